Context: an optimization exercise on an open-source flow, tuned for small area and a short achievable clock period. The choices shown serve that exercise and are no tape-out recipe.
RTL that was checked went through simulation tests only; none was proved equivalent to the original.
The runs stand in the order in which they began. Some may have run side by side, so a run need not build on the results above it, and the first need not be the original design.
Not every run is shown, and edits may drop behaviour that the tests do not exercise.
Only the layout flow was run in runs 2 to 4; the RTL was not checked for function there.
Power and IR drop assume default switching activity.

--- flow/run.sh ---
#!/bin/bash
# synth_recipe.tcl (not shown) runs the flow's synth.tcl, then flattens the netlist and writes it again
# the make line also repeats each setting of config.mk as NAME=value (left out here)
make -C /OpenROAD-flow-scripts/flow DESIGN_CONFIG=/design/flow/config.mk WORK_HOME=/design/flow/orfs CLKGATE_MAP_FILE= SYNTH_SCRIPT=/design/flow/synth_recipe.tcl finish
--- flow/constraint.sdc ---
create_clock -name core_clock -period 16.0 [get_ports {clk}]
set_input_delay 3.2000 -clock core_clock [delete_from_list [all_inputs] [get_ports {clk}]]
set_output_delay 3.2000 -clock core_clock [all_outputs]
set_load 0.01 [all_outputs]
--- flow/design.v ---
typedef logic[31:0] word_t;
typedef logic[4:0] reg_addr_t;
typedef struct packed {
    logic pcsrcD;
    word_t pc_branchD;
    word_t instrD;
} sign_fetch_t; 
typedef struct packed{
    logic regwrite;
    logic memtoreg; 
    logic memwrite; 
    logic[2:0] alucontrol; 
    logic alusrc; 
    logic regdst; 
    logic branch; 
    logic pcsrc;  
    logic jump;
}control_sign_t;    
typedef struct packed {
    word_t instr;
    word_t pc_plus4;
}fetch_data_t;
typedef struct packed{
    word_t RD1_data,RD2_data;
    word_t signimm;
    reg_addr_t rs_addr,rt_addr,rd_addr;
    word_t pc_branch;
    logic zero;
    word_t instr;
    word_t signimm_sl2;
}decode_data_t;
typedef struct packed {
    word_t aluout;
    word_t srcAE;
    word_t srcBE;
    word_t writedata;
    word_t writereg;
    reg_addr_t rs_addr,rt_addr,rd_addr;
    word_t instr;
} execute_data_t;
typedef struct packed {
    word_t aluout;
    word_t writedata;
    word_t writereg;
    word_t readdata;
    word_t instr;
}memory_data_t;
typedef struct packed {
    reg_addr_t writereg;
    word_t result;
    word_t instr;
}wb_data_t;
typedef struct packed {
    logic forwardAD,forwardBD;
    logic[1:0] forwardAE,forwardBE;
    logic stallF,stallD,flushE;
} hazard_sign_t;
`timescale 1ns / 1ps
module adder(
	input wire[31:0] a,b,
	output wire[31:0] y
    );
	assign y = a + b;
endmodule
module alu (
    input wire [2:0] op,
    input wire [31:0] num1,
    input wire [31:0] num2,
    output wire [31:0] ans,  
    output wire zero
);
    assign ans = ({32{op == 3'b010}} & (num1 + num2))
                |({32{op == 3'b110}} & (num1 - num2))
                |({32{op == 3'b000}} & (num1 & num2))
                |({32{op == 3'b001}} & (num1 | num2))
                |({32{op == 3'b111}} & ((num1<num2)?32'h0000_0001:32'h0000_0000));   
    assign zero = (op == 3'b110&num1==num2)?1:0;           
endmodule
module alu_decode (
    input wire [1:0] aluop,
    input wire [5:0] funct,
    output wire [2:0] alucontrol
);
    assign alucontrol =
    (aluop == 2'b10 && funct == 6'b100000)?(3'b010): 
    (aluop == 2'b10 && funct == 6'b100010)?(3'b110): 
    (aluop == 2'b10 && funct == 6'b100100)?(3'b000): 
    (aluop == 2'b10 && funct == 6'b100101)?(3'b001): 
    (aluop == 2'b10 && funct == 6'b101010)?(3'b111): 
    (aluop == 2'b00 )?(3'b010):                      
    (aluop == 2'b01 )?(3'b110):                      
    (3'b000);            
endmodule
module main_decode (
    input wire [5:0] op,
    output wire regdst,regwrite,memtoreg,memwrite,alusrc,branch,jump,
    output wire [1:0] aluop
);
    wire [8:0] s;
    assign s = 
    (op==0)?(9'b1100_0010_0): 
    (op==6'b100011)?(9'b1010_0100_0): 
    (op==6'b101011)?(9'b0010_1000_0): 
    (op==6'b000100)?(9'b0001_0001_0): 
    (op==6'b001000)?(9'b1010_0000_0): 
    (op==6'b000010)?(9'b0000_0000_1):  
    (9'b0000_0000_0);                    
    assign jump = s[0];
    assign aluop = s[2:1];
    assign memtoreg = s[3];
    assign memwrite = s[4];
    assign branch = s[5];
    assign alusrc = s[6];
    assign regdst = s[7];
    assign regwrite = s[8];
endmodule
module controller (
    input word_t instrD,
    output control_sign_t decode_sign,
    input wire zero
);
  wire [1:0]  aluop;
  logic regwrite,memtoreg,memwrite,alusrc,regdst,branch,jump;
  logic [2:0] alucontrol;
  always_comb begin 
    decode_sign.regwrite = regwrite;
    decode_sign.memtoreg = memtoreg;
    decode_sign.memwrite = memwrite;
    decode_sign.alucontrol = alucontrol;
    decode_sign.alusrc = alusrc;
    decode_sign.regdst = regdst;
    decode_sign.branch = branch;
    decode_sign.pcsrc = branch&zero;
    decode_sign.jump = jump;    
  end
    main_decode main_decode_gata (
      .op (instrD[31:26] ),
      .regdst (regdst ),
      .regwrite (regwrite ),
      .memtoreg (memtoreg ),
      .memwrite (memwrite ),
      .alusrc (alusrc ),
      .branch (branch ),
      .jump (jump ),
      .aluop ( aluop)
    );
    alu_decode alu_decode_dut (
      .aluop (aluop ),
      .funct (instrD[5:0] ),
      .alucontrol  ( alucontrol)
    );
endmodule
module mux (
    input  wire [31:0] a_1,b_0,
    input wire sel,
    output wire [31:0] out
);
assign out = (sel == 1) ? a_1:b_0;
endmodule
module mux3_1 (
    input wire [31:0] a_00,b_01,c_10,
    input wire [1:0] sel,
    output wire [31:0] out
);
    assign out = ({32{sel == 2'b00}} & (a_00))
                |({32{sel == 2'b01}} & (b_01))
                |({32{sel == 2'b10}} & (c_10));
endmodule
module pc_plus4(
    input wire [31:0] pc_new,
    output wire [31:0] pc_plus4F
);
assign  pc_plus4F = pc_new + 4;
endmodule
module pc_reg (
    input wire clk,rst,
    input wire [31:0] pc ,
    output reg [31:0] pc_new
);
always @(negedge clk ) begin
    if (rst) begin
        pc_new = 0;
    end
    else begin
        pc_new = pc;
    end
end
endmodule
module regfile(
	input wire clk,
	input wire we3,
	input wire[4:0] ra1,ra2,wa3, 
	input wire[31:0] wd3,
	output wire[31:0] rd1,rd2 
    );
	reg [31:0] rf[31:0];
	always @(negedge clk) begin
		if(we3) begin
			 rf[wa3] <= wd3;
		end
	end
	assign rd1 = (ra1 != 0) ? rf[ra1] : 0; 
	assign rd2 = (ra2 != 0) ? rf[ra2] : 0;
endmodule
module sign_extention #(
    parameter width = 16
) (
    input wire [width-1:0] num,
    output wire [31:0] se_num
);
    assign se_num = {{(32-width){num[width-1]}},num};
endmodule
module f_d_reg (
    input wire clk,
    input wire rst,
    input wire stallD,
    input wire clear,
    input fetch_data_t data_in,
    output fetch_data_t data_out
);
always_ff @( posedge clk ) begin 
    if(rst) begin
        data_out<=0;
    end 
    else if(clear) begin
        data_out<=0;
    end 
    else if(~stallD) begin
        data_out<=data_in;
    end
end
endmodule
module d_e_reg (
    input wire clk,
    input wire rst,
    input wire en,
    input wire clear,
    input decode_data_t data_in,
    input control_sign_t sign_in,
    output control_sign_t sign_out,
    output decode_data_t data_out
);
always_ff @( posedge clk ) begin 
    if(rst) begin
        data_out<=0;
        sign_out<=0;
    end 
    else if(clear) begin
        data_out<=0;
        sign_out<=0;
    end 
    else if(en) begin
        data_out<=data_in;
        sign_out<=sign_in;
    end
end
endmodule
module e_m_reg (
    input wire clk,
    input wire rst,
    input wire en,
    input wire clear,
    input execute_data_t data_in,
    input control_sign_t sign_in,
    output control_sign_t sign_out,
    output execute_data_t data_out
);
always_ff @( posedge clk ) begin 
    if(rst) begin
        data_out<=0;
        sign_out<=0;
    end 
    else if(clear) begin
        data_out<=0;
        sign_out<=0;
    end 
    else if(en) begin
        data_out<=data_in;
        sign_out<=sign_in;
    end
end
endmodule
module m_w_reg (
    input wire clk,
    input wire rst,
    input wire en,
    input wire clear,
    input control_sign_t sign_in,
    output control_sign_t sign_out,
    input memory_data_t data_in,
    output memory_data_t data_out
);
always_ff @( posedge clk ) begin 
    if(rst) begin
        data_out<=0;
        sign_out<=0;
    end 
    else if(clear) begin
        data_out<=0;
        sign_out<=0;
    end 
    else if(en) begin
        data_out<=data_in;
        sign_out<=sign_in;
    end
end
endmodule
module fetch (
    input wire clk,
    input wire rst,
    input word_t instrF,
    output word_t pc,
    output fetch_data_t fetch_data,
    input decode_data_t decode_data,
    input control_sign_t decode_sign
);
word_t pc_plus4F;
word_t pc_new;
word_t PC2F,PC1F;
word_t jump_addr_F;
pc_reg pc_gate (.clk (clk ),.rst (rst ),.pc (PC2F ),.pc_new  ( pc_new));                    
pc_plus4 pc_plus4F_gate (.pc_new (pc_new ),.pc_plus4F ( pc_plus4F));                   
mux mux_pcsrcD (.a_1 (decode_data.pc_branch ),.b_0 (pc_plus4F ),.sel (decode_sign.pcsrc ),.out  ( PC1F));     
assign jump_addr_F = {{pc_plus4F[31:28]},{decode_data.instr[25:0]},{2'b00}};                         
mux mux_jump (.a_1 (jump_addr_F),.b_0 (PC1F ),.sel (decode_sign.jump ),.out  ( PC2F));                
assign pc = pc_new;
always_comb begin 
    fetch_data.pc_plus4 = pc_plus4F;
    fetch_data.instr = instrF;
end
endmodule
module decode (
    input clk,
    input fetch_data_t decode_data_in,
    input logic forwardAD, forwardBD,
    input control_sign_t decode_sign,
    input wb_data_t wb_data,
    input execute_data_t execute_data,
    input control_sign_t wb_sign,
    output decode_data_t decode_data
);
assign decode_data.instr = decode_data_in.instr;
assign decode_data.rs_addr = decode_data_in.instr[25:21];
assign decode_data.rt_addr = decode_data_in.instr[20:16];
assign decode_data.rd_addr = decode_data_in.instr[15:11];
regfile regfile_dut (
  .clk (clk ),
  .we3 (wb_sign.regwrite ),
  .ra1 (decode_data.rs_addr ),
  .ra2 (decode_data.rt_addr ),
  .wa3 (wb_data.writereg ),
  .wd3 ( wb_data.result),
  .rd1 (decode_data.RD1_data),
  .rd2 (decode_data.RD2_data)
);
word_t RD1D_equal,RD2D_equal;
mux mux2_1_RD1D (.a_1 (execute_data.aluout ),.b_0 (decode_data.RD1_data ),.sel (forwardAD ), .out  ( RD1D_equal ));
mux mux2_1_RD2D (.a_1 (execute_data.aluout),.b_0 (decode_data.RD2_data  ),.sel (forwardBD ), .out  ( RD2D_equal ));
assign decode_data.zero = (RD1D_equal==RD2D_equal);
sign_extention #(16) sign_extention_dut (.num (decode_data_in.instr[15:0]),.se_num  (decode_data.signimm));
assign decode_data.signimm_sl2 = decode_data.signimm<<2;
adder adder_dut (.a (decode_data.signimm_sl2  ),.b (decode_data_in.pc_plus4-4),.y  (decode_data.pc_branch));
endmodule
module execute (
    input logic[1:0] forwardAE,forwardBE,
    input control_sign_t execute_sign,
    input decode_data_t execute_data_in,
    input memory_data_t memory_data,
    input wb_data_t wb_data,
    output execute_data_t execute_data
);
assign execute_data.instr=execute_data_in.instr;
always_comb begin 
  execute_data.rs_addr =execute_data_in.rs_addr;
  execute_data.rt_addr =execute_data_in.rt_addr;
  execute_data.rd_addr =execute_data_in.rd_addr;
end
mux3_1 mux3_1_srcAE (
  .a_00 (execute_data_in.RD1_data ),
  .b_01 (wb_data.result),
  .c_10 (memory_data.aluout ),
  .sel (forwardAE ),
  .out  ( execute_data.srcAE)
);
mux3_1 mux3_1_writedataE (
  .a_00 (execute_data_in.RD2_data ),
  .b_01 (wb_data.result ),
  .c_10 (memory_data.aluout ),
  .sel (forwardBE ),
  .out  (execute_data.writedata)
);
mux mux_srcBE (
    .a_1 (execute_data_in.signimm ),
    .b_0 (execute_data.writedata ),
    .sel (execute_sign.alusrc ),
    .out  ( execute_data.srcBE )
);
mux mux_regdst (
    .a_1 ({27'b0, execute_data_in.rd_addr}), 
    .b_0 ({27'b0, execute_data_in.rt_addr}),
    .sel (execute_sign.regdst ),
    .out  ( execute_data.writereg)
);
alu alu_dut (
    .op (execute_sign.alucontrol ),
    .num1 (execute_data.srcAE ),
    .num2 (execute_data.srcBE ),
    .ans  ( execute_data.aluout),
    .zero ()
);
endmodule
module memory (
    input control_sign_t memory_sign,
    input execute_data_t memory_data_in,
    output memory_data_t memory_data,
    input word_t readdataM
);
assign memory_data.instr =memory_data_in.instr;
    always_comb begin 
        memory_data.aluout = memory_data_in.aluout;
        memory_data.writedata = memory_data_in.writedata;
        memory_data.writereg = memory_data_in.writereg;
        memory_data.readdata = readdataM;
    end
endmodule
module writeback (
    input memory_data_t wb_data_in,
    input control_sign_t wb_sign,
    output wb_data_t wb_data
);
assign wb_data.instr=wb_data_in.instr;
mux mux_memtoreg (
  .a_1 (wb_data_in.readdata ),
  .b_0 (wb_data_in.aluout ),
  .sel (wb_sign.memtoreg ),
  .out  ( wb_data.result)
);
always_comb begin 
    wb_data.writereg = wb_data_in.writereg;
end
endmodule
module hazard (
    input  wire rst,
    input decode_data_t decode_data,
    input execute_data_t execute_data,
    input memory_data_t memory_data,
    input wb_data_t wb_data,
    input control_sign_t decode_sign,execute_sign,memory_sign,wb_sign,
    output hazard_sign_t hazard_sign
);
    assign hazard_sign.forwardAE = (memory_sign.regwrite & (execute_data.rs_addr == memory_data.writereg) & (execute_data.rs_addr !=0)) ? 2'b10:        
                        (wb_sign.regwrite& (execute_data.rs_addr == wb_data.writereg) & (execute_data.rs_addr !=0))? 2'b01:2'b00;  
    assign hazard_sign.forwardBE = (memory_sign.regwrite & (execute_data.rt_addr == memory_data.writereg) & (execute_data.rt_addr !=0)) ? 2'b10:
                        (wb_sign.regwrite & (execute_data.rt_addr == wb_data.writereg) & (execute_data.rt_addr !=0))? 2'b01:2'b00;  
    assign hazard_sign.forwardAD = (execute_sign.regwrite & (decode_data.rs_addr == execute_data.writereg) & (decode_data.rs_addr != 0)) ; 
    assign hazard_sign.forwardBD = (execute_sign.regwrite & (decode_data.rt_addr == execute_data.writereg) & (decode_data.rt_addr != 0)) ; 
    wire lwstall , branch_stall;
    assign lwstall = (execute_sign.memtoreg & ((execute_data.rt_addr == decode_data.rt_addr)| (execute_data.rt_addr == decode_data.rs_addr))); 
    assign branch_stall = (decode_sign.branch & execute_sign.regwrite & (execute_data.writereg == decode_data.rs_addr)|(execute_data.writereg == decode_data.rt_addr))| 
                        (decode_sign.branch & memory_sign.memtoreg & (memory_data.writereg == decode_data.rs_addr)|(memory_data.writereg == decode_data.rt_addr));   
    assign hazard_sign.stallF = rst ? 1'b0 : (lwstall | branch_stall);
    assign hazard_sign.stallD = rst ? 1'b0 : (lwstall | branch_stall);
    assign hazard_sign.flushE = rst ? 1'b0 : (lwstall | branch_stall);
endmodule
module datapath (
    input wire clk,rst,
    output wire [31:0]pc,
    input word_t readdataM,
    input word_t instrF,
    output memory_data_t memory_data,
    output decode_data_t decode_data,
    input control_sign_t decode_sign,
    output control_sign_t memory_sign
);
control_sign_t execute_sign,wb_sign;
hazard_sign_t hazard_sign;
fetch_data_t decode_data_in,fetch_data; 
decode_data_t execute_data_in;
execute_data_t execute_data,memory_data_in;
memory_data_t wb_data_in;
wb_data_t wb_data;
fetch  fetch (
  . clk(clk),
  . rst(rst),
  . pc(pc),
  . instrF(instrF),
  . fetch_data(fetch_data),
  . decode_data(decode_data),
  . decode_sign(decode_sign)
);
logic stallD;
assign stallD = (hazard_sign.stallD & decode_sign.pcsrc );
f_d_reg f_d_reg_dut (
  .clk (clk ),
  .rst (rst ),
  .stallD (stallD ),
  .clear (1'b0 ),
  .data_in (fetch_data ),
  .data_out  ( decode_data_in)
);
decode decode_dut (
  .clk(clk),
  .decode_data_in (decode_data_in ),
  .forwardAD (hazard_sign.forwardAD ),
  .forwardBD (hazard_sign.forwardBD ),
  .decode_sign (decode_sign ),
  .execute_data (execute_data ),
  .decode_data  ( decode_data ),
  .wb_data(wb_data),
  .wb_sign(wb_sign)
);
logic flushE;
assign flushE = hazard_sign.flushE & decode_sign.pcsrc;   
d_e_reg d_e_reg_dut (
  .clk (clk ),
  .rst (rst ),
  .en (1'b1 ),
  .clear ( flushE),
  .data_in (decode_data ),
  .sign_in (decode_sign ),
  .sign_out (execute_sign ),
  .data_out  ( execute_data_in)
);
execute execute_dut (
  .forwardAE (hazard_sign.forwardAE ),
  .forwardBE (hazard_sign.forwardBE ),
  .execute_sign (execute_sign ),
  .execute_data_in (execute_data_in ),
  .memory_data (memory_data ),
  .wb_data (wb_data ),
  .execute_data  ( execute_data)
);
e_m_reg e_m_reg_dut (
  .clk (clk ),
  .rst (rst ),
  .en (1'b1 ),
  .clear (1'b0 ),
  .sign_in (execute_sign ),
  .sign_out (memory_sign ),
  .data_in (execute_data ),
  .data_out  ( memory_data_in)
);
memory memory_dut (
  .readdataM(readdataM),
  .memory_sign(memory_sign),
  .memory_data_in (memory_data_in ),
  .memory_data  ( memory_data)
);
m_w_reg m_w_reg_dut (
  .clk (clk ),
  .rst (rst ),
  .en (1'b1 ),
  .clear (1'b0 ),
  .sign_in (memory_sign ),
  .sign_out (wb_sign ),
  .data_in (memory_data ),
  .data_out  ( wb_data_in)
);
writeback writeback_dut (
  .wb_data_in (wb_data_in ),
  .wb_sign (wb_sign ),
  .wb_data  ( wb_data)
);
hazard hazard_dut (
  .rst (rst ),
  .decode_data (decode_data ),
  .execute_data (execute_data ),
  .memory_data (memory_data ),
  .wb_data (wb_data ),
  .decode_sign (decode_sign ),
  .execute_sign (execute_sign ),
  .memory_sign (memory_sign ),
  .wb_sign (wb_sign ),
  .hazard_sign  ( hazard_sign)
);
endmodule
`timescale 1ns / 1ps
module mips(
input wire clk,rst,
output word_t pc,
input word_t instrF,
input word_t readdataM, 
output logic memwriteM,
output word_t aluout,writedata
);
control_sign_t decode_sign;
decode_data_t decode_data;
fetch_data_t fetch_data;
memory_data_t memory_data;
control_sign_t memory_sign;
controller controller_dut (
  .instrD (decode_data.instr ),
  .zero (decode_data.zero ),
  .decode_sign  ( decode_sign)
);
always_comb begin 
	memwriteM = memory_sign.memwrite;
	aluout = memory_data.aluout;
	writedata = memory_data.writedata;
end
datapath datapath_dut (
  .clk (clk ),
  .rst (rst ),
  .pc (pc ),
  .instrF(instrF),
  .readdataM(readdataM),
  .memory_data (memory_data ),
  .decode_data (decode_data ),
  .decode_sign  ( decode_sign),
  .memory_sign(memory_sign)
);
endmodule
--- flow/config.mk ---
export PLATFORM = sky130hd
export DESIGN_NAME = mips
export DESIGN_NICKNAME = mips
export VERILOG_FILES = /design/flow/design.v
export SDC_FILE = /design/flow/constraint.sdc
export NUM_CORES = 4
export LEC_CHECK = 0
export CAP_MARGIN = 20
export CORE_MARGIN = 2
export CORE_UTILIZATION = 40
export SLEW_MARGIN = 20
==> qor.csv, run 1 <==
stage;metric;value;unit
hold_path;hold_end;datapath_dut.e_m_reg_dut.sign_out[8];
grt;grt_max_degree;104;
logic_synthesis;synth_top_area_frac;0.423;
timing;final_max_slew_viol_count;0;
logic_synthesis;synth_cell_types;104;
route;postRouteAntennaNets;0;
timing;rsz0062_at_grt;false;
placement;port_buffers;162;
clock_network;worstSkewPairLatency;0.83;ns
hold_path;holdCritStartpoint;datapath_dut.d_e_reg_dut.sign_out[8];
logic_synthesis;netlist_instances;5585;
logic_synthesis;synthAdderAreaFrac;0.0274;
grt;track_usage;0.289;
run;cap_violations;0;
grt;first_global_vias;56200;
clock_network;h-tree-depth;4;
logic_synthesis;async_reset_ff_frac;0;
floorplanning;ios;163;
setup_path;path_common_cell;mux2i_1;
route;vias;56500;
logic_synthesis;synth-xor-area-share;0.0137;
floorplanning;die_x;430;µm
setup_path;path_cells;buf_12 -> mux2_2 -> mux2i_1 -> o21ai_0 -> mux2i_1 -> ha_1 -> nor2b_1 -> or4_1 -> o211a_1 -> o211ai_1 -> a21oi_1 -> o32ai_1 -> mux2i_1 -> nor4_1 -> a2111oi_1 -> a22oi_1 -> and4_1 -> buf_12 -> nand3_2 -> mux2_2;
timing;finalSetupViolations;0;
logic_synthesis;synth_top_family_by_area;multiplexers;
route;wirelength;274;mm
power_and_ir_drop;powerDensity;117;nW/µm²
timing;fin_skew;0.0664;ns
logic_synthesis;netlist_area;72600;µm²
cells_and_area;fill_cells;16200;
clock_network;clkSlewWorstSetupHoldPaths;0.06;ns
clock_network;clkSinkCount;1361;
clock_network;cts_inserted_buffers;151;
setup_path;reg2reg_depth;20;
timing;final_hold_viol_count;0;
route;wl_per_cell;29.9;µm
setup_path;slowest_stage;a2111oi_1;
setup_path;path_class;flop to flop;
power_and_ir_drop;power_leakage;0.0335;µW
floorplanning;coreArea;181000;µm²
setup_path;arrival;8.49;ns
logic_synthesis;synth.most_common_cell;edfxtp_1;
logic_synthesis;ys_ff_latch;1361;
logic_synthesis;synth_compound_area_frac;0.0876;
clock_network;hold_buffers;0;
logic_synthesis;synth_commonest_cells;edfxtp_1, mux4_2, nand2_1;
route;vias_per_cell;6.16;
clock_network;cts_setup_buffers;0;
hold_path;hp-class;flop to flop;
cells_and_area;area_growth;18.1;%
grt;grt_overflow;0;
cells_and_area;fin_cells;9166;
clock_network;cts_resized;0;
grt;grt_pass1_wl;387;mm
floorplanning;rows;156;
cells_and_area;nets;6890;
route;drc;0;
setup_path;r2r-start;datapath_dut.m_w_reg_dut.sign_out[9];
floorplanning;die_area;185000;µm²
power_and_ir_drop;fin_total_pwr;10000;µW
logic_synthesis;yosys-top-cells-area;edfxtp_1, mux4_2, dfxtp_1, mux2i_1, ha_1;
cells_and_area;drive_gt1_frac;0.163;
clock_network;clockRootBuffer;clkbuf_16;
timing;final.setup.tns;0;ns
setup_path;crit_required;8.66;ns
logic_synthesis;synth_top_area_cell;edfxtp_1;
logic_synthesis;synth_mux_area_frac;0.209;
route;drt_iter0_drc;7235;
clock_network;cts_tree;done;
clock_network;cts_max_path_buffers;3;
setup_path;cp-end-kind;flop;
floorplanning;die_h;430;µm
timing;tightest_slew;1.22;ns
setup_path;worstPathMaxFanout;34;
hold_path;holdPathStages;1;
run_status;status;no timing/DRC/antenna violations;
floorplanning;initial_core_util;0.402;
setup_path;critPathLaunchType;flop;
logic_synthesis;synth-edff-count;1024;
logic_synthesis;synth_seq_area_share;0.516;
logic_synthesis;synthSimpleGateAreaFrac;0.0988;
setup_path;slowest_delay;0.80;ns
logic_synthesis;synth-main-ff-cell;edfxtp_1;
placement;dpl.cell_count;7829;
power_and_ir_drop;peakVddDrop;0.0000841;V
placement;place.gp.congestion;0.990;
logic_synthesis;synth-warning-count;12;
setup_path;timing.rr.end;datapath_dut.fetch.pc_gate.pc_new[28];
setup_path;r2r_setup_slack;0.17;ns
timing;slew_headroom;0.188;
cells_and_area;multi_input_area;32100;µm²
cells_and_area;register_area;37500;µm²
grt;antenna_found_initial;12;
route;first_pass_iters;6;
placement;dp_hpwl;175;mm
logic_synthesis;syn_area_per_cell;13.0;µm²
-- how the worst max path moves through the flow --
| stage | from | endpoint | slack (ns) | depth (start not counted) |
|---|---|---|---|---|
| 2_1_floorplan | datapath_dut.d_e_reg_dut.data_out[104] | datapath_dut.fetch.pc_gate.pc_new[5] | 1.47 | 26 |
| 3_3_place_gp | datapath_dut.d_e_reg_dut.data_out[103] | datapath_dut.fetch.pc_gate.pc_new[28] | 0.51 | 24 |
| 3_5_place_dp | datapath_dut.m_w_reg_dut.sign_out[9] | datapath_dut.fetch.pc_gate.pc_new[28] | 0.38 | 20 |
| 4_1_cts | datapath_dut.m_w_reg_dut.sign_out[9] | datapath_dut.fetch.pc_gate.pc_new[28] | 0.30 | 20 |
| 5_1_grt | datapath_dut.d_e_reg_dut.data_out[103] | datapath_dut.fetch.pc_gate.pc_new[28] | 0.07 | 22 |
| 6_report | datapath_dut.m_w_reg_dut.sign_out[9] | datapath_dut.fetch.pc_gate.pc_new[28] | 0.17 | 20 |
-- final cells by class --
cell class                      count  area share
Timing Repair Buffer              336      0.0374
Inverter                          216     0.00948
Clock inverter                   1158      0.0588
Antenna cell                        4    0.000117
Multi-Input combinational cell   3545       0.374
Clock buffer                      176      0.0481
Sequential cell                  1361       0.438
Tap cell                         2370      0.0346
-- kinds of logic (layout without fill, tap and decap cells) --
family | Yosys count | count (layout)
buffers and inverters | 679 | 1886
muxes | 930 | 930
and+or+nand+nor | 1426 | 1426
DFF | 1361 | 1361
AOI/OAI and AO/OA | 918 | 918
other | 0 | 4
xor gates and xnor gates | 114 | 114
adders and majority gates | 157 | 157
-- critical path, delay by kind of cell (launching register included) --
family	cells	cell delay, ns
DFF	1	0.50
AOI/OAI and AO/OA	7	2.63
adders and majority gates	1	0.59
and+or+nand+nor	5	1.33
buffers and inverters	2	0.49
muxes	5	2.09
-- power breakdown --
| part | leakage, µW | internal [µW] | switching (µW) |
|---|---|---|---|
| combinational | 0.0131 | 500 | 878 |
| sequential | 0.0122 | 3870 | 66.0 |
| clock | 0.00821 | 2490 | 2250 |
-- placed cells by master (no fill, tap or decap), types with 26 or more instances in the layout --
master,count
clkdlybuf4s50_1,161
nand3_1,110
and3_1,44
mux2_2,133
edfxtp_1,1024
nor3_1,156
o21ai_0,157
clkinvlp_2,26
mux2i_1,333
nor2_1,272
nor2_4,33
xor2_1,55
and2_1,65
a31oi_1,42
clkbuf_16,160
ha_1,154
buf_4,152
nor4_1,30
a21oi_1,151
or3_1,28
nand2b_1,41
nand4_1,60
mux4_2,434
xnor2_1,59
a211oi_1,60
o21a_1,29
nand2_1,339
dfxtp_1,324
o22ai_1,46
a21o_1,33
o211ai_1,46
inv_1,1293
a22oi_1,82
nor2b_1,117
-- flip-flops by register name, summed over array words and instances (netlist names), named ones only --
| register | flops |
|---|---|
| datapath_dut.fetch.pc_gate.pc_new | 30 |
| datapath_dut.m_w_reg_dut.sign_out | 2 |
| datapath_dut.e_m_reg_dut.data_out | 69 |
| datapath_dut.f_d_reg_dut.data_out | 64 |
| datapath_dut.m_w_reg_dut.data_out | 69 |
| datapath_dut.decode_dut.regfile_dut.rf | 1024 |
| datapath_dut.d_e_reg_dut.sign_out | 8 |
| datapath_dut.d_e_reg_dut.data_out | 90 |
| datapath_dut.e_m_reg_dut.sign_out | 3 |
-- per-stage QoR --
stage	util	area (µm²)	hold WS (ns)	worst slack, ns
after global placement	0.424	76600	0.432	0.513
after floorplan	-	72600	0.414	1.47
final	0.475	85800	0.445	0.168
after CTS	0.475	85800	0.454	0.302
after global routing	0.475	85800	0.461	0.0677
after detailed placement	0.424	76600	0.437	0.383
-- metal layers --
metal	up-vias	wire (µm)	GRT usage
li1	23800	-	-
met1	28300	103000	0.365
met2	3636	127000	0.450
met3	717	28600	0.0746
met4	2	15500	0.171
met5	-	16	0
==> run 2: changes to the inputs <==
==> flow/design.v (replaced) <==
`timescale 1ns / 1ps
module mips(
  input  wire        clk, rst,
  output wire [31:0] pc,
  input  wire [31:0] instrF,
  input  wire [31:0] readdataM,
  output wire        memwriteM,
  output wire [31:0] aluout, writedata
);
  reg  [31:2] P;             
  reg  [31:0] instrD;        
  reg  [31:2] pcD;           
  reg  [31:0] preA, preB;    
  reg         fwdAD, fwdBD;  
  reg  [31:0] srcAE;         
  reg  [31:0] srcBE;         
  reg  [31:0] writedataE;
  reg         arithE, orE, sltE, cinE;    
  reg         regwriteE, memtoregE, memwriteE;
  reg  [4:0]  wrE;
  reg  [31:0] aluoutM, writedataM;
  reg         memwriteM_r, memtoregM, wenM;
  reg  [4:0]  wrM;
  reg  [31:0] resultW;
  reg         wenW;
  reg  [4:0]  wrW;
  reg  [32*32-1:32] rf;      
  wire [5:0]  opD    = instrD[31:26];
  wire [4:0]  rsD    = instrD[25:21];
  wire [4:0]  rtD    = instrD[20:16];
  wire [4:0]  rdD    = instrD[15:11];
  wire [5:0]  functD = instrD[5:0];
  wire rtypeD  = (opD == 6'b000000);
  wire lwD     = (opD == 6'b100011);
  wire swD     = (opD == 6'b101011);
  wire beqD    = (opD == 6'b000100);
  wire addiD   = (opD == 6'b001000);
  wire jD      = (opD == 6'b000010);
  wire f_add = (functD == 6'b100000);
  wire f_sub = (functD == 6'b100010);
  wire f_or  = (functD == 6'b100101);
  wire f_slt = (functD == 6'b101010);
  wire regwriteD = rtypeD | lwD | addiD;
  wire alusrcD   = lwD | swD | addiD;
  wire [4:0] wrD = rtypeD ? rdD : rtD;
  wire sltD   = rtypeD & f_slt;
  wire orD    = rtypeD & f_or;
  wire arithD = ~rtypeD | f_add | f_sub;
  wire cinD   = beqD | (rtypeD & (f_sub | f_slt));
  wire [31:0] signimmD = {{16{instrD[15]}}, instrD[15:0]};
  wire [32:0] sumE = {1'b0, srcAE} + {1'b0, srcBE} + {32'b0, cinE};
  wire        ltE  = ~sumE[32];
  wire [31:0] aluoutE = arithE ? sumE[31:0] :
                        orE    ? (srcAE | srcBE) :
                        sltE   ? {31'b0, ltE} :
                                 (srcAE & srcBE);
  wire [31:0] K = fwdAD ? preB : preA;
  wire [31:0] xe = srcAE ^ srcBE ^ K;
  wire [31:0] ge = (srcAE & srcBE) | ((srcAE | srcBE) & ~K);
  wire eq_arith = (xe == {ge[30:0], cinE});
  wire eq_or    = ((srcAE | srcBE) == K);
  wire eq_and   = ((srcAE & srcBE) == K);
  wire eq_slt   = (K[31:1] == 31'b0) & (K[0] == ltE);
  wire eqK = arithE ? eq_arith : orE ? eq_or : sltE ? eq_slt : eq_and;
  wire eqAB = (preA == preB);
  wire zero_pre = (fwdAD & fwdBD) | (~fwdAD & ~fwdBD & eqAB) | ((fwdAD ^ fwdBD) & eqK);
  wire pcsrcD = beqD & zero_pre;
  wire [31:2] P4 = P + 30'd1;
  wire [31:2] branchD = pcD + signimmD[29:0];
  wire [31:2] jumpD = {P4[31:28], instrD[25:0]};
  wire [31:2] Pk = rst ? 30'b0 : jD ? jumpD : pcsrcD ? branchD : P4;
  assign pc = {Pk, 2'b00};
  wire [31:0] rd1D = (wenW & (wrW == rsD)) ? resultW : preA;
  wire [31:0] rd2D = (wenW & (wrW == rtD)) ? resultW : preB;
  wire [31:0] cmpA = fwdAD ? aluoutE : rd1D;
  wire [31:0] cmpB = fwdBD ? aluoutE : rd2D;
  wire zero_post = (cmpA == cmpB);
  wire lwstall = memtoregE & ((wrE == rtD) | (wrE == rsD));
  wire bstall  = (regwriteE & (wrE == rsD)) | (wrE == rtD) |
                 (memtoregM & (wrM == rsD)) | (wrM == rtD);
  wire stall = beqD & zero_post & (lwstall | bstall);
  wire [31:0] resultM = memtoregM ? readdataM : aluoutM;
  wire fwdMA = wenM & (wrM == rsD);
  wire fwdMB = wenM & (wrM == rtD);
  wire [31:0] srcA_n = fwdAD ? aluoutE : fwdMA ? resultM : rd1D;
  wire [31:0] srcW_n = fwdBD ? aluoutE : fwdMB ? resultM : rd2D;
  wire [31:0] srcB_n = alusrcD ? signimmD : (cinD ? ~srcW_n : srcW_n);
  wire [4:0] rsF = instrF[25:21];
  wire [4:0] rtF = instrF[20:16];
  reg  [31:0] rdAF, rdBF;
  integer i;
  always @* begin
    rdAF = 32'b0;
    rdBF = 32'b0;
    for (i = 1; i < 32; i = i + 1) begin
      rdAF = rdAF | ({32{rsF == i[4:0]}} & rf[32*i +: 32]);
      rdBF = rdBF | ({32{rtF == i[4:0]}} & rf[32*i +: 32]);
    end
  end
  wire wenD = regwriteD & (wrD != 5'd0);
  always @(posedge clk) begin
    P <= Pk;
    if (!stall) pcD <= Pk;
    if (rst) begin
      instrD <= 32'b0;
      preA <= 32'b0;
      preB <= 32'b0;
      fwdAD <= 1'b0;
      fwdBD <= 1'b0;
    end else if (stall) begin
      preA <= rd1D;
      preB <= rd2D;
      fwdAD <= 1'b0;
      fwdBD <= 1'b0;
    end else begin
      instrD <= instrF;
      preA <= rdAF;
      preB <= rdBF;
      fwdAD <= wenD & (rsF == wrD);
      fwdBD <= wenD & (rtF == wrD);
    end
    writedataE <= srcW_n;
    if (rst | stall) begin
      srcAE <= 32'b0;
      srcBE <= 32'b0;
      arithE <= 1'b0; orE <= 1'b0; sltE <= 1'b0; cinE <= 1'b0;
      regwriteE <= 1'b0; memtoregE <= 1'b0; memwriteE <= 1'b0;
      wrE <= 5'b0;
    end else begin
      srcAE <= srcA_n;
      srcBE <= srcB_n;
      arithE <= arithD; orE <= orD; sltE <= sltD; cinE <= cinD;
      regwriteE <= regwriteD; memtoregE <= lwD; memwriteE <= swD;
      wrE <= wrD;
    end
    writedataM <= writedataE;
    if (rst) begin
      aluoutM <= 32'b0;
      memwriteM_r <= 1'b0; memtoregM <= 1'b0; wenM <= 1'b0;
      wrM <= 5'b0;
    end else begin
      aluoutM <= aluoutE;
      memwriteM_r <= memwriteE; memtoregM <= memtoregE;
      wenM <= regwriteE & (wrE != 5'd0);
      wrM <= wrE;
    end
    resultW <= resultM;
    wrW <= wrM;
    wenW <= ~rst & wenM;
  end
  genvar g;
  generate
    for (g = 1; g < 32; g = g + 1) begin : rfw
      always @(posedge clk)
        if (~rst & wenM & (wrM == g)) rf[32*g +: 32] <= resultM;
    end
  endgenerate
  assign memwriteM = memwriteM_r;
  assign aluout = aluoutM;
  assign writedata = writedataM;
endmodule
==> qor.csv, run 2 <==
stage;metric;value;unit;change
run_status;status;no timing/DRC/antenna violations;;
route;drc;0;;unchanged
grt;antenna_found_initial;20;;+8
timing;final_max_slew_viol_count;0;;unchanged
setup_path;critPathLaunchType;flop;;
logic_synthesis;synth_top_area_cell;edfxtp_1;;
route;drt_iter0_drc;12200;;+68%
logic_synthesis;netlist_area;65900;µm²;-9.3%
power_and_ir_drop;power_leakage;0.0260;µW;-22%
cells_and_area;regMostFlops;rf;;
floorplanning;rows;148;;-5.1%
floorplanning;die_h;410;µm;-4.7%
timing;finalSetupViolations;0;;unchanged
timing;fin_crit_sh;0.595;;
route;first_pass_iters;13;;+7
grt;track_usage;0.361;;+0.0713
setup_path;arrival;6.32;ns;-2.17 ns
logic_synthesis;synth-edff-count;1022;;-0.20%
floorplanning;ios;163;;unchanged
power_and_ir_drop;powerDensity;114;nW/µm²;-2.9%
timing;slew_headroom;0.167;;-0.0209
clock_network;cts_setup_buffers;0;;unchanged
setup_path;r2r_setup_slack;8.24;ns;+8.07 ns
cells_and_area;nets;5787;;-16%
clock_network;hold_buffers;0;;unchanged
timing;max_freq;105;MHz;
logic_synthesis;synth_cell_types;106;;+1.9%
placement;pre_cts_slack;7.41;ns;+7.02 ns
cells_and_area;register_area;37600;µm²;+0.25%
route;vias_per_cell;7.16;;+16%
clock_network;worstSkewPairLatency;0.81;ns;-0.02 ns
timing;fin_hold_ws;0.326;ns;-0.119 ns
clock_network;clkSinkCount;1368;;+0.51%
clock_network;cts_inserted_buffers;148;;-2.0%
placement;port_buffers;160;;-1.2%
grt;grt_max_degree;70;;-33%
setup_path;path_class;flop to output pin;;
setup_path;cpLargestDelayFamily;compound AO/OA/AOI/OAI gates;;
power_and_ir_drop;peakVddDrop;0.0000921;V;+9.5%
route;vias;56300;;-0.38%
cells_and_area;final_cell_mix;edfxtp_1, a22oi_1, dfxtp_1;;
floorplanning;coreArea;163000;µm²;-9.6%
placement;place.gp.congestion;0.991;;about the same
route;postRouteAntennaNets;0;;unchanged
cells_and_area;drive_gt1_frac;0.110;;-0.0532
logic_synthesis;synth.most_common_cell;edfxtp_1;;
clock_network;clockRootBuffer;clkbuf_16;;
clock_network;h-tree-depth;4;;unchanged
clock_network;cts_resized;0;;unchanged
logic_synthesis;synth-warning-count;1;;-11
clock_network;cts_max_path_buffers;3;;unchanged
run;cap_violations;0;;unchanged
timing;final_hold_viol_count;0;;unchanged
floorplanning;die_area;168000;µm²;-9.2%
cells_and_area;multi_input_area;26900;µm²;-16%
timing;tightest_slew;1.24;ns;+0.0231 ns
cells_and_area;fin_cells;7861;;-14%
logic_synthesis;synth_top_area_frac;0.466;;+0.0425
cells_and_area;largest_reg_flops;992;;-3.1%
cells_and_area;layout_commonest_cell;edfxtp_1;;
timing;rsz0062_at_grt;false;;
route;wl_per_cell;40.0;µm;+34%
placement;dpl.cell_count;7585;;-3.1%
setup_path;slowest_delay;0.83;ns;+0.03 ns
grt;first_global_vias;52500;;-6.6%
logic_synthesis;netlist_instances;5489;;-1.7%
setup_path;path_buf_inv;2;;unchanged
cells_and_area;finalInstanceArea;75300;µm²;-12%
logic_synthesis;synth-main-ff-cell;edfxtp_1;;
placement;place_area;70400;µm²;-8.1%
logic_synthesis;syn_area_per_cell;12.0;µm²;-7.7%
placement;dp_hpwl;177;mm;+1.2%
setup_path;worstPathMaxFanout;57;;+68%
logic_synthesis;async_reset_ff_frac;0;;unchanged
timing;fin_skew;0.0322;ns;-0.0342 ns
clock_network;cts_tree;done;;
grt;grt_overflow;0;;unchanged
timing;period_needed;9.52;ns;
route;wirelength;315;mm;+15%
logic_synthesis;yosys-top-cells-area;edfxtp_1, dfxtp_1, a22oi_1, xnor2_1, a221oi_1;;
cells_and_area;fill_cells;14700;;-9.0%
clock_network;clkSlewWorstSetupHoldPaths;0.06;ns;about the same
hold_path;hp-class;flop to flop;;
logic_synthesis;ys_ff_latch;1368;;+0.51%
grt;grt_pass1_wl;424;mm;+9.7%
setup_path;path_cells;mux2i_1 -> fa_1 -> xnor2_1 -> nor4_1 -> nand4_1 -> o41ai_1 -> o311ai_0 -> a21o_2 -> buf_4 -> nor2_1 -> a21oi_1 -> a211oi_1 -> clkdlybuf4s50_1;;
timing;worst_slack;6.48;ns;+6.31 ns
logic_synthesis;synth_commonest_cells;edfxtp_1, a22oi_1, nor2_1;;
logic_synthesis;synth_seq_area_share;0.571;;+0.0548
timing;final.setup.tns;0;ns;unchanged
floorplanning;initial_core_util;0.404;;+0.00149
floorplanning;die_x;410;µm;-4.7%
setup_path;slowest_stage;dfxtp_4;;
cells_and_area;area_growth;14.3;%;
setup_path;crit_required;12.80;ns;+4.14 ns
setup_path;cp-end-kind;output pin;;
## run 2: worst register-to-register path: stages, from the launching register on
cell and delay, ns:
dfxtp_4 0.56, buf_4 0.41, inv_2 0.19, buf_4 0.39
buf_4 0.48, nand2_1 0.71, o211a_1 0.36, o211ai_1 0.75
or3b_1 0.45, nor4_2 0.50, nand4_2 0.57, o31ai_4 0.66
buf_4 0.54, buf_4 0.79, nor2_2 0.25
## run 2: through the flow
step	util	total power, µW
after CTS	0.462	8530
after detailed placement	0.432	5070
after global routing	0.462	8740
after floorplan	-	4600
final	0.462	8570
after global placement	0.432	5070
## run 2: final timing paths
kind,cells after the start,end,from
worst max-delay path,13,pc[25],fwdAD
worst max register to register,14,srcAE[23],fwdAD
worst min register to register,0,writedataM[3],writedataE[3]
worst min-delay path,0,writedataM[3],writedataE[3]
## run 2: metal layers
| layer | GRT usage | wire length (µm) | up-vias |
|---|---|---|---|
| met3 | 0.131 | 46400 | 1519 |
| met4 | 0.229 | 25500 | 18 |
| li1 | - | - | 22000 |
| met2 | 0.534 | 133000 | 5374 |
| met1 | 0.445 | 110000 | 27400 |
| met5 | 0.00201 | 138 | - |
## run 2: power breakdown
part	switching [µW]	internal, µW	total [µW]
Clock	1540	1980	3520
Sequential	72.9	3890	3960
Combinational	740	344	1080
## run 2: final cells by class
type | instances | area share
Clock inverter | 84 | 0.0122
Clock buffer | 184 | 0.0529
Sequential cell | 1368 | 0.499
Antenna cell | 8 | 0.000266
Tap cell | 2175 | 0.0361
Timing Repair Buffer | 301 | 0.0353
Multi-Input combinational cell | 3609 | 0.357
Inverter | 132 | 0.00658
## run 2: cell families after synthesis
group	share of synthesized area
and+or+nand+nor	0.0992
muxes	0.0232
AOI/OAI and AO/OA	0.202
other	0.0000569
xor gates and xnor gates	0.0382
DFF	0.571
adders and majority gates	0.0344
buffers and inverters	0.0319
==> run 3: changes to the inputs <==
==> flow/flow/run.sh (new file) <==
#!/bin/bash
# Standard ORFS layout (standard.sh, unchanged synthesis), with
# repair_timing asked for a larger setup margin so that it keeps improving
# the paths to the pc outputs after the 16 ns constraint is met.
set -euo pipefail
bash standard.sh SETUP_SLACK_MARGIN=9 finish > make_finish.log 2>&1
==> flow/standard.sh (new file) <==
#!/bin/bash
# synth_recipe.tcl (not shown) runs the flow's synth.tcl, then flattens the netlist and writes it again
# the make line also repeats each setting of config.mk as NAME=value (left out here)
make -C /OpenROAD-flow-scripts/flow DESIGN_CONFIG=/design/flow/config.mk WORK_HOME=/design/flow/orfs CLKGATE_MAP_FILE= SYNTH_SCRIPT=/design/flow/synth_recipe.tcl "${@:-finish}"
removed: flow/run.sh
==> qor.csv, run 3 <==
stage;metric;value;unit;change
logic_synthesis;synth_seq_area_share;0.571;;unchanged
logic_synthesis;syn_area_per_cell;12.0;µm²;unchanged
setup_path;cp-end-kind;output pin;;
route;drc;0;;unchanged
floorplanning;die_h;410;µm;unchanged
power_and_ir_drop;peakVddDrop;0.000112;V;+22%
floorplanning;die_area;168000;µm²;unchanged
logic_synthesis;synth_cell_types;106;;unchanged
setup_path;critPathLaunchType;flop;;
clock_network;cts_tree;done;;
route;postRouteAntennaNets;0;;unchanged
timing;fin_crit_sh;0.504;;-0.0912
logic_synthesis;netlist_instances;5489;;unchanged
logic_synthesis;synth.most_common_cell;edfxtp_1;;
cells_and_area;final_cell_mix;edfxtp_1, a22oi_1, dfxtp_1;;
route;vias_per_cell;7.13;;-0.44%
logic_synthesis;netlist_area;65900;µm²;unchanged
clock_network;clkSlewWorstSetupHoldPaths;0.06;ns;about the same
logic_synthesis;async_reset_ff_frac;0;;unchanged
route;wirelength;319;mm;+1.4%
logic_synthesis;synth_commonest_cells;edfxtp_1, a22oi_1, nor2_1;;
grt;track_usage;0.367;;+0.00673
clock_network;cts_inserted_buffers;148;;unchanged
route;vias;56700;;+0.79%
cells_and_area;drive_gt1_frac;0.153;;+0.0432
grt;grt_overflow;0;;unchanged
clock_network;cts_max_path_buffers;3;;unchanged
timing;rsz0062_at_grt;true;;
setup_path;r2r_setup_slack;9.07;ns;+0.83 ns
timing;finalSetupViolations;0;;unchanged
logic_synthesis;ys_ff_latch;1368;;unchanged
run_status;status;no timing/DRC/antenna violations;;
placement;port_buffers;160;;unchanged
clock_network;clockRootBuffer;clkbuf_16;;
route;drt_iter0_drc;11900;;-2.0%
placement;place.gp.congestion;1.03;;+3.5%
hold_path;hold_end;writedataM[15];;
floorplanning;coreArea;163000;µm²;unchanged
clock_network;clkSinkCount;1368;;unchanged
cells_and_area;finalInstanceArea;77500;µm²;+2.8%
route;first_pass_iters;13;;unchanged
cells_and_area;nets;5878;;+1.6%
timing;fin_skew;0.0368;ns;+0.00458 ns
timing;final.setup.tns;0;ns;unchanged
grt;grt_pass1_wl;432;mm;+1.7%
placement;dp_hpwl;181;mm;+2.4%
floorplanning;rows;148;;unchanged
grt;antenna_found_initial;15;;-25%
logic_synthesis;synth-main-ff-cell;edfxtp_1;;
timing;slew_headroom;0.193;;+0.0263
hold_path;hp-class;flop to flop;;
cells_and_area;largest_reg_flops;992;;unchanged
logic_synthesis;synth-warning-count;1;;unchanged
hold_path;holdCritStartpoint;writedataE[15];;
logic_synthesis;synth_top_area_cell;edfxtp_1;;
grt;first_global_vias;53500;;+2.0%
grt;grt_max_degree;70;;unchanged
run;cap_violations;0;;unchanged
setup_path;r2r-start;srcBE[0];;
timing;final_max_slew_viol_count;0;;unchanged
timing;tightest_slew;1.20;ns;-0.0355 ns
logic_synthesis;synth-edff-count;1022;;unchanged
setup_path;path_class;flop to output pin;;
clock_network;worstSkewPairLatency;0.83;ns;+0.02 ns
power_and_ir_drop;powerDensity;111;nW/µm²;-2.2%
cells_and_area;layout_commonest_cell;edfxtp_1;;
timing;period_needed;8.06;ns;-1.46 ns
floorplanning;ios;163;;unchanged
setup_path;worstPathMaxFanout;7;;-88%
timing;max_freq;124;MHz;+18%
cells_and_area;area_growth;17.6;%;
clock_network;h-tree-depth;4;;unchanged
route;wl_per_cell;40.1;µm;+0.19%
setup_path;crit_required;12.80;ns;about the same
cells_and_area;regMostFlops;rf;;
setup_path;timing.rr.end;srcAE[18];;
hold_path;holdPathStages;0;;unchanged
logic_synthesis;yosys-top-cells-area;edfxtp_1, dfxtp_1, a22oi_1, xnor2_1, a221oi_1;;
setup_path;arrival;4.86;ns;-1.46 ns
placement;place_area;70900;µm²;+0.63%
timing;final_hold_viol_count;0;;unchanged
floorplanning;die_x;410;µm;unchanged
logic_synthesis;synth_top_area_frac;0.466;;unchanged
power_and_ir_drop;power_leakage;0.0268;µW;+3.3%
cells_and_area;final_core_util;0.475;;+0.0130
setup_path;reg2reg_depth;18;;+4
floorplanning;initial_core_util;0.404;;unchanged
## run 3: cell types whose count changed in the layout (fill, tap and decap cells not counted), moves of 12 or more
| cell | previous run | this run |
|---|---|---|
| buf_4 | 142 | 205 |
| clkdlybuf4s50_1 | 159 | 129 |
| mux2i_4 | 0 | 26 |
| o22ai_1 | 21 | 5 |
| buf_2 | 0 | 25 |
| o21ai_0 | 85 | 73 |
| mux2i_1 | 111 | 78 |
| buf_6 | 0 | 12 |
## run 3: cell type report
cell class | count | area (µm²)
Inverter | 132 | 500
Tap cell | 2175 | 2720
Clock inverter | 85 | 927
Sequential cell | 1368 | 37600
Multi-Input combinational cell | 3609 | 28100
Antenna cell | 14 | 35.0
Timing Repair Buffer | 392 | 3590
Fill cell | 14400 | 85700
Clock buffer | 183 | 3980
## run 3: timing repair
action | 4_1_cts | 5_1_grt
setup buffers | 52 | 21
endpoints found under the setup margin | 62 | 77
gates cloned | 9 | 0
gates resized for setup | 269 | 44
hold buffers | 0 | 0
pin swaps | 37 | 32
## run 3: worst max-delay path: stages, from the launching register on
cell	delay, ns
dfxtp_4	0.35
buf_12	0.14
buf_8	0.12
buf_16	0.12
buf_12	0.11
buf_6	0.10
buf_6	0.11
mux2i_4	0.20
fa_1	0.59
xor2_1	0.14
nand4_1	0.17
o41ai_4	0.50
o311ai_4	0.18
a21o_4	0.34
buf_12	0.19
mux2_4	0.31
mux2i_4	0.16
nor2_4	0.06
buf_6	0.13
## run 3: worst max path at each step
stage	from	endpoint	slack [ns]	cells past startpoint
floorplan	rst	pc[28]	8.89	4
global placement	fwdAD	pc[7]	6.93	12
detailed placement	fwdAD	pc[7]	6.87	12
CTS	fwdAD	pc[12]	7.93	17
global route	fwdAD	pc[12]	7.80	18
finish	fwdAD	pc[12]	7.94	18
## run 3: where the power goes
| group | internal (µW) | switching (µW) |
|---|---|---|
| Sequential | 3890 | 81.8 |
| Clock | 1980 | 1540 |
| Combinational | 370 | 758 |
| Total | 6240 | 2380 |
## run 3: cells by family after synthesis
logic type,after synthesis,synth area share
AOI/OAI and AO/OA,1746,0.202
xor gates and xnor gates,284,0.0382
adders and majority gates,161,0.0344
buffers and inverters,513,0.0319
DFF,1368,0.571
muxes,148,0.0232
other,1,0.0000569
and+or+nand+nor,1268,0.0992
## run 3: layer usage
layer  track usage  wire [µm]  vias up
met5        0.0170        528        -
met4         0.242      27300       18
met3         0.137      46500     1612
met2         0.540     134000     5477
met1         0.449     111000    27400
li1              -          -    22200
## run 3: stage by stage
| step | worst slack [ns] | hold WS, ns | power (µW) | instances |
|---|---|---|---|---|
| after floorplan | 8.89 | 0.310 | 4620 | 5490 |
| after global placement | 6.93 | 0.312 | 5080 | 7594 |
| after detailed placement | 6.87 | 0.312 | 5080 | 7594 |
| after CTS | 7.93 | 0.318 | 8560 | 7923 |
| after global routing | 7.80 | 0.327 | 8800 | 7948 |
| final | 7.94 | 0.324 | 8620 | 7958 |
==> run 4: changes to the inputs <==
--- a/flow/design.v
+++ b/flow/design.v
@@ -12,6 +12,8 @@
   reg  [31:2] pcD;           
   reg  [31:0] preA, preB;    
   reg         fwdAD, fwdBD;  
+  reg  [31:0] K;             
+  reg         fwd1, fwd2;    
   reg  [31:0] srcAE;         
   reg  [31:0] srcBE;         
   reg  [31:0] writedataE;
@@ -48,27 +50,24 @@
   wire arithD = ~rtypeD | f_add | f_sub;
   wire cinD   = beqD | (rtypeD & (f_sub | f_slt));
   wire [31:0] signimmD = {{16{instrD[15]}}, instrD[15:0]};
-  wire [32:0] sumE = {1'b0, srcAE} + {1'b0, srcBE} + {32'b0, cinE};
-  wire        ltE  = ~sumE[32];
-  wire [31:0] aluoutE = arithE ? sumE[31:0] :
-                        orE    ? (srcAE | srcBE) :
-                        sltE   ? {31'b0, ltE} :
-                                 (srcAE & srcBE);
-  wire [31:0] K = fwdAD ? preB : preA;
+  wire [33:0] sumE = {1'b0, srcAE, 1'b1} + {1'b0, srcBE, cinE};
+  wire        ltE  = ~sumE[33];
+  wire [31:0] logicE = orE  ? (srcAE | srcBE) :
+                       sltE ? {31'b0, ltE} :
+                              (srcAE & srcBE);
+  wire [31:0] aluoutE = arithE ? sumE[32:1] : logicE;
   wire [31:0] xe = srcAE ^ srcBE ^ K;
   wire [31:0] ge = (srcAE & srcBE) | ((srcAE | srcBE) & ~K);
   wire eq_arith = (xe == {ge[30:0], cinE});
-  wire eq_or    = ((srcAE | srcBE) == K);
-  wire eq_and   = ((srcAE & srcBE) == K);
-  wire eq_slt   = (K[31:1] == 31'b0) & (K[0] == ltE);
-  wire eqK = arithE ? eq_arith : orE ? eq_or : sltE ? eq_slt : eq_and;
+  wire eqK = arithE ? eq_arith : (logicE == K);
   wire eqAB = (preA == preB);
-  wire zero_pre = (fwdAD & fwdBD) | (~fwdAD & ~fwdBD & eqAB) | ((fwdAD ^ fwdBD) & eqK);
+  wire zero_pre = fwd1 ? eqK : (fwd2 | eqAB);
   wire pcsrcD = beqD & zero_pre;
   wire [31:2] P4 = P + 30'd1;
   wire [31:2] branchD = pcD + signimmD[29:0];
   wire [31:2] jumpD = {P4[31:28], instrD[25:0]};
-  wire [31:2] Pk = rst ? 30'b0 : jD ? jumpD : pcsrcD ? branchD : P4;
+  wire [31:2] seqD = jD ? jumpD : P4;
+  wire [31:2] Pk = pcsrcD ? (branchD & {30{~rst}}) : (seqD & {30{~rst}});
   assign pc = {Pk, 2'b00};
   wire [31:0] rd1D = (wenW & (wrW == rsD)) ? resultW : preA;
   wire [31:0] rd2D = (wenW & (wrW == rtD)) ? resultW : preB;
@@ -85,8 +84,8 @@
   wire [31:0] srcA_n = fwdAD ? aluoutE : fwdMA ? resultM : rd1D;
   wire [31:0] srcW_n = fwdBD ? aluoutE : fwdMB ? resultM : rd2D;
   wire [31:0] srcB_n = alusrcD ? signimmD : (cinD ? ~srcW_n : srcW_n);
-  wire [4:0] rsF = instrF[25:21];
-  wire [4:0] rtF = instrF[20:16];
+  wire [4:0] rsF = instrF[25:21] & {5{~rst}};
+  wire [4:0] rtF = instrF[20:16] & {5{~rst}};
   reg  [31:0] rdAF, rdBF;
   integer i;
   always @* begin
@@ -98,27 +97,23 @@
     end
   end
   wire wenD = regwriteD & (wrD != 5'd0);
+  wire hold = stall & ~rst;
+  wire [31:0] preA_n = hold ? rd1D : rdAF;
+  wire [31:0] preB_n = hold ? rd2D : rdBF;
+  wire fwdAD_n = ~rst & ~stall & wenD & (instrF[25:21] == wrD);
+  wire fwdBD_n = ~rst & ~stall & wenD & (instrF[20:16] == wrD);
   always @(posedge clk) begin
     P <= Pk;
     if (!stall) pcD <= Pk;
-    if (rst) begin
-      instrD <= 32'b0;
-      preA <= 32'b0;
-      preB <= 32'b0;
-      fwdAD <= 1'b0;
-      fwdBD <= 1'b0;
-    end else if (stall) begin
-      preA <= rd1D;
-      preB <= rd2D;
-      fwdAD <= 1'b0;
-      fwdBD <= 1'b0;
-    end else begin
-      instrD <= instrF;
-      preA <= rdAF;
-      preB <= rdBF;
-      fwdAD <= wenD & (rsF == wrD);
-      fwdBD <= wenD & (rtF == wrD);
-    end
+    preA <= preA_n;
+    preB <= preB_n;
+    K <= fwdAD_n ? preB_n : preA_n;
+    fwdAD <= fwdAD_n;
+    fwdBD <= fwdBD_n;
+    fwd1 <= fwdAD_n ^ fwdBD_n;
+    fwd2 <= fwdAD_n & fwdBD_n;
+    if (rst) instrD <= 32'b0;
+    else if (!stall) instrD <= instrF;
     writedataE <= srcW_n;
     if (rst | stall) begin
       srcAE <= 32'b0;
==> qor.csv, run 4 <==
stage;metric;value;unit;change
clock_network;cts_max_path_buffers;3;;unchanged
logic_synthesis;synth_cell_types;84;;-21%
setup_path;arrival;4.55;ns;-0.31 ns
power_and_ir_drop;power_leakage;0.0269;µW;+0.35%
setup_path;path_cells;inv_2 -> ha_4 -> nand4_1 -> nor2_2 -> a311oi_4 -> a211oi_4 -> buf_6 -> a31oi_4 -> o211a_4 -> xnor2_4 -> a21oi_4 -> a211oi_4 -> buf_6 -> buf_12 -> buf_16 -> buf_8 -> a211oi_4 -> buf_2;;
timing;final.setup.tns;0;ns;unchanged
setup_path;crit_required;12.80;ns;about the same
timing;period_needed;7.75;ns;-0.309 ns
logic_synthesis;synth-main-ff-cell;edfxtp_1;;
run;cap_violations;0;;unchanged
cells_and_area;area_growth;17.6;%;about the same
cells_and_area;register_area;38300;µm²;+1.9%
logic_synthesis;ys_ff_latch;1402;;+2.5%
clock_network;h-tree-depth;4;;unchanged
setup_path;crit_cells;18;;unchanged
setup_path;path_common_cell;a211oi_4;;
logic_synthesis;synth_seq_area_share;0.572;;+0.000755
timing;rsz0062_at_grt;true;;
logic_synthesis;synth.most_common_cell;edfxtp_1;;
placement;dpl.cell_count;7960;;+4.8%
logic_synthesis;netlist_instances;5792;;+5.5%
cells_and_area;nets;6173;;+5.0%
setup_path;cp-end-kind;output pin;;
timing;fin_skew;0.0408;ns;+0.00395 ns
timing;fin_hold_ws;0.319;ns;-0.00444 ns
grt;grt_pass1_wl;413;mm;-4.4%
cells_and_area;largest_reg_flops;992;;unchanged
logic_synthesis;synth_top_area_frac;0.458;;-0.00767
power_and_ir_drop;fin_total_pwr;8930;µW;+3.6%
floorplanning;die_area;171000;µm²;+1.7%
grt;antenna_found_initial;9;;-6
route;drc;0;;unchanged
logic_synthesis;synth-warning-count;1;;unchanged
grt;grt_overflow;0;;unchanged
cells_and_area;drive_gt1_frac;0.143;;-0.0103
clock_network;cts_tree;done;;
route;drt_iter0_drc;10400;;-13%
floorplanning;ios;163;;unchanged
setup_path;timing.rr.end;K[20];;
cells_and_area;fin_cells;8312;;+4.4%
logic_synthesis;synth-edff-count;1022;;unchanged
route;postRouteAntennaNets;0;;unchanged
timing;slew_headroom;0.126;;-0.0666
floorplanning;die_h;413;µm;+0.83%
clock_network;clkSlewWorstSetupHoldPaths;0.07;ns;about the same
route;vias_per_cell;6.84;;-4.0%
placement;dp_hpwl;183;mm;+1.3%
cells_and_area;final_cell_mix;edfxtp_1, a22oi_1, dfxtp_1;;
logic_synthesis;synth_commonest_cells;edfxtp_1, a22oi_1, nor2_1;;
run_status;status;no timing/DRC/antenna violations;;
grt;track_usage;0.341;;-0.0263
floorplanning;coreArea;167000;µm²;+2.2%
power_and_ir_drop;powerDensity;113;nW/µm²;+1.8%
timing;final_max_slew_viol_count;0;;unchanged
cells_and_area;regMostFlops;rf;;
placement;port_buffers;160;;unchanged
route;first_pass_iters;10;;-3
route;wirelength;300;mm;-5.9%
logic_synthesis;netlist_area;67000;µm²;+1.7%
timing;max_freq;129;MHz;+4.0%
logic_synthesis;synth_top_area_cell;edfxtp_1;;
setup_path;worstPathMaxFanout;7;;unchanged
timing;finalSetupViolations;0;;unchanged
cells_and_area;layout_commonest_cell;edfxtp_1;;
clock_network;clockRootBuffer;clkbuf_16;;
route;wl_per_cell;36.1;µm;-9.9%
logic_synthesis;syn_area_per_cell;11.6;µm²;-3.6%
logic_synthesis;yosys-top-cells-area;edfxtp_1, dfxtp_1, a22oi_1, a221oi_1, xnor2_1;;
timing;tightest_slew;1.30;ns;+0.0955 ns
cells_and_area;multi_input_area;28200;µm²;+0.58%
placement;place.gp.congestion;0.987;;-3.8%
setup_path;crit_start;srcBE[8];;
floorplanning;die_x;413;µm;+0.83%
clock_network;cts_inserted_buffers;150;;+1.4%
setup_path;slowest_stage;dfxtp_2;;
setup_path;r2r_setup_slack;9.08;ns;about the same
logic_synthesis;async_reset_ff_frac;0;;unchanged
setup_path;critPathLaunchType;flop;;
setup_path;slowest_delay;0.37;ns;-0.22 ns
cells_and_area;fill_cells;14900;;+3.4%
clock_network;clkSinkCount;1402;;+2.5%
floorplanning;rows;150;;+1.4%
cells_and_area;final_core_util;0.473;;-0.00198
floorplanning;initial_core_util;0.402;;-0.00190
route;vias;56900;;+0.23%
power_and_ir_drop;peakVddDrop;0.000122;V;+8.7%
setup_path;path_buf_inv;7;;-1
clock_network;worstSkewPairLatency;0.84;ns;about the same
hold_path;hp-class;flop to flop;;
setup_path;cp-endpoint;pc[13];;
timing;final_hold_viol_count;0;;unchanged
setup_path;r2r-start;instrD[23];;
setup_path;cpLargestDelayFamily;compound AO/OA/AOI/OAI gates;;
grt;first_global_vias;53800;;+0.51%
setup_path;reg2reg_depth;16;;-2
setup_path;path_class;flop to output pin;;
grt;grt_max_degree;65;;-7.1%
timing;fin_crit_sh;0.484;;-0.0193
clock_network;hold_buffers;0;;unchanged
run 4: through the flow:
step / setup WS [ns] / area [µm²]
after detailed placement: 7.26 / 72300
after CTS: 8.26 / 78300
after global routing: 8.18 / 78800
after global placement: 7.44 / 72300
final: 8.25 / 78800
after floorplan: 8.74 / 67500
run 4: kinds of logic after synthesis:
kind of cell / count (synthesis) / synth area share
other cells: 1 / 0.0000560
compound gates: 1647 / 0.181
buf+inv: 552 / 0.0322
simple gates: 1502 / 0.108
xor+xnor: 305 / 0.0401
fa+ha+maj: 128 / 0.0276
mux: 255 / 0.0398
flops: 1402 / 0.572
run 4: timing repair:
action,CTS,global route
endpoints found under the hold margin,0,0
pin swaps,40,41
gates resized for setup,273,56
cloned,4,1
buffers inserted,39,25
setup endpoints to repair,81,92
run 4: report_power, final:
part / leakage (µW) / switching [µW] / internal (µW) / total (µW)
clock network: 0.00247 / 1560 / 2060 / 3620
registers: 0.0127 / 74.7 / 4010 / 4090
logic: 0.0118 / 793 / 425 / 1220
total: 0.0269 / 2430 / 6500 / 8930
run 4: worst min-delay path by stage:
| stage | startpoint | endpoint | slack (ns) | cells after the start |
|---|---|---|---|---|
| floorplan | writedataE[0] | writedataM[0] | 0.31 | 0 |
| global placement | writedataE[20] | writedataM[20] | 0.31 | 0 |
| detailed placement | writedataE[3] | writedataM[3] | 0.31 | 0 |
| CTS | writedataE[22] | writedataM[22] | 0.32 | 0 |
| global route | writedataE[3] | writedataM[3] | 0.33 | 0 |
| finish | writedataE[22] | writedataM[22] | 0.32 | 0 |
run 4: per-layer routing:
| layer | up-vias | GRT usage | part of all wire |
|---|---|---|---|
| li1 | 22900 | - | - |
| met1 | 27600 | 0.420 | 0.35 |
| met2 | 4966 | 0.515 | 0.43 |
| met3 | 1326 | 0.113 | 0.14 |
| met4 | 10 | 0.213 | 0.076 |
| met5 | - | 0.00424 | 0.00032 |
run 4: final cells by class:
class	count	area share
Tap cell	2204	0.0350
Multi-Input combinational cell	3839	0.358
Clock inverter	87	0.0123
Inverter	170	0.00810
Antenna cell	8	0.000254
Clock buffer	186	0.0520
Timing Repair Buffer	416	0.0474
Sequential cell	1402	0.487
==> run 5: changes to the inputs <==
==> flow/design.v (replaced) <==
`timescale 1ns / 1ps
module mips(
  input  wire        clk, rst,
  output wire [31:0] pc,
  input  wire [31:0] instrF,
  input  wire [31:0] readdataM,
  output wire        memwriteM,
  output wire [31:0] aluout, writedata
);
  reg  [31:2] P4;            
  reg  [31:0] instrD;        
  reg  [31:2] tgtD;          
  reg  [31:0] postA, postB;  
  reg  [31:0] K;             
  reg         eqAB;          
  reg         fwdAD, fwdBD;  
  reg         fwd1, fwd2;    
  reg  [31:0] pE, gE;
  reg  [31:0] writedataE;
  reg         arithE, orE, sltE, cinE;    
  reg         ltE;           
  reg         regwriteE, memtoregE, memwriteE;
  reg  [4:0]  wrE;
  reg  [31:0] aluoutM, writedataM;
  reg         memwriteM_r, memtoregM, wenM;
  reg  [4:0]  wrM;
  reg  [32*32-1:32] rf;      
  wire [5:0]  opD    = instrD[31:26];
  wire [4:0]  rsD    = instrD[25:21];
  wire [4:0]  rtD    = instrD[20:16];
  wire [4:0]  rdD    = instrD[15:11];
  wire [5:0]  functD = instrD[5:0];
  wire rtypeD  = (opD == 6'b000000);
  wire lwD     = (opD == 6'b100011);
  wire swD     = (opD == 6'b101011);
  wire beqD    = (opD == 6'b000100);
  wire addiD   = (opD == 6'b001000);
  wire jD      = (opD == 6'b000010);
  wire f_add = (functD == 6'b100000);
  wire f_sub = (functD == 6'b100010);
  wire f_or  = (functD == 6'b100101);
  wire f_slt = (functD == 6'b101010);
  wire regwriteD = rtypeD | lwD | addiD;
  wire alusrcD   = lwD | swD | addiD;
  wire [4:0] wrD = rtypeD ? rdD : rtD;
  wire sltD   = rtypeD & f_slt;
  wire orD    = rtypeD & f_or;
  wire arithD = ~rtypeD | f_add | f_sub;
  wire cinD   = beqD | (rtypeD & (f_sub | f_slt));
  wire [31:0] signimmD = {{16{instrD[15]}}, instrD[15:0]};
  wire [31:0] sumE = pE + {gE[30:0], cinE};
  wire [31:0] logicE = orE  ? (pE | gE) :
                       sltE ? {31'b0, ltE} :
                              gE;
  wire [31:0] aluoutE = arithE ? sumE : logicE;
  wire [31:0] xe = pE ^ K;
  wire [31:0] ge = gE | (pE & ~K);
  wire [31:0] eqbit = arithE ? ~(xe ^ {ge[30:0], cinE}) : ~(logicE ^ K);
  wire eqK = &eqbit;
  wire zero_pre = fwd1 ? eqK : (fwd2 | eqAB);
  wire pcsrcD = beqD & zero_pre;
  wire [31:2] jumpD = {P4[31:28], instrD[25:0]};
  wire [31:2] seqD = jD ? jumpD : P4;
  wire [31:2] Pk = pcsrcD ? (tgtD & {30{~rst}}) : (seqD & {30{~rst}});
  assign pc = {Pk, 2'b00};
  wire [31:0] cmpA = fwdAD ? aluoutE : postA;
  wire [31:0] cmpB = fwdBD ? aluoutE : postB;
  wire zero_post = (cmpA == cmpB);
  wire lwstall = memtoregE & ((wrE == rtD) | (wrE == rsD));
  wire bstall  = (regwriteE & (wrE == rsD)) | (wrE == rtD) |
                 (memtoregM & (wrM == rsD)) | (wrM == rtD);
  wire stall = beqD & zero_post & (lwstall | bstall);
  wire [31:0] resultM = memtoregM ? readdataM : aluoutM;
  wire fwdMA = wenM & (wrM == rsD);
  wire fwdMB = wenM & (wrM == rtD);
  wire [31:0] srcA_n = fwdAD ? aluoutE : fwdMA ? resultM : postA;
  wire [31:0] srcW_n = fwdBD ? aluoutE : fwdMB ? resultM : postB;
  wire [31:0] srcB_n = alusrcD ? signimmD : (cinD ? ~srcW_n : srcW_n);
  wire [4:0] rsF = instrF[25:21] & {5{~rst}};
  wire [4:0] rtF = instrF[20:16] & {5{~rst}};
  reg  [31:0] rdAF, rdBF;
  integer i;
  always @* begin
    rdAF = 32'b0;
    rdBF = 32'b0;
    for (i = 1; i < 32; i = i + 1) begin
      rdAF = rdAF | ({32{rsF == i[4:0]}} & rf[32*i +: 32]);
      rdBF = rdBF | ({32{rtF == i[4:0]}} & rf[32*i +: 32]);
    end
  end
  wire wenD = regwriteD & (wrD != 5'd0);
  wire hold = stall & ~rst;
  wire [4:0] rsN = hold ? rsD : rsF;
  wire [4:0] rtN = hold ? rtD : rtF;
  wire [31:0] preA_n = hold ? postA : rdAF;
  wire [31:0] preB_n = hold ? postB : rdBF;
  wire hitA_n = wenM & ~rst & (wrM == rsN);
  wire hitB_n = wenM & ~rst & (wrM == rtN);
  wire fwdAD_n = ~rst & ~stall & wenD & (instrF[25:21] == wrD);
  wire fwdBD_n = ~rst & ~stall & wenD & (instrF[20:16] == wrD);
  always @(posedge clk) begin
    P4 <= Pk + 30'd1;
    if (!stall) tgtD <= Pk + {{14{instrF[15]}}, instrF[15:0]};
    postA <= hitA_n ? resultM : preA_n;
    postB <= hitB_n ? resultM : preB_n;
    K <= fwdAD_n ? preB_n : preA_n;
    eqAB <= (preA_n == preB_n);
    fwdAD <= fwdAD_n;
    fwdBD <= fwdBD_n;
    fwd1 <= fwdAD_n ^ fwdBD_n;
    fwd2 <= fwdAD_n & fwdBD_n;
    if (rst) instrD <= 32'b0;
    else if (!stall) instrD <= instrF;
    writedataE <= srcW_n;
    if (rst | stall) begin
      pE <= 32'b0;
      gE <= 32'b0;
      ltE <= 1'b0;
      arithE <= 1'b0; orE <= 1'b0; sltE <= 1'b0; cinE <= 1'b0;
      regwriteE <= 1'b0; memtoregE <= 1'b0; memwriteE <= 1'b0;
      wrE <= 5'b0;
    end else begin
      pE <= srcA_n ^ srcB_n;
      gE <= srcA_n & srcB_n;
      ltE <= srcA_n < srcW_n;
      arithE <= arithD; orE <= orD; sltE <= sltD; cinE <= cinD;
      regwriteE <= regwriteD; memtoregE <= lwD; memwriteE <= swD;
      wrE <= wrD;
    end
    writedataM <= writedataE;
    if (rst) begin
      aluoutM <= 32'b0;
      memwriteM_r <= 1'b0; memtoregM <= 1'b0; wenM <= 1'b0;
      wrM <= 5'b0;
    end else begin
      aluoutM <= aluoutE;
      memwriteM_r <= memwriteE; memtoregM <= memtoregE;
      wenM <= regwriteE & (wrE != 5'd0);
      wrM <= wrE;
    end
  end
  genvar g;
  generate
    for (g = 1; g < 32; g = g + 1) begin : rfw
      always @(posedge clk)
        if (~rst & wenM & (wrM == g)) rf[32*g +: 32] <= resultM;
    end
  endgenerate
  assign memwriteM = memwriteM_r;
  assign aluout = aluoutM;
  assign writedata = writedataM;
endmodule
==> flow/flow/run.sh (replaced) <==
#!/bin/bash
# Standard ORFS layout (standard.sh, unchanged synthesis) with two
# changes to how the layout is made:
#  - repair_timing is asked for a larger setup margin, so that it keeps
#    improving the paths to the pc outputs once the 16 ns constraint is met;
#  - the port buffers are buf_2 cells instead of the default delay buffers
#    (every port still gets its buffer; repair_timing resizes them as needed).
set -euo pipefail
bash standard.sh SETUP_SLACK_MARGIN=9 "BUFFER_PORTS_ARGS=-buffer_cell sky130_fd_sc_hd__buf_2" finish > make_finish.log 2>&1
--- a/flow/config.mk
+++ b/flow/config.mk
@@ -8,4 +8,6 @@
 export CAP_MARGIN = 20
 export CORE_MARGIN = 2
 export CORE_UTILIZATION = 40
+export CTS_CLUSTER_DIAMETER = 60
+export CTS_CLUSTER_SIZE = 30
 export SLEW_MARGIN = 20
==> qor.csv, run 5 <==
stage;metric;value;unit;change
clock_network;clkSinkCount;1366;;-2.6%
timing;fin_skew;0.0635;ns;+0.0228 ns
power_and_ir_drop;fin_total_pwr;8300;µW;-7.0%
route;vias;55200;;-3.0%
floorplanning;coreArea;163000;µm²;-2.3%
clock_network;h-tree-depth;3;;-1
setup_path;critPathLaunchType;primary input;;
floorplanning;die_area;167000;µm²;-2.0%
setup_path;path_cells;buf_16 -> clkinv_8 -> o311a_4 -> buf_2;;
timing;final_max_slew_viol_count;0;;unchanged
placement;port_buffers;160;;unchanged
logic_synthesis;synth.most_common_cell;edfxtp_1;;
setup_path;r2r_setup_slack;9.20;ns;+0.12 ns
placement;dpl.cell_count;7723;;-3.0%
clock_network;clockRootBuffer;clkbuf_16;;
clock_network;worstSkewPairLatency;0.78;ns;-0.06 ns
timing;period_needed;7.12;ns;-0.630 ns
timing;max_freq;140;MHz;+8.8%
logic_synthesis;synth_cell_types;99;;+18%
floorplanning;initial_core_util;0.403;;+0.00115
setup_path;crit_required;12.80;ns;about the same
route;postRouteAntennaNets;0;;unchanged
setup_path;cp-end-kind;output pin;;
timing;final_hold_viol_count;0;;unchanged
clock_network;hold_buffers;0;;unchanged
grt;track_usage;0.328;;-0.0135
cells_and_area;area_growth;15.7;%;
setup_path;arrival;3.92;ns;-0.63 ns
power_and_ir_drop;powerDensity;109;nW/µm²;-3.5%
setup_path;slowest_delay;0.25;ns;-0.12 ns
grt;grt_max_degree;73;;+12%
grt;met1_usage;0.418;;-0.00195
grt;antenna_found_initial;9;;unchanged
run_status;status;no timing/DRC/antenna violations;;
logic_synthesis;synth_top_area_cell;edfxtp_1;;
route;wl_per_cell;35.8;µm;-0.93%
timing;rsz0062_at_grt;true;;
hold_path;hp-class;flop to flop;;
logic_synthesis;async_reset_ff_frac;0;;unchanged
grt;grt_overflow;0;;unchanged
route;vias_per_cell;6.89;;+0.74%
setup_path;worstPathMaxFanout;17;;+10
cells_and_area;largest_reg_flops;992;;unchanged
placement;place_area;69800;µm²;-3.5%
timing;tightest_slew;1.25;ns;-0.0508 ns
logic_synthesis;synth_commonest_cells;edfxtp_1, a22oi_1, nor2_1;;
route;first_pass_iters;12;;+2
logic_synthesis;ys_ff_latch;1366;;-2.6%
logic_synthesis;syn_area_per_cell;11.8;µm²;+1.7%
timing;fin_crit_sh;0.445;;-0.0393
cells_and_area;layout_commonest_cell;edfxtp_1;;
logic_synthesis;yosys-top-cells-area;edfxtp_1, dfxtp_1, a22oi_1, mux2i_1, a221oi_1;;
floorplanning;rows;148;;-1.3%
cells_and_area;nets;5956;;-3.5%
run;cap_violations;0;;unchanged
grt;met2_usage;0.486;;-0.0289
grt;first_global_vias;51500;;-4.4%
clock_network;cts_tree;done;;
grt;grt_pass1_wl;393;mm;-4.7%
clock_network;cts_inserted_buffers;109;;-27%
power_and_ir_drop;peakVddDrop;0.0000884;V;-27%
cells_and_area;finalInstanceArea;75900;µm²;-3.6%
placement;dp_hpwl;172;mm;-6.1%
grt;grt_use_met3;0.109;;-0.00447
logic_synthesis;synth_seq_area_share;0.573;;+0.000997
route;drc;0;;unchanged
placement;place.gp.congestion;0.960;;-2.7%
timing;slew_headroom;0.161;;+0.0341
clock_network;cts_max_path_buffers;3;;unchanged
cells_and_area;drive_gt1_frac;0.153;;+0.0105
cells_and_area;regMostFlops;rf;;
floorplanning;die_x;409;µm;-1.0%
route;wirelength;286;mm;-4.6%
setup_path;slowest_stage;o311a_4;;
cells_and_area;final_cell_mix;edfxtp_1, a22oi_1, dfxtp_1;;
route;drt_iter0_drc;10000;;-3.5%
clock_network;clkSlewWorstSetupHoldPaths;0.07;ns;about the same
setup_path;path_class;primary input to output pin;;
floorplanning;die_h;409;µm;-1.0%
power_and_ir_drop;power_leakage;0.0265;µW;-1.4%
logic_synthesis;synth-warning-count;1;;unchanged
logic_synthesis;synth_top_area_frac;0.468;;+0.00960
logic_synthesis;netlist_instances;5581;;-3.6%
logic_synthesis;synth-edff-count;1022;;unchanged
setup_path;cpLargestDelayFamily;buffers and inverters;;
timing;final.setup.tns;0;ns;unchanged
floorplanning;ios;163;;unchanged
logic_synthesis;synth-main-ff-cell;edfxtp_1;;
logic_synthesis;netlist_area;65600;µm²;-2.1%
timing;finalSetupViolations;0;;unchanged
cells_and_area;fin_cells;8006;;-3.7%
grt;busiest_layer;met2;;
setup_path;path_buf_inv;3;;-4
run 5: changes by cell type after synthesis, moves of 33 or more:
cell	change
nor3_1	-62
ha_1	+61
nand2_1	-62
o21ai_0	+66
o211ai_1	+33
dfxtp_1	-36
nor2_1	-58
and2_1	+68
mux2_2	-64
mux2i_1	+91
a21oi_1	-91
run 5: stage by stage:
stage,worst slack [ns],utilization,hold slack [ns]
floorplan,8.77,-,0.310
global placement,7.88,0.429,0.310
detailed placement,7.90,0.429,0.312
CTS,8.88,0.463,0.328
global route,8.86,0.466,0.331
finish,8.88,0.466,0.325
run 5: power breakdown:
part | switching [µW] | internal, µW | total [µW]
sequential | 121 | 3940 | 4060
clock | 1600 | 1520 | 3120
combinational | 734 | 396 | 1130
run 5: worst register-to-register path: stages, from the launching register on:
cell and delay, ns:
dfxtp_1 0.39, ha_1 0.56, and4_1 0.33, nand3_1 0.17, a211o_1 0.44, a21oi_1 0.45, o41ai_4 0.17, a2111oi_2 0.57
nor4_1 0.13, o31ai_2 0.61, xnor2_1 0.19, o21ai_0 0.15, buf_4 0.23, a21o_1 0.29, a21oi_4 0.19, buf_4 0.56
and3_1 0.39, nand4_2 0.11, buf_6 0.24, mux2i_1 0.50
run 5: path summary, 6_finish.rpt:
kind / from / end / cells after the start
hold reg to reg: writedataE[13] / writedataM[13] / 0
hold / removal: writedataE[13] / writedataM[13] / 0
setup / recovery: rst / pc[10] / 4
setup reg to reg: gE[9] / K[24] / 19
run 5: timing repair:
item,CTS,global route
gates cloned,9,3
endpoints found under the setup margin,49,138
setup buffers,40,20
pin swaps,31,33
gates resized for setup,141,99
run 5: area by class of cell:
cell class	instances	area, µm²
timing repair buffer	394	3060
tap	2175	2720
clock inverter	92	1370
clock buffer	114	2810
inverter	166	653
sequential	1366	37600
timing repair inverter	1	16.3
multi-input combinational	3694	27700
fill	14500	86800
antenna	4	10.0
run 5: metal layers:
| layer | vias up | share of wire |
|---|---|---|
| li1 | 22200 | - |
| met1 | 26800 | 0.36 |
| met2 | 4820 | 0.42 |
| met3 | 1335 | 0.14 |
| met4 | 10 | 0.074 |
| met5 | - | 0.00022 |
run 5: kinds of logic after synthesis:
logic type / synth area share
AOI/OAI and AO/OA: 0.184
buffers and inverters: 0.0314
DFF: 0.573
and+or+nand+nor: 0.103
xor gates and xnor gates: 0.0384
adders and majority gates: 0.0304
other: 0.0000572
muxes: 0.0406
==> run 6: changes to the inputs <==
==> flow/run.sh (new file) <==
#!/bin/bash
# synth_recipe.tcl (not shown) runs the flow's synth.tcl, then flattens the netlist and writes it again
# the make line also repeats each setting of config.mk as NAME=value (left out here)
make -C /OpenROAD-flow-scripts/flow DESIGN_CONFIG=/design/flow/config.mk WORK_HOME=/design/flow/orfs CLKGATE_MAP_FILE= SYNTH_SCRIPT=/design/flow/synth_recipe.tcl finish
--- a/flow/config.mk
+++ b/flow/config.mk
@@ -10,4 +10,5 @@
 export CORE_UTILIZATION = 40
 export CTS_CLUSTER_DIAMETER = 60
 export CTS_CLUSTER_SIZE = 30
+export SETUP_SLACK_MARGIN = 5
 export SLEW_MARGIN = 20
removed: flow/flow/run.sh
removed: flow/standard.sh
==> qor.csv, run 6 <==
stage;metric;value;unit;change
logic_synthesis;synth_commonest_cells;edfxtp_1, a22oi_1, nor2_1;;
route;postRouteAntennaNets;0;;unchanged
timing;fin_skew;0.0388;ns;-0.0247 ns
clock_network;cts_inserted_buffers;110;;+0.92%
cells_and_area;regMostFlops;rf;;
route;vias_per_cell;6.92;;+0.42%
grt;grt_pass1_wl;388;mm;-1.4%
grt;track_usage;0.323;;-0.00461
power_and_ir_drop;power_leakage;0.0254;µW;-4.2%
route;first_pass_iters;14;;+2
power_and_ir_drop;powerDensity;109;nW/µm²;-0.24%
setup_path;cp-end-kind;output pin;;
power_and_ir_drop;power_frac_comb;0.134;;-0.002
timing;rsz0062_at_grt;false;;
route;drc;0;;unchanged
hold_path;hp-class;flop to flop;;
route;drt_iter0_drc;10600;;+5.4%
timing;final_hold_viol_count;0;;unchanged
logic_synthesis;synth_cell_types;99;;unchanged
power_and_ir_drop;seqPwrFrac;0.497;;+0.008
power_and_ir_drop;p_switching;2380;µW;-3.1%
run_status;status;no timing/DRC/antenna violations;;
logic_synthesis;ys_ff_latch;1366;;unchanged
setup_path;crit_cells;12;;+8
floorplanning;rows;148;;unchanged
grt;grt_max_degree;73;;unchanged
timing;tightest_slew;1.32;ns;+0.0716 ns
timing;finalSetupViolations;0;;unchanged
clock_network;cts_resized;0;;-100%
clock_network;clkSinkCount;1366;;unchanged
clock_network;clkSlewWorstSetupHoldPaths;0.07;ns;about the same
timing;period_needed;9.30;ns;+2.18 ns
hold_path;holdPathStages;0;;unchanged
logic_synthesis;synth-edff-count;1022;;unchanged
setup_path;path_cells;inv_1 -> ha_1 -> xnor2_1 -> nand4_1 -> or4_1 -> o21ai_0 -> a41oi_4 -> buf_4 -> nor2_2 -> a21oi_1 -> nor2_1 -> clkdlybuf4s50_1;;
placement;place_area;70400;µm²;+0.92%
cells_and_area;fin_cells;7938;;-0.85%
setup_path;arrival;6.10;ns;+2.18 ns
route;vias;54900;;-0.43%
setup_path;path_class;flop to output pin;;
floorplanning;die_h;409;µm;unchanged
cells_and_area;area_growth;13.8;%;
floorplanning;initial_core_util;0.403;;unchanged
grt;first_global_vias;51000;;-0.89%
timing;final.setup.tns;0;ns;unchanged
grt;antenna_found_initial;11;;+2
power_and_ir_drop;internal-power;5770;µW;-1.4%
logic_synthesis;netlist_instances;5581;;unchanged
setup_path;cpLargestDelayFamily;simple AND/OR/NAND/NOR gates;;
setup_path;slowest_stage;nor2_2;;
logic_synthesis;async_reset_ff_frac;0;;unchanged
floorplanning;ios;163;;unchanged
logic_synthesis;synth.most_common_cell;edfxtp_1;;
clock_network;cts_tree;done;;
route;wirelength;281;mm;-1.9%
logic_synthesis;synth-main-ff-cell;edfxtp_1;;
placement;dpl.cell_count;7717;;-0.078%
route;wl_per_cell;35.4;µm;-1.0%
placement;port_buffers;160;;unchanged
clock_network;hold_buffers;0;;unchanged
setup_path;crit_required;12.80;ns;about the same
cells_and_area;drive_gt1_frac;0.0907;;-0.0626
logic_synthesis;yosys-top-cells-area;edfxtp_1, dfxtp_1, a22oi_1, mux2i_1, a221oi_1;;
logic_synthesis;synth_top_area_cell;edfxtp_1;;
setup_path;reg2reg_depth;26;;+7
floorplanning;die_x;409;µm;unchanged
clock_network;h-tree-depth;3;;unchanged
cells_and_area;nets;5884;;-1.2%
placement;place.gp.congestion;1.00;;+4.1%
clock_network;clockRootBuffer;clkbuf_16;;
logic_synthesis;synth-warning-count;1;;unchanged
cells_and_area;final_cell_mix;edfxtp_1, a22oi_1, dfxtp_1;;
cells_and_area;largest_reg_flops;992;;unchanged
setup_path;path_buf_inv;3;;unchanged
floorplanning;die_area;167000;µm²;unchanged
setup_path;slowest_delay;0.85;ns;+0.60 ns
setup_path;worstPathMaxFanout;43;;+26
timing;final_max_slew_viol_count;0;;unchanged
clock_network;cts_setup_buffers;0;;-100%
setup_path;critPathLaunchType;flop;;
clock_network;worstSkewPairLatency;0.79;ns;about the same
power_and_ir_drop;swShare;0.292;;-0.00352
run;cap_violations;0;;unchanged
clock_network;cts_max_path_buffers;3;;unchanged
grt;grt_overflow;0;;unchanged
placement;dp_hpwl;173;mm;+0.41%
timing;slew_headroom;0.112;;-0.0481
timing;max_freq;107;MHz;-23%
cells_and_area;layout_commonest_cell;edfxtp_1;;
logic_synthesis;syn_area_per_cell;11.8;µm²;unchanged
floorplanning;coreArea;163000;µm²;unchanged
power_and_ir_drop;peakVddDrop;0.000109;V;+24%
logic_synthesis;synth_seq_area_share;0.573;;unchanged
logic_synthesis;netlist_area;65600;µm²;unchanged
power_and_ir_drop;clkPwrFrac;0.369;;-0.006
cells_and_area;finalInstanceArea;74700;µm²;-1.7%
timing;fin_crit_sh;0.581;;+0.136
logic_synthesis;synth_top_area_frac;0.468;;unchanged
==> run 6: cell types whose count changed in the layout (fill, tap and decap cells not counted), sizes merged <==
cell / before / now
inv: 216 / 211
clkbuf: 118 / 117
diode: 4 / 7
buf: 385 / 162
clkinv: 34 / 42
bufbuf: 5 / 0
clkdlybuf4s50: 0 / 159
bufinv: 6 / 2
==> run 6: metal layers <==
metal	share of wire	up-vias	global-route usage
met5	0.0010	-	0.00690
met4	0.073	20	0.175
met3	0.15	1443	0.116
met2	0.42	4980	0.472
met1	0.36	26400	0.415
li1	-	22100	-
==> run 6: cells by family (layout without fill, tap and decap cells) <==
group / count (synthesis) / count (layout) / synth area share
AND/OR/NAND/NOR: 1368 / 1368 / 0.103
flip-flops: 1366 / 1366 / 0.573
multiplexers: 264 / 264 / 0.0406
XOR/XNOR: 288 / 288 / 0.0384
adder cells (fa/ha/maj): 158 / 158 / 0.0304
buffers and inverters: 522 / 696 / 0.0314
other: 1 / 9 / 0.0000572
AO/OA/AOI/OAI: 1614 / 1614 / 0.184
==> run 6: cell type report <==
| cell class | instances | area (µm²) |
|---|---|---|
| clock buffer | 116 | 2850 |
| timing repair buffer | 322 | 2930 |
| antenna | 7 | 17.5 |
| inverter | 166 | 623 |
| sequential | 1366 | 37600 |
| multi-input combinational | 3694 | 26800 |
| clock inverter | 92 | 1180 |
| fill | 14600 | 88100 |
| tap | 2175 | 2720 |
==> run 6: worst paths after layout <==
kind	from	endpoint	slack (ns)
worst max-delay path	K[10]	pc[24]	6.70
worst min register to register	writedataE[15]	writedataM[15]	0.33
worst max register to register	K[10]	tgtD[31]	7.94
worst min-delay path	writedataE[15]	writedataM[15]	0.33
==> run 6: stage by stage <==
step           total power (µW)  hold slack (ns)  setup WS, ns   util
4_1_cts                    8120            0.325          6.82  0.457
3_3_place_gp               5160            0.310          7.14  0.433
6_report                   8150            0.325          6.70  0.459
5_1_grt                    8370            0.332          6.68  0.459
2_1_floorplan              4720            0.310          8.17      -
3_5_place_dp               5170            0.312          6.97  0.433
==> run 6: power by group through the flow <==
stage	clock network (µW)	registers [µW]	logic, µW
floorplan	0	4080	643
global placement	0	4120	1040
detailed placement	0	4120	1050
CTS	3020	4040	1050
global route	3160	4060	1160
finish	3000	4050	1090
==> run 7: changes to the inputs <==
--- a/flow/design.v
+++ b/flow/design.v
@@ -12,7 +12,7 @@
   reg  [31:2] tgtD;          
   reg  [31:0] postA, postB;  
   reg  [31:0] K;             
-  reg         eqAB;          
+  reg  [3:0]  eqAB;          
   reg         fwdAD, fwdBD;  
   reg         fwd1, fwd2;    
   reg  [31:0] pE, gE;
@@ -22,6 +22,7 @@
   reg         regwriteE, memtoregE, memwriteE;
   reg  [4:0]  wrE;
   reg  [31:0] aluoutM, writedataM;
+  reg         rstM;          
   reg         memwriteM_r, memtoregM, wenM;
   reg  [4:0]  wrM;
   reg  [32*32-1:32] rf;      
@@ -57,7 +58,7 @@
   wire [31:0] ge = gE | (pE & ~K);
   wire [31:0] eqbit = arithE ? ~(xe ^ {ge[30:0], cinE}) : ~(logicE ^ K);
   wire eqK = &eqbit;
-  wire zero_pre = fwd1 ? eqK : (fwd2 | eqAB);
+  wire zero_pre = fwd1 ? eqK : (fwd2 | (&eqAB));
   wire pcsrcD = beqD & zero_pre;
   wire [31:2] jumpD = {P4[31:28], instrD[25:0]};
   wire [31:2] seqD = jD ? jumpD : P4;
@@ -104,13 +105,15 @@
     postA <= hitA_n ? resultM : preA_n;
     postB <= hitB_n ? resultM : preB_n;
     K <= fwdAD_n ? preB_n : preA_n;
-    eqAB <= (preA_n == preB_n);
+    eqAB <= {preA_n[31:24] == preB_n[31:24], preA_n[23:16] == preB_n[23:16],
+             preA_n[15:8] == preB_n[15:8], preA_n[7:0] == preB_n[7:0]};
     fwdAD <= fwdAD_n;
     fwdBD <= fwdBD_n;
     fwd1 <= fwdAD_n ^ fwdBD_n;
     fwd2 <= fwdAD_n & fwdBD_n;
-    if (rst) instrD <= 32'b0;
-    else if (!stall) instrD <= instrF;
+    if (rst) {instrD[31:11], instrD[5:0]} <= 27'b0;
+    else if (!stall) {instrD[31:11], instrD[5:0]} <= {instrF[31:11], instrF[5:0]};
+    if (!stall) instrD[10:6] <= instrF[10:6];
     writedataE <= srcW_n;
     if (rst | stall) begin
       pE <= 32'b0;
@@ -128,12 +131,12 @@
       wrE <= wrD;
     end
     writedataM <= writedataE;
+    aluoutM <= aluoutE;
+    rstM <= rst;
     if (rst) begin
-      aluoutM <= 32'b0;
       memwriteM_r <= 1'b0; memtoregM <= 1'b0; wenM <= 1'b0;
       wrM <= 5'b0;
     end else begin
-      aluoutM <= aluoutE;
       memwriteM_r <= memwriteE; memtoregM <= memtoregE;
       wenM <= regwriteE & (wrE != 5'd0);
       wrM <= wrE;
@@ -147,6 +150,6 @@
     end
   endgenerate
   assign memwriteM = memwriteM_r;
-  assign aluout = aluoutM;
+  assign aluout = aluoutM & {32{~rstM}};
   assign writedata = writedataM;
 endmodule
==> flow/flow/run.sh (new file) <==
#!/bin/bash
# Standard ORFS layout (standard.sh, unchanged synthesis) with two
# changes to how the layout is made:
#  - repair_timing is asked for a larger setup margin, so that it keeps
#    improving the paths to the pc outputs once the 16 ns constraint is met;
#  - the port buffers are buf_2 cells instead of the default delay buffers
#    (every port still gets its buffer; repair_timing resizes them as needed).
set -euo pipefail
bash standard.sh SETUP_SLACK_MARGIN=9 "BUFFER_PORTS_ARGS=-buffer_cell sky130_fd_sc_hd__buf_2" finish > make_finish.log 2>&1
==> flow/standard.sh (new file) <==
#!/bin/bash
# synth_recipe.tcl (not shown) runs the flow's synth.tcl, then flattens the netlist and writes it again
# the make line also repeats each setting of config.mk as NAME=value (left out here)
make -C /OpenROAD-flow-scripts/flow DESIGN_CONFIG=/design/flow/config.mk WORK_HOME=/design/flow/orfs CLKGATE_MAP_FILE= SYNTH_SCRIPT=/design/flow/synth_recipe.tcl "${@:-finish}"
--- a/flow/config.mk
+++ b/flow/config.mk
@@ -7,8 +7,7 @@
 export LEC_CHECK = 0
 export CAP_MARGIN = 20
 export CORE_MARGIN = 2
-export CORE_UTILIZATION = 40
+export CORE_UTILIZATION = 60
 export CTS_CLUSTER_DIAMETER = 60
 export CTS_CLUSTER_SIZE = 30
-export SETUP_SLACK_MARGIN = 5
 export SLEW_MARGIN = 20
removed: flow/run.sh
==> qor.csv, run 7 <==
stage;metric;value;unit;change
hold_path;hp-class;flop to flop;;
logic_synthesis;yosys-top-cells-area;edfxtp_1, dfxtp_1, a22oi_1, mux2i_1, a221oi_1;;
logic_synthesis;async_reset_ff_frac;0;;unchanged
route;drc;0;;unchanged
setup_path;slowest_delay;0.25;ns;-0.60 ns
route;wirelength;265;mm;-5.6%
setup_path;path_class;primary input to output pin;;
timing;slew_headroom;0.0820;;-0.0305
clock_network;hold_buffers;0;;unchanged
logic_synthesis;netlist_instances;5604;;+0.41%
floorplanning;die_area;112000;µm²;-33%
floorplanning;die_x;335;µm;-18%
route;postRouteAntennaNets;0;;unchanged
clock_network;worstSkewPairLatency;0.76;ns;-0.03 ns
cells_and_area;final_cell_mix;edfxtp_1, a22oi_1, dfxtp_1;;
clock_network;clockRootBuffer;clkbuf_16;;
power_and_ir_drop;powerDensity;111;nW/µm²;+1.5%
route;vias_per_cell;7.59;;+9.7%
placement;place.gp.congestion;0.993;;-0.71%
route;vias;55000;;+0.15%
timing;rsz0062_at_grt;true;;
cells_and_area;area_growth;13.3;%;
grt;grt_overflow;0;;unchanged
route;wl_per_cell;36.6;µm;+3.4%
setup_path;slowest_stage;or2_4;;
cells_and_area;drive_gt1_frac;0.139;;+0.0488
run;cap_violations;0;;unchanged
cells_and_area;regMostFlops;rf;;
setup_path;crit_required;12.80;ns;about the same
placement;dpl.cell_count;6962;;-9.8%
logic_synthesis;synth-edff-count;1027;;+0.49%
logic_synthesis;synth-main-ff-cell;edfxtp_1;;
cells_and_area;layout_commonest_cell;edfxtp_1;;
timing;max_freq;140;MHz;+31%
floorplanning;rows;121;;-18%
setup_path;path_buf_inv;4;;+1
placement;place_area;68700;µm²;-2.5%
logic_synthesis;synth_commonest_cells;edfxtp_1, a22oi_1, nor2_1;;
logic_synthesis;synth-warning-count;1;;unchanged
grt;grt_pass1_wl;368;mm;-5.1%
setup_path;cp-end-kind;output pin;;
logic_synthesis;synth_seq_area_share;0.573;;+0.000693
run_status;status;no timing/DRC/antenna violations;;
timing;fin_crit_sh;0.445;;-0.136
grt;first_global_vias;50700;;-0.63%
cells_and_area;fin_cells;7245;;-8.7%
grt;track_usage;0.461;;+0.138
cells_and_area;nets;5956;;+1.2%
clock_network;clkSlewWorstSetupHoldPaths;0.07;ns;about the same
logic_synthesis;synth_top_area_cell;edfxtp_1;;
floorplanning;die_h;335;µm;-18%
grt;grt_max_degree;73;;unchanged
setup_path;critPathLaunchType;primary input;;
clock_network;h-tree-depth;3;;unchanged
power_and_ir_drop;peakVddDrop;0.000151;V;+38%
power_and_ir_drop;fin_total_pwr;8250;µW;+1.3%
logic_synthesis;netlist_area;65800;µm²;+0.23%
timing;tightest_slew;1.37;ns;+0.0454 ns
logic_synthesis;synth_cell_types;94;;-5.1%
clock_network;cts_tree;done;;
logic_synthesis;synth_top_area_frac;0.469;;+0.00123
floorplanning;coreArea;109000;µm²;-33%
setup_path;worstPathMaxFanout;7;;-84%
power_and_ir_drop;power_leakage;0.0266;µW;+4.7%
setup_path;cpLargestDelayFamily;buffers and inverters;;
placement;dp_hpwl;151;mm;-13%
timing;final.setup.tns;0;ns;unchanged
floorplanning;initial_core_util;0.604;;+0.201
timing;final_hold_viol_count;0;;unchanged
timing;finalSetupViolations;0;;unchanged
timing;period_needed;7.13;ns;-2.18 ns
clock_network;cts_max_path_buffers;3;;unchanged
grt;antenna_found_initial;11;;unchanged
route;drt_iter0_drc;11400;;+7.5%
placement;port_buffers;160;;unchanged
logic_synthesis;syn_area_per_cell;11.7;µm²;-0.19%
cells_and_area;finalInstanceArea;74500;µm²;-0.16%
setup_path;path_common_cell;buf_16;;
timing;fin_skew;0.0660;ns;+0.0272 ns
setup_path;path_cells;buf_16 -> buf_16 -> or2_4 -> inv_4 -> buf_6;;
floorplanning;ios;163;;unchanged
cells_and_area;largest_reg_flops;992;;unchanged
logic_synthesis;ys_ff_latch;1370;;+0.29%
setup_path;arrival;3.93;ns;-2.17 ns
clock_network;cts_inserted_buffers;104;;-5.5%
route;first_pass_iters;11;;-3
clock_network;clkSinkCount;1370;;+0.29%
logic_synthesis;synth.most_common_cell;edfxtp_1;;
timing;final_max_slew_viol_count;0;;unchanged
==> run 7: changes by cell type after synthesis, moves of 13 or more <==
cell / change
nand2_1: +43
o311a_1: -18
nand3_1: -27
o21a_1: +13
clkbuf_1: -16
xnor2_1: -31
xor2_1: +35
nor2b_1: +32
o211ai_1: -30
nor3_1: +18
==> run 7: worst paths after layout <==
| check | startpoint | end | slack (ns) | cells after the start |
|---|---|---|---|---|
| hold / removal | writedataE[16] | writedataM[16] | 0.33 | 0 |
| hold reg to reg | writedataE[16] | writedataM[16] | 0.33 | 0 |
| setup reg to reg | pE[0] | K[18] | 9.14 | 16 |
| setup / recovery | rst | pc[2] | 8.87 | 5 |
==> run 7: per-stage QoR <==
stage | util | worst slack (ns) | hold slack, ns
floorplan | - | 8.74 | 0.310
global placement | 0.631 | 7.93 | 0.310
detailed placement | 0.631 | 7.91 | 0.312
CTS | 0.679 | 8.89 | 0.330
global route | 0.685 | 8.87 | 0.332
finish | 0.685 | 8.87 | 0.327
==> run 7: logic make-up (layout without fill, tap and decap cells) <==
family | Yosys count | in the layout | share of synthesized area
mux | 268 | 268 | 0.0412
compound gates | 1558 | 1558 | 0.176
buf+inv | 503 | 721 | 0.0300
xor+xnor | 293 | 293 | 0.0392
other cells | 1 | 10 | 0.0000570
flops | 1370 | 1370 | 0.573
fa+ha+maj | 158 | 158 | 0.0303
simple gates | 1453 | 1453 | 0.110
==> run 7: repair_timing <==
item / 4_1_cts / 5_1_grt
endpoints found under the setup margin: 129 / 117
gates cloned: 11 / 3
pin swaps: 25 / 28
setup buffers: 35 / 27
gates resized for setup: 128 / 73
==> run 7: routing by layer <==
layer / track usage / share of wire / vias to the layer above
met5: 0.00608 / 0.00064 / -
met3: 0.174 / 0.16 / 1483
li1: - / - / 22100
met2: 0.668 / 0.42 / 5307
met1: 0.597 / 0.35 / 26100
met4: 0.251 / 0.075 / 16
==> run 7: area by class of cell <==
class | count | area [µm²]
sequential | 1370 | 37700
fill | 7884 | 34300
multi-input combinational | 3732 | 27400
timing repair buffer | 364 | 2960
clock buffer | 107 | 2610
tap | 1414 | 1770
clock inverter | 90 | 1390
inverter | 160 | 623
antenna | 8 | 20.0
==> run 7: where the power goes <==
group	switching, µW	internal [µW]	total (µW)
Sequential	110	4020	4130
Clock	1590	1370	2960
Combinational	774	385	1160
==> run 8: changes to the inputs <==
--- a/flow/design.v
+++ b/flow/design.v
@@ -22,7 +22,8 @@
   reg         regwriteE, memtoregE, memwriteE;
   reg  [4:0]  wrE;
   reg  [31:0] aluoutM, writedataM;
-  reg         rstM;          
+  reg         bubbleE;       
+  reg         bubbleM;       
   reg         memwriteM_r, memtoregM, wenM;
   reg  [4:0]  wrM;
   reg  [32*32-1:32] rf;      
@@ -115,24 +116,21 @@
     else if (!stall) {instrD[31:11], instrD[5:0]} <= {instrF[31:11], instrF[5:0]};
     if (!stall) instrD[10:6] <= instrF[10:6];
     writedataE <= srcW_n;
+    pE <= srcA_n ^ srcB_n;
+    gE <= srcA_n & srcB_n;
+    ltE <= srcA_n < srcW_n;
+    arithE <= arithD; orE <= orD; sltE <= sltD; cinE <= cinD;
+    bubbleE <= rst | stall;
     if (rst | stall) begin
-      pE <= 32'b0;
-      gE <= 32'b0;
-      ltE <= 1'b0;
-      arithE <= 1'b0; orE <= 1'b0; sltE <= 1'b0; cinE <= 1'b0;
       regwriteE <= 1'b0; memtoregE <= 1'b0; memwriteE <= 1'b0;
       wrE <= 5'b0;
     end else begin
-      pE <= srcA_n ^ srcB_n;
-      gE <= srcA_n & srcB_n;
-      ltE <= srcA_n < srcW_n;
-      arithE <= arithD; orE <= orD; sltE <= sltD; cinE <= cinD;
       regwriteE <= regwriteD; memtoregE <= lwD; memwriteE <= swD;
       wrE <= wrD;
     end
     writedataM <= writedataE;
     aluoutM <= aluoutE;
-    rstM <= rst;
+    bubbleM <= rst | bubbleE;
     if (rst) begin
       memwriteM_r <= 1'b0; memtoregM <= 1'b0; wenM <= 1'b0;
       wrM <= 5'b0;
@@ -150,6 +148,6 @@
     end
   endgenerate
   assign memwriteM = memwriteM_r;
-  assign aluout = aluoutM & {32{~rstM}};
+  assign aluout = aluoutM & {32{~bubbleM}};
   assign writedata = writedataM;
 endmodule
==> qor.csv, run 8 <==
stage;metric;value;unit;change
cells_and_area;largest_reg_flops;992;;unchanged
logic_synthesis;synth-warning-count;1;;unchanged
clock_network;cts_inserted_buffers;102;;-1.9%
timing;worst_slack;8.89;ns;+0.0130 ns
logic_synthesis;ys_ff_latch;1371;;+0.073%
timing;finalSetupViolations;0;;unchanged
cells_and_area;fin_cells;7154;;-1.3%
timing;final_max_slew_viol_count;0;;unchanged
floorplanning;coreArea;108000;µm²;-0.42%
timing;final.setup.tns;0;ns;unchanged
timing;max_freq;141;MHz;+0.18%
cells_and_area;drive_gt1_frac;0.150;;+0.0101
clock_network;cts_tree;done;;
clock_network;worstSkewPairLatency;0.78;ns;+0.02 ns
floorplanning;rows;121;;unchanged
setup_path;cp-end-kind;output pin;;
logic_synthesis;synth_commonest_cells;edfxtp_1, a22oi_1, nor2_1;;
logic_synthesis;synth_cell_types;101;;+7.4%
route;postRouteAntennaNets;0;;unchanged
power_and_ir_drop;peakVddDrop;0.000132;V;-13%
grt;grt_overflow;0;;unchanged
setup_path;slowest_delay;0.27;ns;+0.02 ns
logic_synthesis;synth_top_area_cell;edfxtp_1;;
route;first_pass_iters;11;;unchanged
timing;final_hold_viol_count;0;;unchanged
route;vias;54800;;-0.29%
route;wirelength;268;mm;+0.97%
floorplanning;die_x;334;µm;-0.36%
power_and_ir_drop;power_leakage;0.0269;µW;+0.98%
setup_path;worstPathMaxFanout;6;;-1
timing;period_needed;7.11;ns;-0.0130 ns
cells_and_area;area_growth;14.1;%;
placement;dpl.cell_count;6872;;-1.3%
timing;fin_skew;0.0624;ns;-0.00353 ns
floorplanning;die_area;111000;µm²;-0.72%
logic_synthesis;synth_top_area_frac;0.472;;+0.00343
hold_path;hp-class;flop to flop;;
clock_network;clkSlewWorstSetupHoldPaths;0.09;ns;+0.02 ns
floorplanning;initial_core_util;0.602;;-0.00188
cells_and_area;fill_cells;7850;;-0.43%
placement;pre_cts_slack;8.14;ns;+0.232 ns
run;cap_violations;0;;unchanged
run_status;status;no timing/DRC/antenna violations;;
setup_path;critPathLaunchType;primary input;;
clock_network;clockRootBuffer;clkbuf_16;;
grt;grt_pass1_wl;370;mm;+0.54%
grt;antenna_found_initial;13;;+2
placement;port_buffers;160;;unchanged
cells_and_area;multi_input_area;27100;µm²;-1.1%
logic_synthesis;syn_area_per_cell;11.8;µm²;+0.97%
cells_and_area;regMostFlops;rf;;
clock_network;clkSinkCount;1371;;+0.073%
placement;dp_hpwl;153;mm;+1.6%
setup_path;crit_required;12.80;ns;about the same
logic_synthesis;yosys-top-cells-area;edfxtp_1, dfxtp_1, a22oi_1, mux2i_1, a221oi_1;;
grt;grt_max_degree;64;;-12%
logic_synthesis;synth.most_common_cell;edfxtp_1;;
route;wl_per_cell;37.5;µm;+2.3%
clock_network;h-tree-depth;3;;unchanged
power_and_ir_drop;powerDensity;127;nW/µm²;+14%
grt;track_usage;0.467;;+0.00621
cells_and_area;nets;5867;;-1.5%
cells_and_area;register_area;37800;µm²;about the same
timing;rsz0062_at_grt;true;;
setup_path;path_cells;buf_12 -> buf_16 -> or2_4 -> inv_4 -> buf_6;;
route;vias_per_cell;7.67;;+0.98%
clock_network;hold_buffers;0;;unchanged
timing;fin_crit_sh;0.445;;-0.000813
logic_synthesis;netlist_instances;5510;;-1.7%
setup_path;path_class;primary input to output pin;;
setup_path;slowest_stage;or2_4;;
placement;place.gp.congestion;0.976;;-1.7%
logic_synthesis;async_reset_ff_frac;0;;unchanged
power_and_ir_drop;fin_total_pwr;9440;µW;+14%
logic_synthesis;synth-edff-count;1027;;unchanged
setup_path;arrival;3.91;ns;-0.02 ns
logic_synthesis;synth_seq_area_share;0.578;;+0.00450
route;drc;0;;unchanged
logic_synthesis;netlist_area;65300;µm²;-0.73%
clock_network;cts_max_path_buffers;3;;unchanged
timing;tightest_slew;1.31;ns;-0.0594 ns
route;drt_iter0_drc;11100;;-2.6%
timing;slew_headroom;0.127;;+0.0446
cells_and_area;final_cell_mix;edfxtp_1, a22oi_1, dfxtp_1;;
grt;first_global_vias;51100;;+0.79%
floorplanning;ios;163;;unchanged
floorplanning;die_h;334;µm;-0.36%
logic_synthesis;synth-main-ff-cell;edfxtp_1;;
cells_and_area;layout_commonest_cell;edfxtp_1;;
==> run 8: layout make-up <==
cell class | instances | area share
inverter | 179 | 0.00914
sequential | 1371 | 0.507
tap | 1414 | 0.0237
clock inverter | 88 | 0.0200
clock buffer | 105 | 0.0347
antenna | 8 | 0.000269
multi-input combinational | 3616 | 0.364
timing repair buffer | 373 | 0.0415
==> run 8: where the power goes <==
| group | internal, µW | switching, µW |
|---|---|---|
| Sequential | 4340 | 159 |
| Combinational | 552 | 1380 |
| Clock | 1400 | 1610 |
==> run 8: cell families (layout without fill, tap and decap cells) <==
kind of cell             count (synthesis)  count (layout)  synth area share
XOR/XNOR                               279             279            0.0374
AND/OR/NAND/NOR                       1302            1302            0.0960
adder cells (fa/ha/maj)                158             158            0.0305
buffers and inverters                  524             745            0.0315
AO/OA/AOI/OAI                         1587            1587             0.182
other                                    1              10         0.0000574
flip-flops                            1371            1371             0.578
multiplexers                           288             288            0.0447
==> run 8: through the flow <==
stage          hold WS, ns  area, µm²   util
3_5_place_dp         0.312      68200  0.629
3_3_place_gp         0.310      68200  0.629
6_report             0.315      74500  0.687
2_1_floorplan        0.310      65400      -
4_1_cts              0.314      73600  0.679
5_1_grt              0.322      74500  0.687
==> run 8: layer usage <==
layer	GRT usage	vias to the layer above	wire length [µm]
met5	0.0178	-	338
met4	0.280	28	21400
met3	0.189	1516	42100
met2	0.674	5220	112000
met1	0.589	26200	92300
li1	-	21900	-
==> run 8: what timing repair did <==
action,CTS,global route
gates cloned,11,4
setup endpoints to repair,127,105
pin swaps,34,37
resized for setup,178,104
buffers inserted,24,41
==> run 8: critical path: cells and delay by family <==
family / cells / cell delay, ns
AND/OR/NAND/NOR: 1 / 0.27
buffers and inverters: 4 / 0.43
==> run 8: worst paths after layout <==
check	depth (start not counted)	slack, ns	start	end
hold reg to reg	0	0.32	writedataE[13]	writedataM[13]
setup / recovery	5	8.89	rst	pc[7]
setup reg to reg	19	9.18	pE[0]	postB[6]
hold / removal	0	0.32	writedataE[13]	writedataM[13]
==> run 9: changes to the inputs <==
--- a/flow/design.v
+++ b/flow/design.v
@@ -16,13 +16,13 @@
   reg         fwdAD, fwdBD;  
   reg         fwd1, fwd2;    
   reg  [31:0] pE, gE;
+  reg         cinE;
   reg  [31:0] writedataE;
-  reg         arithE, orE, sltE, cinE;    
-  reg         ltE;           
   reg         regwriteE, memtoregE, memwriteE;
   reg  [4:0]  wrE;
   reg  [31:0] aluoutM, writedataM;
   reg         bubbleE;       
+  reg         rstD;          
   reg         bubbleM;       
   reg         memwriteM_r, memtoregM, wenM;
   reg  [4:0]  wrM;
@@ -50,15 +50,10 @@
   wire arithD = ~rtypeD | f_add | f_sub;
   wire cinD   = beqD | (rtypeD & (f_sub | f_slt));
   wire [31:0] signimmD = {{16{instrD[15]}}, instrD[15:0]};
-  wire [31:0] sumE = pE + {gE[30:0], cinE};
-  wire [31:0] logicE = orE  ? (pE | gE) :
-                       sltE ? {31'b0, ltE} :
-                              gE;
-  wire [31:0] aluoutE = arithE ? sumE : logicE;
+  wire [31:0] aluoutE = pE + {gE[30:0], cinE};
   wire [31:0] xe = pE ^ K;
   wire [31:0] ge = gE | (pE & ~K);
-  wire [31:0] eqbit = arithE ? ~(xe ^ {ge[30:0], cinE}) : ~(logicE ^ K);
-  wire eqK = &eqbit;
+  wire eqK = (xe == {ge[30:0], cinE});
   wire zero_pre = fwd1 ? eqK : (fwd2 | (&eqAB));
   wire pcsrcD = beqD & zero_pre;
   wire [31:2] jumpD = {P4[31:28], instrD[25:0]};
@@ -78,8 +73,14 @@
   wire [31:0] srcA_n = fwdAD ? aluoutE : fwdMA ? resultM : postA;
   wire [31:0] srcW_n = fwdBD ? aluoutE : fwdMB ? resultM : postB;
   wire [31:0] srcB_n = alusrcD ? signimmD : (cinD ? ~srcW_n : srcW_n);
-  wire [4:0] rsF = instrF[25:21] & {5{~rst}};
-  wire [4:0] rtF = instrF[20:16] & {5{~rst}};
+  wire        lt_n = srcA_n < srcW_n;
+  wire [31:0] pE_n = arithD ? (srcA_n ^ srcB_n) :
+                     orD    ? (srcA_n | srcB_n) :
+                     sltD   ? {31'b0, lt_n} :
+                              (srcA_n & srcB_n);
+  wire [31:0] gE_n = arithD ? (srcA_n & srcB_n) : 32'b0;
+  wire [4:0] rsF = instrF[25:21];
+  wire [4:0] rtF = instrF[20:16];
   reg  [31:0] rdAF, rdBF;
   integer i;
   always @* begin
@@ -116,11 +117,11 @@
     else if (!stall) {instrD[31:11], instrD[5:0]} <= {instrF[31:11], instrF[5:0]};
     if (!stall) instrD[10:6] <= instrF[10:6];
     writedataE <= srcW_n;
-    pE <= srcA_n ^ srcB_n;
-    gE <= srcA_n & srcB_n;
-    ltE <= srcA_n < srcW_n;
-    arithE <= arithD; orE <= orD; sltE <= sltD; cinE <= cinD;
-    bubbleE <= rst | stall;
+    pE <= pE_n;
+    gE <= gE_n;
+    cinE <= cinD & arithD;
+    rstD <= rst;
+    bubbleE <= rst | stall | rstD;
     if (rst | stall) begin
       regwriteE <= 1'b0; memtoregE <= 1'b0; memwriteE <= 1'b0;
       wrE <= 5'b0;
==> qor.csv, run 9 <==
stage;metric;value;unit;change
run_status;status;no timing/DRC/antenna violations;;
floorplanning;initial_core_util;0.605;;+0.00302
cells_and_area;drive_gt1_frac;0.146;;-0.00394
placement;port_buffers;160;;unchanged
route;postRouteAntennaNets;0;;unchanged
logic_synthesis;netlist_area;66000;µm²;+1.1%
timing;slew_headroom;0.0851;;-0.0414
clock_network;clockRootBuffer;clkbuf_16;;
setup_path;path_cells;buf_16 -> buf_16 -> or2_4 -> inv_4 -> buf_6;;
timing;rsz0062_at_grt;true;;
route;first_pass_iters;13;;+2
power_and_ir_drop;power_leakage;0.0270;µW;+0.60%
setup_path;worstPathMaxFanout;6;;unchanged
timing;fin_skew;0.104;ns;+0.0412 ns
cells_and_area;largest_reg_flops;992;;unchanged
timing;period_needed;7.09;ns;-0.0194 ns
logic_synthesis;yosys-top-cells-area;edfxtp_1, dfxtp_1, a22oi_1, ha_1, mux2i_1;;
clock_network;clkSlewWorstSetupHoldPaths;0.07;ns;-0.02 ns
grt;grt_pass1_wl;386;mm;+4.3%
setup_path;r2r_setup_slack;9.16;ns;-0.02 ns
grt;grt_overflow;0;;unchanged
hold_path;hp-class;flop to flop;;
route;drc;0;;unchanged
logic_synthesis;synth_top_area_cell;edfxtp_1;;
timing;final_max_slew_viol_count;0;;unchanged
cells_and_area;regMostFlops;rf;;
timing;tightest_slew;1.36;ns;+0.0548 ns
floorplanning;die_x;336;µm;+0.52%
floorplanning;die_h;336;µm;+0.52%
logic_synthesis;synth-edff-count;1027;;unchanged
floorplanning;rows;121;;unchanged
setup_path;r2r-start;pE[0];;
route;wirelength;283;mm;+5.5%
logic_synthesis;async_reset_ff_frac;0;;unchanged
floorplanning;ios;163;;unchanged
setup_path;timing.rr.end;postA[25];;
setup_path;cp-endpoint;pc[27];;
cells_and_area;fin_cells;7115;;-0.55%
placement;dpl.cell_count;6864;;-0.12%
timing;final_hold_viol_count;0;;unchanged
timing;max_freq;141;MHz;+0.27%
power_and_ir_drop;powerDensity;132;nW/µm²;+4.6%
cells_and_area;layout_commonest_cell;edfxtp_1;;
setup_path;slowest_delay;0.27;ns;about the same
setup_path;crit_start;rst;;
logic_synthesis;ys_ff_latch;1367;;-0.29%
grt;grt_max_degree;97;;+52%
route;drt_iter0_drc;12200;;+10%
placement;dp_hpwl;163;mm;+6.2%
clock_network;cts_max_path_buffers;3;;unchanged
clock_network;worstSkewPairLatency;0.82;ns;+0.04 ns
logic_synthesis;synth_top_area_frac;0.467;;-0.00497
power_and_ir_drop;peakVddDrop;0.000124;V;-6.1%
timing;final.setup.tns;0;ns;unchanged
logic_synthesis;synth-warning-count;1;;unchanged
setup_path;reg2reg_depth;18;;-1
clock_network;clkSinkCount;1367;;-0.29%
clock_network;h-tree-depth;3;;unchanged
setup_path;cp-end-kind;output pin;;
setup_path;critPathLaunchType;primary input;;
grt;antenna_found_initial;27;;+14
logic_synthesis;synth-main-ff-cell;edfxtp_1;;
grt;track_usage;0.490;;+0.0230
timing;fin_crit_sh;0.443;;-0.00121
floorplanning;die_area;113000;µm²;+1.1%
setup_path;slowest_stage;or2_4;;
logic_synthesis;synth_commonest_cells;edfxtp_1, a22oi_1, nor2_1;;
grt;first_global_vias;51200;;+0.26%
logic_synthesis;synth_seq_area_share;0.571;;-0.00730
cells_and_area;final_cell_mix;edfxtp_1, a22oi_1, nor2_1;;
route;wl_per_cell;39.7;µm;+6.0%
clock_network;cts_tree;done;;
timing;finalSetupViolations;0;;unchanged
setup_path;arrival;3.89;ns;-0.02 ns
setup_path;path_common_cell;buf_16;;
logic_synthesis;synth.most_common_cell;edfxtp_1;;
route;vias_per_cell;7.79;;+1.6%
floorplanning;coreArea;109000;µm²;+0.56%
route;vias;55400;;+1.0%
run;cap_violations;0;;unchanged
placement;place.gp.congestion;0.970;;-0.59%
setup_path;crit_required;12.80;ns;about the same
clock_network;cts_inserted_buffers;106;;+3.9%
cells_and_area;nets;5851;;-0.27%
logic_synthesis;netlist_instances;5493;;-0.31%
setup_path;path_class;primary input to output pin;;
logic_synthesis;synth_cell_types;107;;+5.9%
cells_and_area;area_growth;12.0;%;
logic_synthesis;syn_area_per_cell;12.0;µm²;+1.4%
run 9: logic make-up after synthesis:
logic type / Yosys count / share of synthesized area
adders and majority gates: 190 / 0.0363
DFF: 1367 / 0.571
other: 1 / 0.0000568
and+or+nand+nor: 1304 / 0.0974
muxes: 307 / 0.0501
xor gates and xnor gates: 272 / 0.0386
buffers and inverters: 551 / 0.0331
AOI/OAI and AO/OA: 1501 / 0.174
run 9: cell type report:
class,count,area [µm²]
diodes,13,32.5
clock buffers,113,2740
clock inverters,88,1260
fillers,7980,35100
inverters,204,776
multi-input cells,3576,27300
flip-flops and latches,1367,37700
well taps,1414,1770
repair buffers,339,2420
repair inverters,1,5.00
run 9: per-layer routing:
layer | vias up | global-route usage | wire (µm)
met5 | - | 0.0174 | 592
met3 | 1788 | 0.222 | 49100
li1 | 21700 | - | -
met2 | 5707 | 0.691 | 113000
met4 | 38 | 0.318 | 25600
met1 | 26200 | 0.605 | 93800
run 9: power breakdown:
part	internal, µW	switching [µW]
clock	1400	1590
sequential	4360	140
combinational	698	1610
total	6460	3330
run 9: per-stage QoR:
stage | setup WS, ns | power [µW] | util | area [µm²] | hold WS (ns)
finish | 8.91 | 9790 | 0.678 | 73900 | 0.326
global route | 8.87 | 10000 | 0.678 | 73900 | 0.333
CTS | 8.90 | 9650 | 0.676 | 73700 | 0.330
detailed placement | 7.98 | 6720 | 0.633 | 69000 | 0.312
global placement | 8.02 | 6680 | 0.633 | 69000 | 0.310
floorplan | 8.37 | 5900 | - | 66200 | 0.310
run 9: timing repair:
item / in CTS / in global routing
pin swaps: 20 / 12
endpoints found under the setup margin: 31 / 58
hold buffers: 0 / 0
gates cloned: 5 / 2
resized for setup: 64 / 16
buffers inserted: 20 / 8
run 9: worst min-delay path by stage:
stage	from	to	cells after the start
global placement	writedataE[28]	writedataM[28]	0
CTS	writedataE[8]	writedataM[8]	0
finish	writedataE[23]	writedataM[23]	0
floorplan	writedataE[0]	writedataM[0]	0
global route	writedataE[16]	writedataM[16]	0
detailed placement	writedataE[0]	writedataM[0]	0
run 9: worst max-delay path: cells and delay by family:
family	cells	cell delay, ns
buffers and inverters	4	0.43
and+or+nand+nor	1	0.27
==> run 10: changes to the inputs <==
--- a/flow/design.v
+++ b/flow/design.v
@@ -57,9 +57,9 @@
   wire zero_pre = fwd1 ? eqK : (fwd2 | (&eqAB));
   wire pcsrcD = beqD & zero_pre;
   wire [31:2] jumpD = {P4[31:28], instrD[25:0]};
-  wire [31:2] seqD = jD ? jumpD : P4;
-  wire [31:2] Pk = pcsrcD ? (tgtD & {30{~rst}}) : (seqD & {30{~rst}});
-  assign pc = {Pk, 2'b00};
+  wire [31:2] seqD = jD ? jumpD : rstD ? 30'd1 : P4;
+  wire [31:2] Pn = pcsrcD ? tgtD : seqD;
+  assign pc = {Pn & {30{~rst}}, 2'b00};
   wire [31:0] cmpA = fwdAD ? aluoutE : postA;
   wire [31:0] cmpB = fwdBD ? aluoutE : postB;
   wire zero_post = (cmpA == cmpB);
@@ -102,8 +102,8 @@
   wire fwdAD_n = ~rst & ~stall & wenD & (instrF[25:21] == wrD);
   wire fwdBD_n = ~rst & ~stall & wenD & (instrF[20:16] == wrD);
   always @(posedge clk) begin
-    P4 <= Pk + 30'd1;
-    if (!stall) tgtD <= Pk + {{14{instrF[15]}}, instrF[15:0]};
+    P4 <= Pn + 30'd1;
+    if (!stall) tgtD <= Pn + {{14{instrF[15]}}, instrF[15:0]};
     postA <= hitA_n ? resultM : preA_n;
     postB <= hitB_n ? resultM : preB_n;
     K <= fwdAD_n ? preB_n : preA_n;
==> qor.csv, run 10 <==
stage;metric;value;unit;change
cells_and_area;area_growth;11.8;%;
logic_synthesis;syn_area_per_cell;12.1;µm²;+0.48%
route;drt_iter0_drc;13000;;+6.5%
route;vias_per_cell;7.87;;+1.1%
logic_synthesis;synth_top_area_frac;0.471;;+0.00345
timing;final_max_slew_viol_count;0;;unchanged
power_and_ir_drop;swShare;0.333;;-0.00766
logic_synthesis;synth-main-ff-cell;edfxtp_1;;
setup_path;reg2reg_depth;19;;+1
logic_synthesis;ys_ff_latch;1367;;unchanged
setup_path;r2r-start;pE[0];;
floorplanning;coreArea;109000;µm²;-0.42%
placement;port_buffers;160;;unchanged
logic_synthesis;synth_commonest_cells;edfxtp_1, a22oi_1, nor2_1;;
clock_network;h-tree-depth;3;;unchanged
grt;first_global_vias;50900;;-0.63%
cells_and_area;nets;5756;;-1.6%
logic_synthesis;synth-edff-count;1027;;unchanged
timing;fin_skew;0.0604;ns;-0.0432 ns
clock_network;cts_inserted_buffers;115;;+8.5%
logic_synthesis;netlist_instances;5427;;-1.2%
timing;final_hold_viol_count;0;;unchanged
route;postRouteAntennaNets;0;;unchanged
logic_synthesis;synth.most_common_cell;edfxtp_1;;
clock_network;cts_tree;done;;
power_and_ir_drop;clkPwrFrac;0.322;;+0.017
hold_path;holdPathStages;0;;unchanged
setup_path;critPathLaunchType;primary input;;
run;cap_violations;0;;unchanged
cells_and_area;drive_gt1_frac;0.155;;+0.00935
run_status;status;no timing/DRC/antenna violations;;
cells_and_area;final_cell_mix;edfxtp_1, a22oi_1, dfxtp_1;;
setup_path;arrival;3.86;ns;-0.03 ns
clock_network;clockRootBuffer;clkbuf_16;;
power_and_ir_drop;fin_total_pwr;9830;µW;+0.36%
power_and_ir_drop;power_frac_comb;0.221;;-0.014
timing;tightest_slew;1.30;ns;-0.0638 ns
hold_path;holdCritStartpoint;writedataE[17];;
placement;place.gp.congestion;0.997;;+2.8%
timing;rsz0062_at_grt;true;;
setup_path;timing.rr.end;postA[31];;
logic_synthesis;yosys-top-cells-area;edfxtp_1, dfxtp_1, a22oi_1, ha_1, a221oi_1;;
route;vias;55400;;-0.10%
setup_path;worstPathMaxFanout;11;;+5
route;first_pass_iters;15;;+2
setup_path;cp-end-kind;output pin;;
timing;period_needed;7.06;ns;-0.0369 ns
grt;grt_pass1_wl;381;mm;-1.1%
cells_and_area;layout_commonest_cell;edfxtp_1;;
hold_path;hp-class;flop to flop;;
floorplanning;die_x;334;µm;-0.36%
floorplanning;ios;163;;unchanged
clock_network;hold_buffers;0;;unchanged
setup_path;path_class;primary input to output pin;;
route;wirelength;279;mm;-1.2%
floorplanning;rows;121;;unchanged
floorplanning;die_h;334;µm;-0.36%
grt;track_usage;0.485;;-0.00501
logic_synthesis;synth_cell_types;111;;+3.7%
cells_and_area;largest_reg_flops;992;;unchanged
timing;final.setup.tns;0;ns;unchanged
route;wl_per_cell;39.7;µm;about the same
floorplanning;initial_core_util;0.603;;-0.00192
setup_path;crit_required;12.80;ns;about the same
power_and_ir_drop;power_leakage;0.0263;µW;-2.5%
timing;fin_crit_sh;0.441;;-0.00231
power_and_ir_drop;internal-power;6560;µW;+1.5%
grt;antenna_found_initial;15;;-44%
timing;slew_headroom;0.128;;+0.0428
route;drc;0;;unchanged
power_and_ir_drop;peakVddDrop;0.000125;V;+0.51%
placement;dp_hpwl;161;mm;-0.94%
logic_synthesis;synth_seq_area_share;0.575;;+0.00421
timing;max_freq;142;MHz;+0.52%
logic_synthesis;synth_top_area_cell;edfxtp_1;;
logic_synthesis;synth-warning-count;1;;unchanged
power_and_ir_drop;p_switching;3270;µW;-1.9%
clock_network;cts_max_path_buffers;3;;unchanged
clock_network;clkSlewWorstSetupHoldPaths;0.06;ns;about the same
power_and_ir_drop;seqPwrFrac;0.458;;about the same
hold_path;hold_end;writedataM[17];;
timing;finalSetupViolations;0;;unchanged
grt;grt_overflow;0;;unchanged
cells_and_area;regMostFlops;rf;;
clock_network;worstSkewPairLatency;0.78;ns;-0.04 ns
power_and_ir_drop;powerDensity;134;nW/µm²;+1.3%
clock_network;clkSinkCount;1367;;unchanged
setup_path;r2r_setup_slack;9.26;ns;+0.10 ns
floorplanning;die_area;112000;µm²;-0.72%
logic_synthesis;async_reset_ff_frac;0;;unchanged
logic_synthesis;netlist_area;65500;µm²;-0.73%
grt;grt_max_degree;97;;unchanged
[run 10: changes by cell type after synthesis, moves of 45 or more]
| cell | change |
|---|---|
| nand3_1 | -123 |
| mux2i_1 | -117 |
| nand2_1 | +56 |
| a22oi_1 | -91 |
| nor2_1 | -88 |
| or4_1 | -45 |
| nand4_1 | +93 |
| a221oi_1 | +47 |
| nor3_1 | +90 |
| a22o_1 | +46 |
[run 10: kinds of logic (layout without fill, tap and decap cells)]
family,Yosys count,in the layout,synth area share
compound gates,1502,1502,0.176
xor+xnor,275,275,0.0380
other cells,1,16,0.0000573
fa+ha+maj,190,190,0.0365
mux,230,230,0.0413
flops,1367,1367,0.575
simple gates,1307,1309,0.100
buf+inv,555,728,0.0334
[run 10: critical path, cell delays in order]
cell,delay (ns)
buf_12,0.11
buf_12,0.14
buf_12,0.15
nor2_2,0.11
buf_2,0.14
[run 10: worst max-delay path by stage]
stage / to / slack (ns) / cells past startpoint / from
detailed placement: pc[29] / 8.26 / 5 / rst
global route: pc[31] / 8.92 / 5 / rst
global placement: pc[29] / 8.29 / 5 / rst
CTS: pc[31] / 8.96 / 5 / rst
floorplan: pc[10] / 8.95 / 3 / rst
finish: pc[18] / 8.94 / 5 / rst
[run 10: power by group through the flow]
stage	Combinational, µW	Sequential, µW	Clock [µW]
2_1_floorplan	1320	4510	0
3_3_place_gp	2020	4570	0
3_5_place_dp	2050	4570	0
4_1_cts	2060	4490	3150
5_1_grt	2270	4510	3280
6_report	2170	4500	3160
[run 10: what timing repair did]
action                                  4_1_cts  5_1_grt
resized for setup                            46       32
pin swaps                                     2        6
buffers inserted                              3        3
cloned                                        4        0
endpoints found under the setup margin       67       96
[run 10: routing by layer]
metal / wire length (µm) / track usage / up-vias / share of wire
met4: 23300 / 0.289 / 30 / 0.083
li1: - / - / 21400 / -
met2: 111000 / 0.673 / 5937 / 0.40
met5: 437 / 0.0178 / - / 0.0016
met3: 49300 / 0.212 / 1702 / 0.18
met1: 95200 / 0.624 / 26300 / 0.34
[run 10: per-stage QoR]
| stage | std cells | util | area [µm²] | hold WS, ns | setup slack, ns |
|---|---|---|---|---|---|
| 2_1_floorplan | 5428 | - | 65500 | 0.310 | 8.95 |
| 3_3_place_gp | 6785 | 0.630 | 68400 | 0.311 | 8.29 |
| 3_5_place_dp | 6785 | 0.630 | 68400 | 0.312 | 8.26 |
| 4_1_cts | 7012 | 0.672 | 73000 | 0.328 | 8.96 |
| 5_1_grt | 7022 | 0.674 | 73200 | 0.331 | 8.92 |
| 6_report | 7031 | 0.675 | 73200 | 0.327 | 8.94 |
[run 10: final cells by class]
| cell class | count | area, µm² |
|---|---|---|
| diodes | 14 | 35.0 |
| clock buffers | 125 | 2980 |
| clock inverters | 95 | 1320 |
| fillers | 8050 | 35300 |
| inverters | 194 | 732 |
| multi-input cells | 3508 | 26600 |
| flip-flops and latches | 1367 | 37700 |
| well taps | 1414 | 1770 |
| repair buffers | 314 | 2120 |
==> run 11: changes to the inputs <==
--- a/flow/config.mk
+++ b/flow/config.mk
@@ -7,7 +7,7 @@
 export LEC_CHECK = 0
 export CAP_MARGIN = 20
 export CORE_MARGIN = 2
-export CORE_UTILIZATION = 60
+export CORE_UTILIZATION = 50
 export CTS_CLUSTER_DIAMETER = 60
 export CTS_CLUSTER_SIZE = 30
 export SLEW_MARGIN = 20
==> qor.csv, run 11 <==
stage;metric;value;unit;change
timing;final_max_slew_viol_count;0;;unchanged
grt;grt_pass1_wl;394;mm;+3.2%
setup_path;critPathLaunchType;primary input;;
clock_network;clkSlewWorstSetupHoldPaths;0.06;ns;about the same
timing;finalSetupViolations;0;;unchanged
clock_network;cts_max_path_buffers;3;;unchanged
route;wl_per_cell;39.1;µm;-1.6%
clock_network;cts_tree;done;;
setup_path;cp-end-kind;output pin;;
setup_path;arrival;3.85;ns;about the same
floorplanning;initial_core_util;0.505;;-0.0988
timing;fin_crit_sh;0.441;;about the same
logic_synthesis;netlist_instances;5427;;unchanged
floorplanning;ios;163;;unchanged
logic_synthesis;synth_top_area_cell;edfxtp_1;;
route;drt_iter0_drc;12900;;-0.70%
timing;rsz0062_at_grt;true;;
timing;tightest_slew;1.28;ns;-0.0186 ns
power_and_ir_drop;peakVddDrop;0.000109;V;-13%
logic_synthesis;netlist_area;65500;µm²;unchanged
placement;place.gp.congestion;0.985;;-1.2%
route;vias;54700;;-1.2%
floorplanning;die_area;134000;µm²;+20%
timing;final.setup.tns;0;ns;unchanged
logic_synthesis;ys_ff_latch;1367;;unchanged
run_status;status;no timing/DRC/antenna violations;;
logic_synthesis;yosys-top-cells-area;edfxtp_1, dfxtp_1, a22oi_1, ha_1, a221oi_1;;
clock_network;clkSinkCount;1367;;unchanged
floorplanning;rows;132;;+9.1%
timing;fin_skew;0.0620;ns;+0.00153 ns
cells_and_area;nets;5772;;+0.28%
placement;port_buffers;160;;unchanged
route;first_pass_iters;14;;-1
timing;max_freq;142;MHz;about the same
cells_and_area;area_growth;12.6;%;
timing;slew_headroom;0.145;;+0.0170
route;drc;0;;unchanged
power_and_ir_drop;power_leakage;0.0264;µW;+0.21%
timing;period_needed;7.05;ns;-0.00297 ns
logic_synthesis;synth_seq_area_share;0.575;;unchanged
route;vias_per_cell;7.42;;-5.8%
grt;grt_overflow;0;;unchanged
logic_synthesis;synth_top_area_frac;0.471;;unchanged
cells_and_area;final_core_util;0.568;;-0.107
hold_path;holdCritStartpoint;writedataE[26];;
cells_and_area;final_cell_mix;edfxtp_1, a22oi_1, dfxtp_1;;
grt;antenna_found_initial;16;;+1
cells_and_area;drive_gt1_frac;0.157;;+0.00223
setup_path;worstPathMaxFanout;6;;-5
logic_synthesis;synth.most_common_cell;edfxtp_1;;
logic_synthesis;synth-edff-count;1027;;unchanged
logic_synthesis;syn_area_per_cell;12.1;µm²;unchanged
cells_and_area;largest_reg_flops;992;;unchanged
cells_and_area;layout_commonest_cell;edfxtp_1;;
floorplanning;die_h;366;µm;+9.4%
clock_network;clockRootBuffer;clkbuf_16;;
placement;dp_hpwl;169;mm;+4.7%
clock_network;cts_inserted_buffers;118;;+2.6%
floorplanning;coreArea;130000;µm²;+20%
setup_path;crit_required;12.80;ns;about the same
hold_path;hp-class;flop to flop;;
logic_synthesis;synth-warning-count;1;;unchanged
clock_network;worstSkewPairLatency;0.78;ns;about the same
power_and_ir_drop;powerDensity;134;nW/µm²;-0.29%
logic_synthesis;synth_commonest_cells;edfxtp_1, a22oi_1, nor2_1;;
setup_path;path_class;primary input to output pin;;
clock_network;h-tree-depth;3;;unchanged
grt;first_global_vias;51200;;+0.57%
logic_synthesis;synth_cell_types;111;;unchanged
run;cap_violations;0;;unchanged
floorplanning;die_x;366;µm;+9.4%
route;postRouteAntennaNets;0;;unchanged
grt;track_usage;0.415;;-0.0696
setup_path;r2r-start;instrD[26];;
grt;grt_max_degree;97;;unchanged
logic_synthesis;async_reset_ff_frac;0;;unchanged
cells_and_area;regMostFlops;rf;;
route;wirelength;288;mm;+3.2%
timing;final_hold_viol_count;0;;unchanged
logic_synthesis;synth-main-ff-cell;edfxtp_1;;
setup_path;crit_start;rst;;
==> run 11: cell counts after synthesis <==
No cell type changed its count.
==> run 11: worst paths after layout <==
check              endpoint  slack (ns)  cells after the start
min          writedataM[26]        0.33                      0
max reg2reg       postA[31]        9.15                     17
max                  pc[30]        8.95                      5
min reg2reg  writedataM[26]        0.33                      0
==> run 11: final cells by class <==
cell class | count | area, µm²
clock inverter | 97 | 1240
clock buffer | 126 | 3060
fill | 10800 | 56100
timing repair buffer | 327 | 2240
antenna | 11 | 27.5
inverter | 194 | 732
tap | 1742 | 2180
multi-input combinational | 3508 | 26600
sequential | 1367 | 37700
==> run 11: cell families (layout without fill, tap and decap cells) <==
kind of cell | Yosys count | in the layout | share of synthesized area
AOI/OAI and AO/OA | 1502 | 1502 | 0.176
xor gates and xnor gates | 275 | 275 | 0.0380
buffers and inverters | 555 | 744 | 0.0334
other | 1 | 13 | 0.0000573
muxes | 230 | 230 | 0.0413
DFF | 1367 | 1367 | 0.575
adders and majority gates | 190 | 190 | 0.0365
and+or+nand+nor | 1307 | 1309 | 0.100
==> run 11: where the power goes <==
group,internal [µW],switching [µW],total [µW]
sequential,4370,137,4500
combinational,652,1540,2190
clock,1600,1580,3170
total,6620,3250,9870
==> run 11: worst max-delay path, cell delays in order <==
cell and delay (ns):
buf_12 0.10, buf_12 0.13, clkinvlp_4 0.12, and2_1 0.15, buf_2 0.14
==> run 11: per-layer routing <==
layer / up-vias / share of wire / global-route usage
met5: - / 0.00032 / 0.00214
met4: 12 / 0.075 / 0.241
met3: 1468 / 0.16 / 0.170
met2: 5432 / 0.40 / 0.580
met1: 26400 / 0.36 / 0.541
li1: 21400 / - / -
==> run 11: what timing repair did <==
action	in CTS	in global routing
hold buffers	0	0
hold endpoints to repair	0	0
gates cloned	5	0
setup buffers	6	2
pin swaps	11	1
gates resized for setup	46	29
setup endpoints to repair	134	130
==> run 11: per-stage QoR <==
stage / cells / cell area [µm²] / setup slack (ns) / power [µW] / hold slack, ns
after floorplan: 5428 / 65500 / 8.95 / 5830 / 0.310
after detailed placement: 7122 / 68900 / 8.24 / 6660 / 0.312
final: 7372 / 73700 / 8.95 / 9870 / 0.327
after global placement: 7122 / 68900 / 8.27 / 6640 / 0.310
after CTS: 7356 / 73500 / 8.95 / 9770 / 0.330
after global routing: 7364 / 73700 / 8.89 / 10100 / 0.333

afterwards: timing with drivers on the ports:
The results above use ideal ports. As a check the final layouts listed here were re-extracted and re-timed, cells and wires unchanged.
Step 1: set_driving_cell puts a clkbuf_16 on clk and a buf_2 on each other input, an assumption about the parent block.
Step 2 also shifts input and output timing later by t, the mid clock arrival at the registers, as if the neighbouring blocks saw the same clock.
Three values: no drivers, after step 1, after step 2; two values: the first two.
| run | t (ns) | setup slack, ns | hold slack, ns | worst data-port slew with drivers (ns) |
|---|---|---|---|---|
| run 2 | 0.897 | 6.482 / 6.389 / 7.286 | 0.326 / 0.326 / 0.326 | 0.08 |
| run 3 | 0.894 | 7.940 / 7.856 / 8.068 | 0.324 / 0.324 / 0.324 | 0.09 |
| run 4 | 0.887 | 8.249 / 8.168 / 8.136 | 0.319 / 0.319 / 0.319 | 0.10 |
| run 5 | 0.836 | 8.879 / 8.820 / 8.063 | 0.325 / 0.325 / 0.325 | 0.25 |
| run 6 | 0.851 | 6.697 / 6.614 / 6.772 | 0.325 / 0.325 / 0.325 | 0.20 |
| run 7 | 0.819 | 8.873 / 8.774 / 8.135 | 0.327 / 0.327 / 0.327 | 0.15 |
| run 8 | 0.819 | 8.886 / 8.823 / 8.377 | 0.315 / 0.315 / 0.315 | 0.08 |
| run 9 | 0.835 | 8.905 / 8.736 / 8.131 | 0.326 / 0.326 / 0.326 | 0.31 |
| run 10 | 0.823 | 8.942 / 8.884 / 8.490 | 0.327 / 0.327 / 0.327 | 0.15 |
| run 11 | 0.831 | 8.945 / 8.877 / 8.411 | 0.327 / 0.327 / 0.327 | 0.13 |
After both steps setup and hold are still met in every run listed. For run 5, which loses most, drivers alone change the setup slack by -0.059 ns; drivers and shift together by -0.816 ns.
